Background: an optimization exercise with open tools, aiming at small area. Do not read the settings as production practice. Where RTL was checked, it was by simulation tests only, not by an equivalence proof against the original. The runs stand in the order in which they began. Some may have run side by side, so a run need not build on the results above it, and the first need not be the original design. Some runs may be left out. An edit can pass the tests and still lose a function that they never use. No functional check of the RTL was part of runs 2 to 6 and 9 to 12. No activity file was given, so power comes from the tool's default toggle rates.

File: run.sh
#!/bin/bash
# synth_recipe.tcl (not shown) runs the flow's synth.tcl, then flattens the netlist and writes it again
# the make line also repeats each setting of config.mk as NAME=value (left out here)
make -C /OpenROAD-flow-scripts/flow DESIGN_CONFIG=/design/flow/config.mk WORK_HOME=/design/flow/orfs CLKGATE_MAP_FILE= SYNTH_SCRIPT=/design/flow/synth_recipe.tcl finish
File: config.mk
export PLATFORM = sky130hd
export DESIGN_NAME = pid_bank
export DESIGN_NICKNAME = pid_bank
export VERILOG_FILES = /design/flow/design.v
export SDC_FILE = /design/flow/constraint.sdc
export NUM_CORES = 4
export LEC_CHECK = 0
export CAP_MARGIN = 20
export CORE_MARGIN = 2
export CORE_UTILIZATION = 40
export SLEW_MARGIN = 20
File: constraint.sdc
create_clock -name core_clock -period 20.0 [get_ports {clk}]
set_input_delay 4.0000 -clock core_clock [delete_from_list [all_inputs] [get_ports {clk}]]
set_output_delay 4.0000 -clock core_clock [all_outputs]
set_load 0.01 [all_outputs]
File: design.v
module pid_bank (
	input          clk,
	input          rst,
	input          sample,
	input  [7:0]   ch_reset,
	input  [7:0]   k1,
	input  [7:0]   k2,
	input  [7:0]   k3,
	input  [255:0] e_in,
	output [255:0] u_out
);
	reg [255:0] U, E, A, B;
	reg [6:0]   ph;
	reg         run, sw, s;
	reg         zE, zA, zB, uz;    
	reg [7:0]   cres;              
	reg [23:0]  kT, kR;
	reg signed [10:0] acc;
	assign u_out = U;
	wire [23:0] k     = {k3, k2, k1};
	wire        bnd   = (ph == 7'd127);
	wire        tick  = sample & ~rst;
	wire [2:0]  ch    = ph[6:4];
	wire        first = (ph[3:0] == 4'd0);
	wire        crm   = ~sw & cres[ch];           
	wire [1:0] tE = zE ? 2'b00 : E[1:0];
	wire [1:0] tA = zA ? 2'b00 : A[1:0];
	wire [1:0] tB = zB ? 2'b00 : B[1:0];
	wire [1:0] tU = (uz | crm) ? 2'b00 : U[1:0];
	wire [1:0] ts = s ? tB : tA;                  
	wire [1:0] to = s ? tA : tB;                  
	wire [1:0] xb  = sw ? ts : tE;
	wire [1:0] x1  = crm ? 2'b00 : (sw ? tE : ts);
	wire [1:0] x0  = crm ? 2'b00 : to;
	wire signed [8:0] d1 = {1'b0, kT[7:0]}   - {1'b0, kR[7:0]};
	wire signed [8:0] d2 = {1'b0, kR[15:8]}  - {1'b0, kT[15:8]};
	wire signed [8:0] d3 = {1'b0, kT[23:16]} - {1'b0, kR[23:16]};
	wire signed [2:0] sb = {1'b0, xb};
	wire signed [2:0] s0 = {1'b0, x0};
	wire signed [2:0] s1 = {1'b0, x1};
	wire signed [2:0] su = {1'b0, tU};
	wire signed [10:0] ai = first ? 11'sd0 : acc;
	wire signed [12:0] sum = su + ai + d1 * sb + d2 * s0 + d3 * s1;
	wire        pend  = run & bnd;                  
	wire [23:0] kR_n  = tick ? 24'd0 : (pend ? kT : kR);
	wire        uz_n  = pend ? 1'b0 : uz;
	wire        sw_n  = tick ? 1'b0 : (pend ? 1'b1 : sw);
	wire        need  = (k != kR_n) | uz_n | ~sw_n;
	wire swp = run & ~sw;
	wire [1:0] E_in = swp ? (s ? B[1:0] : A[1:0]) & {2{~cres[ch]}} : E[1:0];
	wire [1:0] A_in = (swp & ~s) ? E[1:0] : (A[1:0] & {2{~(swp & s & cres[ch])}});
	wire [1:0] B_in = (swp &  s) ? E[1:0] : (B[1:0] & {2{~(swp & ~s & cres[ch])}});
	always @(posedge clk) begin
		A <= {A_in, A[255:2]};
		B <= {B_in, B[255:2]};
		acc <= sum[12:2];
		if (run)
			U <= {sum[1:0], U[255:2]};
		if (tick)
			E <= e_in;
		else if (run)
			E <= {E_in, E[255:2]};
		if (bnd)
			kT <= k;
		if (tick)
			cres <= ch_reset;
		if (rst) begin
			ph  <= 7'd127;
			run <= 1'b0;
			sw  <= 1'b1;
			zE  <= 1'b1;
			zA  <= 1'b1;
			zB  <= 1'b1;
			uz  <= 1'b1;
			kR  <= 24'd0;
			s   <= 1'b0;
		end else begin
			ph  <= ph + 7'd1;
			kR  <= kR_n;
			uz  <= uz_n;
			sw  <= sw_n;
			if (tick) begin
				zE <= 1'b0;
				s  <= ~s;
			end else if (pend & ~sw) begin
				zE <= s ? zB : zA;
				if (s) zB <= zE; else zA <= zE;
			end
			if (bnd)
				run <= need;
		end
	end
endmodule
==> results_dict.tcl, run 1 <==
set metrics [dict create \
    outcome "timing/DRC/antenna clean" \
    antenna_found_initial 14 \
    worstMarginPinSlew_ns 1.21 \
    drive_above_1_share 0.0674 \
    setup_viol 0 \
    core.rowCount 109 \
    grt_pass1_wl_mm 117 \
    setup_slack_ns 13.02 \
    cts_setup_buffers 0 \
    hp-class "reg2reg" \
    ioPinCount 547 \
    min_to "B[152]" \
    final_cell_mix "nand2_1 (787), dfxtp_1 (560), clkdlybuf4s50_1 (546)" \
    final_common_cell "nand2_1" \
    r2r-end "acc[9]" \
    path_cells "clkdlybuf4s50_1, nand2b_4, buf_4, buf_4, buf_4, nand2_1, nand2_1" \
    gp_congestion 0.843 \
    placed_area_um2 42400 \
    r2r_slack_ns 13.42 \
    synth_edf_count 544 \
    final_cell_count_no_fill 4453 \
    path_class "in2reg" \
    synth_area_leaders "edfxtp_1 (46%), dfxtp_1 (31%), nand2_1 (8.3%)" \
    met2_length_mm 35.8 \
    cts_tree "done" \
    r2r_start "ph[5]" \
    dr_total_vias 20525 \
    min_from "B[154]" \
    critPathSlowestCell "buf_4" \
    arrival_ns 7.50 \
    fmax_mhz 143 \
    min_path_cells 0 \
    drt-met1-wl_mm 33.1 \
    p_per_area_nw_per_um2 116 \
    viasPerCell 4.61 \
    final_nets 3606 \
    hpwl_mm 53.0 \
    routed.top_layer "met5" \
    final_cell_area_um2 46200 \
    synthesis.nets 3014 \
    clk_pin_slew_worst_paths_ns 0.06 \
    cpLargestDelayFamily "buffers and inverters" \
    cts_max_path_buffers 3 \
    clock_latency_ns 0.67 \
    wirelength_mm 76.9 \
    relSlewSlack 0.187 \
    start_util 0.404 \
    area_growth_pct 29.6 \
    yosys.area.top_type_share 0.458 \
    drv_slew 0 \
    rsz0062_at_grt "no" \
    ant_nets 0 \
    peakVddDrop_v 0.0000904 \
    critPathBufInv 4 \
    grt_pass1_vias 20500 \
    cts_made_buffers 108 \
    hold_violations 0 \
    syn-cell-area_um2 35700 \
    period_share 0.349 \
    ys_seq_elements 1105 \
    synth.avg_cell_area_um2 13.7 \
    worstPathRequired_ns 20.53 \
    die_area_um2 91600 \
    gr-usage-all-layers 0.165 \
    die_w_um 303 \
    die_h_um 303 \
    synth_cell_types 55 \
    core-area_um2 88400 \
    port_buffers 546 \
    fin_util 0.523 \
    synth_cells 2597 \
    maxCapViolations 0 \
    async_reset_ff_frac 0 \
    h-tree-depth 3 \
    end_kind "register" \
    seq_area_frac_synth 0.772 \
    critPathLaunchType "primary input" \
    overflow 0 \
    met3_length_mm 5.68 \
    grt_max_degree 190 \
    ctsResizeCount 0 \
    cpPeakStageDelay_ns 0.87 \
    drt-initial-drc-count 1406 \
    drc 0 \
    finalCriticalPeriod_ns 6.98 \
    crit_path_frequent_cell "buf_4" \
    leakagePower_nw 18.0 \
    place_ws_ns 12.27 \
    wire_per_inst_um 17.3 \
    skew_ns 0.0367 \
    tns_ns 0 \
    drtPass1Iterations 5 \
    dp.cells 4244 \
    synth_flop_cell "dfxtp_1" \
    netlist.top_cell.by_area "edfxtp_1" \
    r2r_cells 22 \
    cts_root_buf "clkbuf_16" \
    postCtsHoldBufs 0 \
    cp_max_fo 100 \
    ys.warnings.count 1 \
    cts_sinks 1105 \
]
report_power, final:
part | switching, W | internal, W | total, W
Clock | 0.000867 | 0.00123 | 0.00210
Combinational | 0.000335 | 0.000230 | 0.000565
Sequential | 0.0000733 | 0.00261 | 0.00269
worst max-delay path by stage:
stage,start,to,slack [ns],depth (start not counted)
6_report,rst,E[206],13.02,7
5_1_grt,rst,E[54],12.64,7
4_1_cts,rst,E[50],12.98,7
3_5_place_dp,rst,E[54],12.27,7
3_3_place_gp,rst,E[57],12.37,7
2_1_floorplan,run,E[0],7.24,1
worst reg2reg max path: stages (launching register included):
cell and delay, ns:
dfxtp_1 0.51, mux4_2 0.26, mux2_2 0.26, nor3_1 0.08, a31oi_1 0.89, nor2_1 0.15, fa_1 0.50, ha_1 0.28
inv_1 0.05, fa_1 0.51, fa_1 0.49, inv_1 0.04, ha_1 0.28, ha_1 0.22, fa_1 0.48, a21o_1 0.18
a21oi_1 0.24, o21bai_1 0.09, a21oi_1 0.25, o21ai_0 0.19, a21o_1 0.21, a21oi_1 0.18, xnor2_1 0.13
layer usage:
metal	GRT usage	up-vias
met1	0.220	9890
met3	0.0431	164
met4	0.0564	18
li1	-	9814
met2	0.261	639
met5	0	-
layout make-up:
class / instances / area, um2
multi-input combinational: 1286 / 7340
timing repair buffer: 557 / 5560
tap: 1165 / 1460
clock inverter: 45 / 475
fill: 7423 / 42100
inverter: 131 / 499
sequential: 1105 / 27600
antenna: 7 / 17.5
clock buffer: 157 / 3320
synth_stat cells, types with 5 or more instances:
| cell type | instances |
|---|---|
| o32ai_1 | 6 |
| dfxtp_1 | 561 |
| a21oi_2 | 5 |
| ha_1 | 72 |
| fa_1 | 54 |
| xnor2_1 | 43 |
| clkbuf_1 | 60 |
| or2_2 | 5 |
| inv_1 | 130 |
| edfxtp_1 | 544 |
| nor2b_1 | 10 |
| o32a_1 | 5 |
| nand2b_1 | 12 |
| a21boi_0 | 5 |
| nor3_1 | 8 |
| nor3b_1 | 6 |
| a21o_1 | 14 |
| buf_1 | 5 |
| a31oi_1 | 7 |
| mux2i_1 | 6 |
| xor2_1 | 12 |
| nand2_1 | 787 |
| and2_1 | 6 |
| nor2_1 | 80 |
| buf_2 | 7 |
| a21oi_1 | 53 |
| o21ai_0 | 26 |
| nand4_1 | 9 |
| nand3_1 | 19 |
per-stage QoR:
stage	total power (W)	hold WS (ns)
after floorplan	0.00310	0.310
after global placement	0.00329	0.310
after detailed placement	0.00331	0.312
after CTS	0.00541	0.305
after global routing	0.00558	0.313
final	0.00535	0.305
registers in the layout, summed over array words and instances (netlist names), 7 cells and up:
signal  cells
A         256
B         256
E         256
U         256
acc        11
cres        8
kR         24
kT         24
ph          7
kinds of logic after synthesis:
family                     Yosys count  synth area share
adders and majority gates          126            0.0555
muxes                                9           0.00337
DFF                               1105             0.772
and+or+nand+nor                    952             0.107
buffers and inverters              206            0.0225
xor gates and xnor gates            55            0.0135
AOI/OAI and AO/OA                  144            0.0261
==> run 2, diff against run 1 <==
--- a/design.v
+++ b/design.v
@@ -11,7 +11,7 @@
 );
 	reg [255:0] U, E, A, B;
 	reg [6:0]   ph;
-	reg         run, sw, s;
+	reg         run, idl, sw, s;    
 	reg         zE, zA, zB, uz;    
 	reg [7:0]   cres;              
 	reg [23:0]  kT, kR;
@@ -54,12 +54,8 @@
 		A <= {A_in, A[255:2]};
 		B <= {B_in, B[255:2]};
 		acc <= sum[12:2];
-		if (run)
-			U <= {sum[1:0], U[255:2]};
-		if (tick)
-			E <= e_in;
-		else if (run)
-			E <= {E_in, E[255:2]};
+		U <= ({256{run}} & {sum[1:0], U[255:2]}) | ({256{idl}} & U);
+		E <= ({256{tick}} & e_in) | ({256{run}} & {E_in, E[255:2]}) | ({256{~(tick|run)}} & E);
 		if (bnd)
 			kT <= k;
 		if (tick)
@@ -67,6 +63,7 @@
 		if (rst) begin
 			ph  <= 7'd127;
 			run <= 1'b0;
+			idl <= 1'b1;
 			sw  <= 1'b1;
 			zE  <= 1'b1;
 			zA  <= 1'b1;
@@ -86,8 +83,10 @@
 				zE <= s ? zB : zA;
 				if (s) zB <= zE; else zA <= zE;
 			end
-			if (bnd)
+			if (bnd) begin
 				run <= need;
+				idl <= ~need;
+			end
 		end
 	end
 endmodule
--- a/config.mk
+++ b/config.mk
@@ -8,4 +8,6 @@
 export CAP_MARGIN = 20
 export CORE_MARGIN = 2
 export CORE_UTILIZATION = 40
+export CTS_BUF_LIST = sky130_fd_sc_hd__clkbuf_8
+export CTS_CLUSTER_SIZE = 30
 export SLEW_MARGIN = 20
==> run 2 against run 1 <==
  * First-iteration DRC count up 6.5%
  * Area after synthesis down 3.8%
  * Clock power down about 10%
  * Clock skew up 0.017 ns
  * Count of clock-buffer cells in the layout up 52
  * Sequential cell count up 1
==> results_dict.tcl, run 2 <==
set metrics [dict create \
    synth_cells 2982 \
    core.rowCount 107 \
    h-tree-depth 4 \
    cpLargestDelayFamily "simple AND/OR/NAND/NOR gates" \
    ant_nets 0 \
    drv_slew 0 \
    die_area_um2 88200 \
    yosys.area.top_type_share 0.626 \
    rsz0062_at_grt "no" \
    gr-usage-all-layers 0.182 \
    grt_pass1_wl_mm 128 \
    worstPathRequired_ns 20.73 \
    wire_per_inst_um 16.9 \
    peakVddDrop_v 0.0000734 \
    p_switching_w 0.00148 \
    clock_latency_ns 0.81 \
    synth_cell_types 62 \
    die_h_um 297 \
    ys.warnings.count 1 \
    final_nets 3969 \
    path_class "in2reg" \
    critPathBufInv 3 \
    dr_total_vias 23121 \
    p_seq_frac 0.502 \
    end_kind "register" \
    critPathLaunchType "primary input" \
    antenna_found_initial 20 \
    ctsResizeCount 0 \
    ys_seq_elements 1106 \
    netlist.top_cell.by_area "dfxtp_1" \
    syn-cell-area_um2 34300 \
    outcome "timing/DRC/antenna clean" \
    async_reset_ff_frac 0 \
    cts_sinks 1106 \
    final_common_cell "dfxtp_1" \
    synth.avg_cell_area_um2 11.5 \
    drt-initial-drc-count 1498 \
    cts_root_buf "clkbuf_8" \
    synth_flop_cell "dfxtp_1" \
    leakagePower_nw 18.6 \
    synth_edf_count 32 \
    relSlewSlack 0.213 \
    core-area_um2 85100 \
    finalCriticalPeriod_ns 7.56 \
    crit_path_frequent_cell "nand2_1" \
    p_sw_frac 0.279 \
    drc 0 \
    synth_area_leaders "dfxtp_1 (63%), a22o_1 (6.6%), nand2_1 (6.2%)" \
    p_per_area_nw_per_um2 120 \
    wirelength_mm 81.7 \
    area_growth_pct 29.0 \
    final_cell_mix "dfxtp_1 (1072), nand2_1 (567), clkdlybuf4s50_1 (546)" \
    maxCapViolations 0 \
    drive_above_1_share 0.0795 \
    tns_ns 0 \
    skew_ns 0.0533 \
    cpPeakStageDelay_ns 0.98 \
    seq_area_frac_synth 0.654 \
    period_share 0.378 \
    port_buffers 546 \
    synthesis.nets 3399 \
    total_power_w 0.00532 \
    hold_violations 0 \
    cts_max_path_buffers 3 \
    combinationalPowerShare 0.142 \
    cp.depth 7 \
    overflow 0 \
    clk_pin_slew_worst_paths_ns 0.06 \
    start_util 0.403 \
    cts_made_buffers 174 \
    min_path_cells 0 \
    grt_max_degree 220 \
    path_cells "clkdlybuf4s50_1, nand2b_1, inv_8, nor2_4, buf_12, nand2_1, nand2_1" \
    die_w_um 297 \
    fmax_mhz 132 \
    postCtsHoldBufs 0 \
    cts_tree "done" \
    power.internal_w 0.00383 \
    yosysMostFrequentCell "dfxtp_1" \
    hpwl_mm 54.3 \
    synth_commonest_cells "dfxtp_1 (1074), nand2_1 (567), a22o_1 (258)" \
    hold-worst-slack_ns 0.293 \
    cts_setup_buffers 0 \
    ioPinCount 547 \
    setup_slack_ns 12.44 \
    critPathSlowestCell "nor2_4" \
    viasPerCell 4.77 \
    cp_max_fo 217 \
    clkPwrFrac 0.356 \
    place_ws_ns 11.80 \
    hp-class "reg2reg" \
    gp_congestion 0.825 \
    setup_viol 0 \
    drtPass1Iterations 7 \
    worstMarginPinSlew_ns 1.18 \
    r2r_cells 21 \
    grt_pass1_vias 22629 \
    arrival_ns 8.29 \
]
[run 2: cell count changes after synthesis, sizes merged, moves of 6 or more]
cell / before / now
o32ai: 6 / 0
a22oi: 0 / 256
a21o: 14 / 7
nand4: 10 / 16
nor2: 81 / 57
a22o: 2 / 258
buf: 15 / 53
dfxtp: 561 / 1074
nand2: 787 / 569
edfxtp: 544 / 32
a21oi: 59 / 52
nor3: 8 / 18
clkbuf: 60 / 114
[run 2: kinds of logic (layout without fill, tap and decap cells)]
kind of cell             Yosys count  count (layout)  synth area share
AND/OR/NAND/NOR                  738             738            0.0891
AO/OA/AOI/OAI                    654             654             0.147
multiplexers                       7               7           0.00310
adder cells (fa/ha/maj)          126             126            0.0577
flip-flops                      1106            1106             0.654
buffers and inverters            298            1002            0.0347
XOR/XNOR                          53              53            0.0135
other                              0              15                 0
[run 2: layout make-up]
type                       instances  area [um2]
timing repair buffer             561        5620
sequential                      1106       22500
fill                            7757       40900
tap                             1144        1430
multi-input combinational       1578       10700
clock buffer                     209        2880
antenna                           15        37.5
clock inverter                   101         664
inverter                         131         499
[run 2: final timing paths]
path                               end  startpoint  slack, ns
worst max-delay path            E[118]         rst      12.44
worst min-delay path            A[201]      A[203]       0.29
worst max register to register  acc[9]       ph[4]      13.30
worst min register to register  A[201]      A[203]       0.29
[run 2: layer usage]
metal | track usage | up-vias | part of all wire
li1 | - | 11426 | -
met1 | 0.233 | 10900 | 0.44
met2 | 0.278 | 632 | 0.45
met3 | 0.0635 | 151 | 0.076
met4 | 0.0774 | 12 | 0.029
met5 | 0 | - | 0.0010
[run 2: through the flow]
stage / util / cells / cell area (um2)
final: 0.520 / 4845 / 44300
after global routing: 0.520 / 4841 / 44300
after CTS: 0.520 / 4830 / 44200
after detailed placement: 0.478 / 4520 / 40700
after global placement: 0.478 / 4520 / 40700
after floorplan: - / 2982 / 34300
[run 2: power groups by stage]
stage          logic (W)  clock network [W]  registers (W)
2_1_floorplan   0.000550                  0        0.00266
3_3_place_gp    0.000747                  0        0.00271
3_5_place_dp    0.000762                  0        0.00271
4_1_cts         0.000764            0.00196        0.00267
5_1_grt         0.000863            0.00207        0.00270
6_report        0.000757            0.00189        0.00267
==> run 3, diff against run 2 <==
--- a/config.mk
+++ b/config.mk
@@ -8,6 +8,6 @@
 export CAP_MARGIN = 20
 export CORE_MARGIN = 2
 export CORE_UTILIZATION = 40
-export CTS_BUF_LIST = sky130_fd_sc_hd__clkbuf_8
-export CTS_CLUSTER_SIZE = 30
+export CTS_BUF_LIST = sky130_fd_sc_hd__clkbuf_4
+export CTS_CLUSTER_SIZE = 20
 export SLEW_MARGIN = 20
==> run 3 against run 2 <==
  * Die area unchanged
  * Worst setup slack better by 0.32 ns
  * First-iteration DRC count down 4.9%
  * Global-route usage up 0.18 points
  * Critical endpoint is now E[68]
  * Still clean
  * Clock skew up 0.031 ns
  * Largest cell class unchanged
  * Sequential cell count unchanged
==> results_dict.tcl, run 3 <==
set metrics [dict create \
    outcome "timing/DRC/antenna clean" \
    hold_violations 0 \
    ant_nets 0 \
    synth_flop_cell "dfxtp_1" \
    gp_congestion 0.825 \
    ys.warnings.count 1 \
    grt_pass1_vias 23733 \
    min_path_cells 0 \
    cts_root_buf "clkbuf_4" \
    drt-initial-drc-count 1424 \
    overflow 0 \
    r2r-end "acc[9]" \
    maxCapViolations 0 \
    ys_seq_elements 1106 \
    cts_max_path_buffers 4 \
    synth_cell_types 62 \
    clock_latency_ns 1.09 \
    p_per_area_nw_per_um2 119 \
    r2r_cells 21 \
    final_common_cell "dfxtp_1" \
    h-tree-depth 5 \
    setup_viol 0 \
    drtPass1Iterations 7 \
    total_power_w 0.00528 \
    finalCriticalPeriod_ns 7.24 \
    core-area_um2 85100 \
    cts_setup_buffers 0 \
    worstMarginPinSlew_ns 1.18 \
    setup_slack_ns 12.76 \
    worstPathRequired_ns 20.95 \
    synth.avg_cell_area_um2 11.5 \
    synth_area_leaders "dfxtp_1 (63%), a22o_1 (6.6%), nand2_1 (6.2%)" \
    synth_edf_count 32 \
    gr-usage-all-layers 0.184 \
    end_kind "register" \
    seq_area_frac_synth 0.654 \
    grt_pass1_wl_mm 130 \
    tns_ns 0 \
    syn-cell-area_um2 34300 \
    start_util 0.403 \
    die_h_um 297 \
    drive_above_1_share 0.128 \
    cp_max_fo 217 \
    dr_total_vias 23877 \
    ctsResizeCount 0 \
    cts_made_buffers 298 \
    final_nets 4093 \
    yosysMostFrequentCell "dfxtp_1" \
    period_share 0.362 \
    async_reset_ff_frac 0 \
    path_class "in2reg" \
    peakVddDrop_v 0.0000715 \
    viasPerCell 4.76 \
    hpwl_mm 54.3 \
    crit_start "rst" \
    crit_end "E[68]" \
    hold-worst-slack_ns 0.244 \
    clk_pin_slew_worst_paths_ns 0.06 \
    core.rowCount 107 \
    drv_slew 0 \
    cts_sinks 1106 \
    r2r_start "ph[4]" \
    antenna_found_initial 20 \
    fmax_mhz 138 \
    wire_per_inst_um 16.4 \
    die_area_um2 88200 \
    area_growth_pct 28.9 \
    place_ws_ns 11.80 \
    die_w_um 297 \
    postCtsHoldBufs 0 \
    drc 0 \
    grt_max_degree 220 \
    rsz0062_at_grt "no" \
    ioPinCount 547 \
    hp-class "reg2reg" \
    yosys.area.top_type_share 0.626 \
    port_buffers 546 \
    skew_ns 0.0846 \
    cts_tree "done" \
    critPathLaunchType "primary input" \
    arrival_ns 8.19 \
    synth_commonest_cells "dfxtp_1 (1074), nand2_1 (567), a22o_1 (258)" \
    netlist.top_cell.by_area "dfxtp_1" \
    leakagePower_nw 18.7 \
    relSlewSlack 0.214 \
    final_cell_mix "dfxtp_1 (1072), nand2_1 (567), clkdlybuf4s50_1 (546)" \
    r2r_slack_ns 13.32 \
    wirelength_mm 82.4 \
    synth_cells 2982 \
    synthesis.nets 3399 \
]
## run 3: cell counts after synthesis
No cell type changed its count.
## run 3: power by group
| part | switching (W) | internal [W] |
|---|---|---|
| Sequential | 0.000172 | 0.00249 |
| Combinational | 0.000432 | 0.000325 |
| Clock | 0.000851 | 0.00101 |
## run 3: layout make-up
| class | count | area [um2] |
|---|---|---|
| tap | 1144 | 1430 |
| multi-input combinational | 1578 | 10700 |
| inverter | 131 | 499 |
| timing repair buffer | 561 | 5620 |
| antenna | 17 | 42.5 |
| fill | 7856 | 40900 |
| clock inverter | 47 | 235 |
| sequential | 1106 | 22500 |
| clock buffer | 434 | 3260 |
## run 3: critical path, stage by stage
cell             delay (ns)
clkdlybuf4s50_1        0.84
nand2b_1               0.70
inv_8                  0.41
nor2_4                 0.97
buf_12                 0.63
nand2_1                0.13
nand2_1                0.10
## run 3: worst min-delay path by stage
stage,start,to
2_1_floorplan,A[2],A[0]
3_3_place_gp,A[70],A[68]
3_5_place_dp,A[21],A[19]
4_1_cts,A[167],A[165]
5_1_grt,A[167],A[165]
6_report,A[167],A[165]
## run 3: cells by family (layout without fill, tap and decap cells)
logic type | count (synthesis) | in the layout | synth area share
other | 0 | 17 | 0
AND/OR/NAND/NOR | 738 | 738 | 0.0891
XOR/XNOR | 53 | 53 | 0.0135
multiplexers | 7 | 7 | 0.00310
adder cells (fa/ha/maj) | 126 | 126 | 0.0577
AO/OA/AOI/OAI | 654 | 654 | 0.147
buffers and inverters | 298 | 1173 | 0.0347
flip-flops | 1106 | 1106 | 0.654
## run 3: metal layers
metal / track usage / up-vias / wire [um]
li1: - / 11827 / -
met1: 0.227 / 11179 / 36300
met2: 0.282 / 683 / 37400
met3: 0.0697 / 174 / 6260
met4: 0.0889 / 14 / 2320
met5: 0 / - / 94
## run 3: per-stage QoR
step	std cells	cell area, um2	utilization
finish	5018	44200	0.519
global route	5014	44200	0.519
CTS	5001	44200	0.519
detailed placement	4520	40700	0.478
global placement	4520	40700	0.478
floorplan	2982	34300	-
==> run 4, diff against run 3 <==
==> flow/run.sh (new file) <==
#!/bin/bash
# Layout flow: the standard flow (standard.sh) with one change: the
# ports are buffered with sky130_fd_sc_hd__buf_1 (buffer_ports -buffer_cell)
# instead of the cell buffer_ports picks by itself. Every port still gets its
# own buffer. The full output of the flow goes to standard.log here.
set -euo pipefail
export BUFFER_PORTS_ARGS="-buffer_cell sky130_fd_sc_hd__buf_1"
bash standard.sh > standard.log 2>&1
==> standard.sh (new file) <==
#!/bin/bash
# synth_recipe.tcl (not shown) runs the flow's synth.tcl, then flattens the netlist and writes it again
# the make line also repeats each setting of config.mk as NAME=value (left out here)
make -C /OpenROAD-flow-scripts/flow DESIGN_CONFIG=/design/flow/config.mk WORK_HOME=/design/flow/orfs CLKGATE_MAP_FILE= SYNTH_SCRIPT=/design/flow/synth_recipe.tcl "${@:-finish}"
--- a/config.mk
+++ b/config.mk
@@ -8,6 +8,4 @@
 export CAP_MARGIN = 20
 export CORE_MARGIN = 2
 export CORE_UTILIZATION = 40
-export CTS_BUF_LIST = sky130_fd_sc_hd__clkbuf_4
-export CTS_CLUSTER_SIZE = 20
 export SLEW_MARGIN = 20
removed: run.sh
==> run 4 against run 3 <==
  * Clock power rose by 13%
  * Critical path type unchanged
  * Still clean
  * Area after synthesis is the same
  * Largest power group unchanged
  * Combinational power down 8.3%
==> results_dict.tcl, run 4 <==
set metrics [dict create \
    outcome "timing/DRC/antenna clean" \
    synth_edf_count 32 \
    cts_made_buffers 108 \
    path_class "in2reg" \
    fmax_mhz 123 \
    ys_seq_elements 1106 \
    clk_pin_slew_worst_paths_ns 0.06 \
    overflow 0 \
    final_nets 3906 \
    core.rowCount 107 \
    die_area_um2 88200 \
    min_to "B[224]" \
    final_common_cell "dfxtp_1" \
    ys.warnings.count 1 \
    hpwl_mm 52.0 \
    synth.avg_cell_area_um2 11.5 \
    drt-initial-drc-count 1564 \
    syn-cell-area_um2 34300 \
    hold_violations 0 \
    ioPinCount 547 \
    port_buffers 546 \
    grt_pass1_vias 21937 \
    gp_congestion 0.843 \
    setup_viol 0 \
    cp_max_fo 101 \
    synth_cell_types 62 \
    cts_root_buf "clkbuf_16" \
    min_path_cells 0 \
    synth_cells 2982 \
    ctsResizeCount 0 \
    finalCriticalPeriod_ns 8.11 \
    drv_slew 0 \
    synth_commonest_cells "dfxtp_1 (1074), nand2_1 (567), a22o_1 (258)" \
    cts_max_path_buffers 3 \
    critPathLaunchType "primary input" \
    relSlewSlack 0.296 \
    gr-usage-all-layers 0.173 \
    arrival_ns 8.71 \
    place_ws_ns 11.30 \
    async_reset_ff_frac 0 \
    wire_per_inst_um 16.5 \
    ant_nets 0 \
    peakVddDrop_v 0.0000829 \
    cpLargestDelayFamily "buffers and inverters" \
    leakagePower_nw 17.0 \
    cts_sinks 1106 \
    crit_path_frequent_cell "buf_4" \
    synth_area_leaders "dfxtp_1 (63%), a22o_1 (6.6%), nand2_1 (6.2%)" \
    hp-class "reg2reg" \
    cts_tree "done" \
    final_cell_count_no_fill 4739 \
    r2r_slack_ns 13.40 \
    drc 0 \
    seq_area_frac_synth 0.654 \
    yosysMostFrequentCell "dfxtp_1" \
    fin_util 0.483 \
    cpPeakStageDelay_ns 0.93 \
    synthesis.nets 3399 \
    crit_start "rst" \
    r2r_cells 21 \
    drive_above_1_share 0.0640 \
    synth_flop_cell "dfxtp_1" \
    rsz0062_at_grt "no" \
    worstPathRequired_ns 20.60 \
    yosys.area.top_type_share 0.626 \
    setup_slack_ns 11.89 \
    maxCapViolations 0 \
    cts_setup_buffers 0 \
    wirelength_mm 78.1 \
    clock_latency_ns 0.66 \
    path_cells "buf_1, nand2b_1, inv_8, nor2_4, buf_4, buf_4, buf_4, nand2_1, nand2_1" \
    critPathSlowestCell "buf_4" \
    period_share 0.406 \
    h-tree-depth 3 \
    r2r-end "acc[9]" \
    grt_max_degree 217 \
    critPathBufInv 5 \
    grt_pass1_wl_mm 123 \
    antenna_found_initial 21 \
    p_per_area_nw_per_um2 133 \
    worstMarginPinSlew_ns 1.06 \
    area_growth_pct 19.8 \
    netlist.top_cell.by_area "dfxtp_1" \
    dr_total_vias 22933 \
    die_w_um 297 \
    die_h_um 297 \
    postCtsHoldBufs 0 \
    start_util 0.403 \
    end_kind "register" \
    final_cell_mix "dfxtp_1 (1072), nand2_1 (567), buf_1 (546)" \
    drtPass1Iterations 5 \
    nFillCells 7903 \
    tns_ns 0 \
    viasPerCell 4.84 \
    dp.cells 4523 \
    skew_ns 0.0320 \
    r2r_start "ph[4]" \
    min_from "B[226]" \
    core-area_um2 85100 \
]
-- run 4: cell types whose count changed in the layout (fill, tap and decap cells not counted), sizes merged, moves of 5 or more --
cell / previous run / this run
buf: 15 / 564
clkinvlp: 0 / 6
bufinv: 2 / 13
clkinv: 37 / 32
clkbuf: 434 / 141
clkdlybuf4s50: 546 / 0
-- run 4: area by class of cell --
type / count / area, um2 / share of cell area
clock inverter: 56 / 741 / 0.0180
multi-input combinational: 1578 / 10700 / 0.260
tap: 1144 / 1430 / 0.0348
antenna: 19 / 47.5 / 0.00116
clock buffer: 141 / 3050 / 0.0742
inverter: 131 / 499 / 0.0121
sequential: 1106 / 22500 / 0.546
timing repair buffer: 564 / 2200 / 0.0535
-- run 4: logic make-up after synthesis --
logic type,synth area share
flops,0.654
buf+inv,0.0347
compound gates,0.147
fa+ha+maj,0.0577
xor+xnor,0.0135
simple gates,0.0891
mux,0.00310
-- run 4: worst max-delay path by stage --
stage / cells after the start / to / slack (ns)
CTS: 9 / E[76] / 12.02
detailed placement: 9 / E[76] / 11.30
global route: 9 / E[63] / 11.58
global placement: 9 / E[76] / 11.35
floorplan: 21 / acc[9] / 14.34
finish: 9 / E[76] / 11.89
-- run 4: through the flow --
step	hold WS [ns]	cell area (um2)	total power, W
2_1_floorplan	0.310	34300	0.00321
3_3_place_gp	0.310	37300	0.00339
3_5_place_dp	0.312	37300	0.00341
4_1_cts	0.294	41100	0.00554
5_1_grt	0.303	41100	0.00577
6_report	0.301	41100	0.00548
-- run 4: power breakdown --
part / internal (W) / leakage [nW] / total (W) / switching (W)
Sequential: 0.00249 / 9.05 / 0.00267 / 0.000175
Clock: 0.00125 / 1.86 / 0.00211 / 0.000863
Combinational: 0.000264 / 6.14 / 0.000694 / 0.000431
Total: 0.00401 / 17.0 / 0.00548 / 0.00147
-- run 4: worst reg2reg max path, delay by kind of cell (launching register included) --
family	cells	cell delay, ns
AO/OA/AOI/OAI	5	0.93
adder cells (fa/ha/maj)	7	2.63
buffers and inverters	2	0.09
flip-flops	1	0.44
multiplexers	2	1.04
AND/OR/NAND/NOR	5	1.38
-- run 4: routing by layer --
metal	vias to the layer above	routed length (um)	track usage
met5	-	55	0
met4	8	2650	0.0678
met3	154	5900	0.0527
met2	626	34300	0.260
met1	10829	35200	0.231
li1	11316	-	-
==> run 5, diff against run 4 <==
==> flow/run.sh (replaced) <==
#!/bin/bash
# Layout flow: the standard flow (standard.sh) with two changes:
#  - the ports are buffered with sky130_fd_sc_hd__buf_1 (buffer_ports
#    -buffer_cell) instead of the cell buffer_ports picks by itself; every
#    port still gets its own buffer;
#  - clock tree synthesis clusters up to 30 registers per leaf buffer.
# The full output of the flow goes to standard.log here.
set -euo pipefail
export BUFFER_PORTS_ARGS="-buffer_cell sky130_fd_sc_hd__buf_1"
export CTS_ARGS="-sink_clustering_enable -repair_clock_nets -buf_list sky130_fd_sc_hd__clkbuf_16 -sink_clustering_size 30 -sink_clustering_max_diameter 60 -sink_buffer_max_cap_derate 1.0"
bash standard.sh > standard.log 2>&1
==> run 5 against run 4 <==
  * Still clean on timing, DRC and antenna
  * Highest routed layer unchanged
  * Critical path depth stayed put
  * Maximum frequency is 0.66% lower
  * Total power is 8.4% lower
  * Critical endpoint is now E[74]
  * Die area stayed put
==> results_dict.tcl, run 5 <==
set metrics [dict create \
    outcome "timing/DRC/antenna clean" \
    ctsResizeCount 0 \
    cts_made_buffers 73 \
    rsz0062_at_grt "no" \
    viasPerCell 4.83 \
    synth_cells 2982 \
    fin_util 0.470 \
    final_nets 3871 \
    relSlewSlack 0.302 \
    synth_edf_count 32 \
    end_kind "register" \
    synthesis.nets 3399 \
    wirelength_mm 76.9 \
    h-tree-depth 3 \
    antenna_found_initial 21 \
    async_reset_ff_frac 0 \
    cts_max_path_buffers 3 \
    r2r_slack_ns 13.36 \
    grt_pass1_wl_mm 121 \
    die_w_um 297 \
    p_per_area_nw_per_um2 125 \
    overflow 0 \
    min_from "B[251]" \
    r2r-end "acc[9]" \
    tns_ns 0 \
    maxCapViolations 0 \
    netlist.top_cell.by_area "dfxtp_1" \
    min_path_cells 0 \
    final_cell_area_um2 40000 \
    die_area_um2 88200 \
    gr-usage-all-layers 0.169 \
    postCtsHoldBufs 0 \
    min_to "B[249]" \
    crit_path_frequent_cell "buf_4" \
    fmax_mhz 122 \
    worstMarginPinSlew_ns 1.05 \
    core.rowCount 107 \
    area_growth_pct 16.5 \
    synth_area_leaders "dfxtp_1 (63%), a22o_1 (6.6%), nand2_1 (6.2%)" \
    final_cell_mix "dfxtp_1 (1072), nand2_1 (567), buf_1 (546)" \
    drc 0 \
    nFillCells 7995 \
    period_share 0.408 \
    cts_tree "done" \
    ys.warnings.count 1 \
    drtPass1Iterations 5 \
    yosysMostFrequentCell "dfxtp_1" \
    setup_viol 0 \
    cp_max_fo 101 \
    start_util 0.403 \
    wire_per_inst_um 16.5 \
    grt_max_degree 217 \
    final_common_cell "dfxtp_1" \
    seq_area_frac_synth 0.654 \
    core-area_um2 85100 \
    path_class "in2reg" \
    cts_root_buf "clkbuf_16" \
    synth.avg_cell_area_um2 11.5 \
    synth_commonest_cells "dfxtp_1 (1074), nand2_1 (567), a22o_1 (258)" \
    cts_sinks 1106 \
    syn-cell-area_um2 34300 \
    hp-class "reg2reg" \
    synth_flop_cell "dfxtp_1" \
    worstPathRequired_ns 20.57 \
    r2r_cells 21 \
    critPathSlowestCell "buf_4" \
    dr_total_vias 22579 \
    critPathLaunchType "primary input" \
    drt-initial-drc-count 1520 \
    ys_seq_elements 1106 \
    yosys.area.top_type_share 0.626 \
    die_h_um 297 \
    skew_ns 0.0371 \
    hpwl_mm 52.0 \
    ioPinCount 547 \
    drv_slew 0 \
    clk_pin_slew_worst_paths_ns 0.10 \
    finalCriticalPeriod_ns 8.17 \
    hold_violations 0 \
    port_buffers 546 \
    arrival_ns 8.74 \
    grt_pass1_vias 21456 \
    path_cells "buf_1, nand2b_1, inv_8, nor2_4, buf_4, buf_4, buf_4, nand2_1, nand2_1" \
    peakVddDrop_v 0.0000806 \
    cpPeakStageDelay_ns 0.93 \
    ant_nets 0 \
    clock_latency_ns 0.64 \
    gp_congestion 0.843 \
    placed_area_um2 37300 \
    leakagePower_nw 16.5 \
    synth_cell_types 62 \
    r2r_start "ph[4]" \
    cts_setup_buffers 0 \
    drive_above_1_share 0.0498 \
]
[run 5: cell families (layout without fill, tap and decap cells)]
group	count (synthesis)	count (layout)	share of synthesized area
AND/OR/NAND/NOR	738	738	0.0891
flip-flops	1106	1106	0.654
AO/OA/AOI/OAI	654	654	0.147
adder cells (fa/ha/maj)	126	126	0.0577
buffers and inverters	298	828	0.0347
XOR/XNOR	53	53	0.0135
multiplexers	7	7	0.00310
other	0	16	0
[run 5: area by class of cell]
class / count / area [um2] / share of cell area
Antenna cell: 16 / 40.0 / 0.00100
Sequential cell: 1106 / 22500 / 0.562
Inverter: 131 / 499 / 0.0125
Multi-Input combinational cell: 1578 / 10700 / 0.267
Tap cell: 1144 / 1430 / 0.0358
Clock inverter: 59 / 813 / 0.0203
Clock buffer: 74 / 1850 / 0.0463
Timing Repair Buffer: 564 / 2200 / 0.0550
[run 5: worst max path at each step]
stage          start      to  slack (ns)  depth (start not counted)
2_1_floorplan  ph[4]  acc[9]       14.34                         21
3_3_place_gp     rst   E[76]       11.35                          9
3_5_place_dp     rst   E[76]       11.30                          9
4_1_cts          rst   E[74]       11.99                          9
5_1_grt          rst   E[74]       11.53                          9
6_report         rst   E[74]       11.83                          9
[run 5: power breakdown]
| part | switching [W] | internal (W) | leakage (nW) |
|---|---|---|---|
| clock network | 0.000867 | 0.000787 | 1.29 |
| logic | 0.000431 | 0.000264 | 6.14 |
| registers | 0.000175 | 0.00249 | 9.05 |
| total | 0.00147 | 0.00354 | 16.5 |
[run 5: layer usage]
metal	vias to the layer above	routed length [um]	GRT usage	part of all wire
met3	146	5920	0.0500	0.077
li1	11193	-	-	-
met1	10633	34800	0.227	0.45
met4	8	2550	0.0714	0.033
met2	599	33600	0.255	0.44
met5	-	52	0	0.00068
[run 5: stage by stage]
| step | total power (W) | cells | setup WS [ns] | hold WS [ns] |
|---|---|---|---|---|
| 3_3_place_gp | 0.00339 | 4523 | 11.35 | 0.310 |
| 5_1_grt | 0.00530 | 4667 | 11.53 | 0.298 |
| 4_1_cts | 0.00507 | 4656 | 11.99 | 0.305 |
| 2_1_floorplan | 0.00321 | 2982 | 14.34 | 0.310 |
| 3_5_place_dp | 0.00341 | 4523 | 11.30 | 0.312 |
| 6_report | 0.00501 | 4672 | 11.83 | 0.306 |
[run 5: worst max-delay path: cells and delay by family]
kind | cells | cell delay (ns)
buffers and inverters | 5 | 3.20
and+or+nand+nor | 4 | 1.33
==> run 6, diff against run 5 <==
==> flow/run.sh (replaced) <==
#!/bin/bash
# Layout flow: the standard flow (standard.sh) with two changes:
#  - the ports are buffered with sky130_fd_sc_hd__buf_1 (buffer_ports
#    -buffer_cell) instead of the cell buffer_ports picks by itself; every
#    port still gets its own buffer;
#  - clock tree synthesis clusters up to 25 registers per leaf buffer.
# The full output of the flow goes to standard.log here.
set -euo pipefail
export BUFFER_PORTS_ARGS="-buffer_cell sky130_fd_sc_hd__buf_1"
export CTS_ARGS="-sink_clustering_enable -repair_clock_nets -buf_list sky130_fd_sc_hd__clkbuf_16 -sink_clustering_size 25 -sink_clustering_max_diameter 80 -sink_buffer_max_cap_derate 1.0"
bash standard.sh > standard.log 2>&1
==> run 6 against run 5 <==
  * Still clean
  * Final cell count down 1.3%
  * Die area unchanged
  * Maximum frequency up 1.3%
  * Sequential share of layout area up 1.6 points
  * Wire length down 0.86%
  * Critical path type unchanged
  * Critical endpoint is now E[67]
==> results_dict.tcl, run 6 <==
set metrics [dict create \
    setup_viol 0 \
    drive_above_1_share 0.0336 \
    die_area_um2 88200 \
    postCtsHoldBufs 0 \
    fin_util 0.457 \
    start_util 0.403 \
    synth_cell_types 62 \
    ioPinCount 547 \
    period_share 0.403 \
    placed_area_um2 37300 \
    final_common_cell "dfxtp_1" \
    rsz0062_at_grt "no" \
    grt_pass1_wl_mm 120 \
    r2r_slack_ns 13.41 \
    grt_pass1_vias 21157 \
    synth.avg_cell_area_um2 11.5 \
    drv_slew 0 \
    synth_area_leaders "dfxtp_1 (63%), a22o_1 (6.6%), nand2_1 (6.2%)" \
    cts_root_buf "clkbuf_16" \
    cts_sinks 1106 \
    maxCapViolations 0 \
    clk_pin_slew_worst_paths_ns 0.10 \
    drt-initial-drc-count 1363 \
    synth_cells 2982 \
    gp_congestion 0.843 \
    h-tree-depth 2 \
    yosysMostFrequentCell "dfxtp_1" \
    core.rowCount 107 \
    path_class "in2reg" \
    hp-class "reg2reg" \
    synth_edf_count 32 \
    clock_latency_ns 0.63 \
    outcome "timing/DRC/antenna clean" \
    die_h_um 297 \
    syn-cell-area_um2 34300 \
    critPathLaunchType "primary input" \
    final_nets 3853 \
    area_growth_pct 13.3 \
    drc 0 \
    leakagePower_nw 16.0 \
    wire_per_inst_um 16.5 \
    synth_commonest_cells "dfxtp_1 (1074), nand2_1 (567), a22o_1 (258)" \
    dr_total_vias 22430 \
    p_per_area_nw_per_um2 118 \
    wirelength_mm 76.2 \
    antenna_found_initial 21 \
    grt_max_degree 217 \
    synthesis.nets 3399 \
    worstMarginPinSlew_ns 1.15 \
    fmax_mhz 124 \
    netlist.top_cell.by_area "dfxtp_1" \
    final_cell_area_um2 38900 \
    cts_made_buffers 55 \
    core-area_um2 85100 \
    port_buffers 546 \
    cp_max_fo 101 \
    async_reset_ff_frac 0 \
    cts_max_path_buffers 3 \
    yosys.area.top_type_share 0.626 \
    peakVddDrop_v 0.0000725 \
    arrival_ns 8.64 \
    die_w_um 297 \
    ys_seq_elements 1106 \
    gr-usage-all-layers 0.167 \
    finalCriticalPeriod_ns 8.06 \
    ys.warnings.count 1 \
    overflow 0 \
    worstPathRequired_ns 20.58 \
    final_cell_mix "dfxtp_1 (1072), nand2_1 (567), buf_1 (546)" \
    ctsResizeCount 0 \
    synth_flop_cell "dfxtp_1" \
    cts_tree "done" \
    hold_violations 0 \
    end_kind "register" \
    drtPass1Iterations 7 \
    hpwl_mm 52.0 \
    tns_ns 0 \
    viasPerCell 4.86 \
    cts_setup_buffers 0 \
    relSlewSlack 0.234 \
    seq_area_frac_synth 0.654 \
    ant_nets 0 \
    skew_ns 0.0249 \
]
run 6: cell count changes in the layout (fill, tap and decap cells not counted), moves of 4 or more:
cell | before | now
inv_16 | 7 | 1
clkbuf_16 | 74 | 56
inv_12 | 6 | 2
clkinv_8 | 10 | 0
inv_8 | 12 | 5
run 6: path summary, 6_finish.rpt:
path	cells past startpoint	from	to
worst max-delay path	9	rst	E[67]
worst min-delay path	0	B[49]	B[47]
worst max register to register	21	ph[4]	acc[9]
worst min register to register	0	B[49]	B[47]
run 6: layer usage:
| layer | wire, um | global-route usage | vias up |
|---|---|---|---|
| li1 | - | - | 11109 |
| met5 | 64 | 0 | - |
| met1 | 34800 | 0.228 | 10599 |
| met2 | 33000 | 0.251 | 577 |
| met4 | 2610 | 0.0601 | 10 |
| met3 | 5720 | 0.0491 | 135 |
run 6: through the flow:
stage / setup WS, ns / total power [W] / cells / hold WS, ns
final: 11.94 / 0.00458 / 4611 / 0.323
after global routing: 11.55 / 0.00485 / 4607 / 0.318
after CTS: 12.01 / 0.00464 / 4596 / 0.311
after detailed placement: 11.30 / 0.00341 / 4523 / 0.312
after global placement: 11.35 / 0.00339 / 4523 / 0.310
after floorplan: 14.34 / 0.00321 / 2982 / 0.310
run 6: worst max-delay path, cell delays in order:
cell and delay, ns:
buf_1 0.51, nand2b_1 0.70, inv_8 0.38, nor2_4 0.34
buf_4 0.52, buf_4 0.83, buf_4 0.91, nand2_1 0.14
nand2_1 0.10
run 6: power by group:
| group | internal, W | switching (W) |
|---|---|---|
| logic | 0.000264 | 0.000430 |
| registers | 0.00249 | 0.000174 |
| clock network | 0.000521 | 0.000702 |
| total | 0.00327 | 0.00131 |
run 6: cell families after synthesis:
family,count (synthesis),share of synthesized area
compound gates,654,0.147
simple gates,738,0.0891
mux,7,0.00310
fa+ha+maj,126,0.0577
xor+xnor,53,0.0135
buf+inv,298,0.0347
flops,1106,0.654
run 6: area by class of cell:
class / instances / area [um2]
clock buffer: 56 / 1400
clock inverter: 17 / 186
inverter: 131 / 499
tap: 1144 / 1430
timing repair buffer: 564 / 2200
multi-input combinational: 1578 / 10700
fill: 8119 / 46200
antenna: 15 / 37.5
sequential: 1106 / 22500
==> run 7, diff against run 6 <==
--- a/design.v
+++ b/design.v
@@ -15,7 +15,7 @@
 	reg         zE, zA, zB, uz;    
 	reg [7:0]   cres;              
 	reg [23:0]  kT, kR;
-	reg signed [10:0] acc;
+	reg [10:0]  accb;              
 	assign u_out = U;
 	wire [23:0] k     = {k3, k2, k1};
 	wire        bnd   = (ph == 7'd127);
@@ -35,12 +35,16 @@
 	wire signed [8:0] d1 = {1'b0, kT[7:0]}   - {1'b0, kR[7:0]};
 	wire signed [8:0] d2 = {1'b0, kR[15:8]}  - {1'b0, kT[15:8]};
 	wire signed [8:0] d3 = {1'b0, kT[23:16]} - {1'b0, kR[23:16]};
-	wire signed [2:0] sb = {1'b0, xb};
-	wire signed [2:0] s0 = {1'b0, x0};
-	wire signed [2:0] s1 = {1'b0, x1};
-	wire signed [2:0] su = {1'b0, tU};
-	wire signed [10:0] ai = first ? 11'sd0 : acc;
-	wire signed [12:0] sum = su + ai + d1 * sb + d2 * s0 + d3 * s1;
+	function [8:0] pp;
+		input [8:0] d;
+		input       x;
+		pp = x ? {~d[8], d[7:0]} : 9'h100;
+	endfunction
+	wire [10:0] ab = first ? 11'd1024 : accb;
+	wire [12:0] sum = tU + ab + 13'd768
+	                + pp(d1, xb[0]) + {pp(d1, xb[1]), 1'b0}
+	                + pp(d2, x0[0]) + {pp(d2, x0[1]), 1'b0}
+	                + pp(d3, x1[0]) + {pp(d3, x1[1]), 1'b0};
 	wire        pend  = run & bnd;                  
 	wire [23:0] kR_n  = tick ? 24'd0 : (pend ? kT : kR);
 	wire        uz_n  = pend ? 1'b0 : uz;
@@ -53,7 +57,7 @@
 	always @(posedge clk) begin
 		A <= {A_in, A[255:2]};
 		B <= {B_in, B[255:2]};
-		acc <= sum[12:2];
+		accb <= sum[12:2];
 		U <= ({256{run}} & {sum[1:0], U[255:2]}) | ({256{idl}} & U);
 		E <= ({256{tick}} & e_in) | ({256{run}} & {E_in, E[255:2]}) | ({256{~(tick|run)}} & E);
 		if (bnd)
--- a/config.mk
+++ b/config.mk
@@ -7,5 +7,6 @@
 export LEC_CHECK = 0
 export CAP_MARGIN = 20
 export CORE_MARGIN = 2
-export CORE_UTILIZATION = 40
+export CORE_UTILIZATION = 60
+export PLACE_DENSITY = 0.7
 export SLEW_MARGIN = 20
==> run 7 against run 6 <==
  * Still clean
  * Critical path depth up 10
  * Combinational power hardly changed
  * Wire length rose by 0.81%
  * Utilization up 22 points
  * Total power fell by 3.2%
  * Area after synthesis fell by 1.8%
  * Largest power group unchanged
  * Highest routed layer unchanged
==> results_dict.tcl, run 7 <==
set metrics [dict create \
    outcome "timing/DRC/antenna clean" \
    wire_per_inst_um 18.5 \
    grt_pass1_vias 21516 \
    leakagePower_nw 15.5 \
    synth_cell_types 55 \
    worstPathRequired_ns 20.57 \
    drtPass1Iterations 8 \
    grt_max_degree 117 \
    yosysMostFrequentCell "dfxtp_1" \
    async_reset_ff_frac 0 \
    setup_viol 0 \
    area_growth_pct 11.3 \
    cts_tree "done" \
    nFillCells 4395 \
    final_cell_mix "dfxtp_1 (1072), nand2_1 (554), buf_1 (546)" \
    drv_slew 0 \
    hp-class "reg2reg" \
    worstMarginPinSlew_ns 1.16 \
    r2r-end "accb[10]" \
    cp_max_fo 7 \
    r2r_slack_ns 13.77 \
    r2r_cells 19 \
    end_kind "register" \
    antenna_found_initial 20 \
    crit_path_frequent_cell "fa_1" \
    drt-met1-wl_mm 31.9 \
    synth_flop_cell "dfxtp_1" \
    hold-worst-slack_ns 0.319 \
    yosys.area.top_type_share 0.638 \
    ys.warnings.count 1 \
    fmax_mhz 160 \
    cts_root_buf "clkbuf_16" \
    seq_area_frac_synth 0.666 \
    final_nets 3766 \
    start_util 0.609 \
    viasPerCell 5.46 \
    place_ws_ns 13.05 \
    finalCriticalPeriod_ns 6.23 \
    syn-cell-area_um2 33700 \
    arrival_ns 6.80 \
    met3_length_mm 6.82 \
    routed.top_layer "met5" \
    gr-usage-all-layers 0.253 \
    grt_pass1_wl_mm 116 \
    cts_setup_buffers 0 \
    p_per_area_nw_per_um2 118 \
    min_from "B[96]" \
    core.rowCount 86 \
    r2r_start "ph[4]" \
    path_class "reg2reg" \
    ctsResizeCount 0 \
    dp.cells 4073 \
    cts_sinks 1106 \
    clock_latency_ns 0.63 \
    setup_slack_ns 13.77 \
    crit_end "accb[10]" \
    synth_cells 2933 \
    cts_max_path_buffers 3 \
    drt-initial-drc-count 1666 \
    ys_seq_elements 1106 \
    drc 0 \
    fin_util 0.678 \
    core-area_um2 55300 \
    tns_ns 0 \
    cts_made_buffers 50 \
    wirelength_mm 76.8 \
    die_area_um2 58100 \
    synthesis.nets 3322 \
    netlist.top_cell.by_area "dfxtp_1" \
    met2_length_mm 35.7 \
    maxCapViolations 0 \
    synth_area_leaders "dfxtp_1 (64%), a22o_1 (6.7%), nand2_1 (6.2%)" \
    synth_edf_count 32 \
    peakVddDrop_v 0.0000919 \
    ant_nets 0 \
    skew_ns 0.0300 \
    clk_pin_slew_worst_paths_ns 0.10 \
    final_cell_count_no_fill 4148 \
    postCtsHoldBufs 0 \
    synth.avg_cell_area_um2 11.5 \
    h-tree-depth 2 \
    path_cells "mux4_1, mux2_2, and2_1, nor2b_1, and2_1, fa_1, fa_1, inv_1, fa_1, fa_1, inv_1, ha_1, a21o_1, a21oi_1, o21bai_1, a21oi_1, o21ai_0, or4_1, nand3_1" \
    dr_total_vias 22662 \
    die_w_um 241 \
    period_share 0.312 \
    rsz0062_at_grt "no" \
    synth_commonest_cells "dfxtp_1 (1074), nand2_1 (554), a22o_1 (257)" \
    hpwl_mm 53.6 \
    critPathLaunchType "register" \
    hold_violations 0 \
    final_common_cell "dfxtp_1" \
    critPathSlowestCell "mux4_1" \
    port_buffers 546 \
    drive_above_1_share 0.0260 \
    gp_congestion 0.917 \
    die_h_um 241 \
    ioPinCount 547 \
    cpPeakStageDelay_ns 0.58 \
    relSlewSlack 0.222 \
    crit_start "ph[4]" \
    overflow 0 \
]
## run 7: changes by cell type in the layout (fill, tap and decap cells not counted), moves of 12 or more
cell	change
o211ai_1	+14
ha_1	-23
nand2_1	-13
inv_1	-13
and3_1	+12
xnor2_1	-24
a21oi_1	+13
## run 7: area by class of cell
| cell class | count | area, um2 | share of cell area |
|---|---|---|---|
| multi-input cells | 1546 | 10200 | 0.271 |
| clock buffers | 50 | 1250 | 0.0333 |
| diodes | 13 | 32.5 | 0.000867 |
| well taps | 748 | 936 | 0.0249 |
| repair buffers | 562 | 2180 | 0.0580 |
| inverters | 111 | 424 | 0.0113 |
| flip-flops and latches | 1106 | 22500 | 0.599 |
| clock inverters | 12 | 80.1 | 0.00213 |
## run 7: cell families after synthesis
logic type	count (synthesis)	synth area share
AOI/OAI and AO/OA	663	0.150
xor gates and xnor gates	26	0.00676
adders and majority gates	98	0.0473
buffers and inverters	281	0.0328
DFF	1106	0.666
muxes	6	0.00267
and+or+nand+nor	753	0.0941
## run 7: worst max-delay path: cells and delay by family (launching register included)
kind / cells / cell delay (ns)
AOI/OAI and AO/OA: 5 / 1.02
buffers and inverters: 2 / 0.10
adders and majority gates: 5 / 2.23
DFF: 1 / 0.49
muxes: 2 / 0.94
and+or+nand+nor: 5 / 1.38
## run 7: through the flow
stage                     total power [W]  area, um2
after global placement            0.00333      36100
final                             0.00444      37500
after detailed placement          0.00337      36100
after CTS                         0.00446      37500
after global routing              0.00467      37500
after floorplan                   0.00317      33700
## run 7: worst min path at each step
stage,to,slack [ns],cells past startpoint
finish,B[94],0.32,0
global route,B[216],0.33,0
detailed placement,A[50],0.31,0
CTS,B[216],0.32,0
floorplan,A[0],0.31,0
global placement,B[120],0.31,0
## run 7: power by group
part	internal [W]	switching (W)
clock network	0.000456	0.000648
registers	0.00247	0.000168
logic	0.000263	0.000432
## run 7: routing by layer
metal | up-vias | GRT usage
li1 | 10951 | -
met1 | 10846 | 0.325
met2 | 708 | 0.406
met3 | 137 | 0.0825
met4 | 20 | 0.0817
met5 | - | 0
==> run 8, diff against run 7 <==
==> flow/run.sh (replaced) <==
#!/bin/bash
# Layout flow: the standard flow (standard.sh) with two changes:
#  - the ports are buffered with sky130_fd_sc_hd__buf_1 (buffer_ports
#    -buffer_cell) instead of the cell buffer_ports picks by itself; every
#    port still gets its own buffer;
#  - clock tree synthesis clusters up to 30 registers per leaf buffer.
# The full output of the flow goes to standard.log here.
set -euo pipefail
export BUFFER_PORTS_ARGS="-buffer_cell sky130_fd_sc_hd__buf_1"
export CTS_ARGS="-sink_clustering_enable -repair_clock_nets -buf_list sky130_fd_sc_hd__clkbuf_16 -sink_clustering_size 30 -sink_clustering_max_diameter 80 -sink_buffer_max_cap_derate 1.0"
bash standard.sh > standard.log 2>&1
==> run 8 against run 7 <==
  * Utilization fell by 0.14 points
  * Hold slack better by 0.0019 ns
  * Clock power shrank 4%
  * Still clean on timing, DRC and antenna
  * Sequential share of layout area rose by 0.13 points
  * Count of clock-buffer cells in the layout down 5
  * Cell area decreased by 0.21%
  * Clock skew increased by 0.0067 ns
  * Final cell count barely moved
==> results_dict.tcl, run 8 <==
set metrics [dict create \
    r2r-end "accb[10]" \
    core.rowCount 86 \
    gr-usage-all-layers 0.253 \
    hold_violations 0 \
    outcome "timing/DRC/antenna clean" \
    cp_max_fo 116 \
    ctsResizeCount 0 \
    h-tree-depth 2 \
    hpwl_mm 53.6 \
    leakagePower_nw 15.4 \
    critPathLaunchType "primary input" \
    multi_input_area_um2 10200 \
    hp-class "reg2reg" \
    arrival_ns 6.73 \
    end_kind "register" \
    grt_pass1_vias 21374 \
    r2r_cells 19 \
    cts_root_buf "clkbuf_16" \
    synth_top_family_by_area "compound AO/OA/AOI/OAI gates" \
    min_from "B[96]" \
    wire_per_inst_um 18.4 \
    synth_cells 2933 \
    synth_xor_area_frac 0.00676 \
    worstPathRequired_ns 20.56 \
    synth_area_leaders "dfxtp_1 (64%), a22o_1 (6.7%), nand2_1 (6.2%)" \
    area_growth_pct 11.1 \
    drtPass1Iterations 6 \
    syn-cell-area_um2 33700 \
    wirelength_mm 76.5 \
    yosys.area_share.simple 0.0941 \
    synth_mux_area_frac 0.00267 \
    die_h_um 241 \
    r2r_start "ph[4]" \
    port_buffers 546 \
    maxCapViolations 0 \
    final_cell_mix "dfxtp_1 (1072), nand2_1 (554), buf_1 (546)" \
    cts_setup_buffers 0 \
    clk_pin_slew_worst_paths_ns 0.10 \
    die_w_um 241 \
    relSlewSlack 0.231 \
    cts_max_path_buffers 3 \
    final_common_cell "dfxtp_1" \
    finalCriticalPeriod_ns 6.17 \
    peakVddDrop_v 0.0000810 \
    antenna_found_initial 20 \
    crit_end "E[213]" \
    ant_nets 0 \
    ioPinCount 547 \
    crit_start "rst" \
    die_area_um2 58100 \
    viasPerCell 5.47 \
    core-area_um2 55300 \
    gp_congestion 0.917 \
    p_per_area_nw_per_um2 117 \
    async_reset_ff_frac 0 \
    drive_above_1_share 0.0260 \
    cts_sinks 1106 \
    synthesis.nets 3322 \
    cts_made_buffers 44 \
    yosysMostFrequentCell "dfxtp_1" \
    synth_cell_types 55 \
    yosys.area.top_type_share 0.638 \
    ys_seq_elements 1106 \
    synth.avg_cell_area_um2 11.5 \
    place_ws_ns 13.05 \
    final_cell_area_um2 37400 \
    path_class "in2reg" \
    setup_slack_ns 13.83 \
    ys.warnings.count 1 \
    tns_ns 0 \
    drt-initial-drc-count 1813 \
    r2r_slack_ns 13.84 \
    placed_area_um2 36100 \
    nFillCells 4405 \
    postCtsHoldBufs 0 \
    grt_pass1_wl_mm 116 \
    clock_latency_ns 0.62 \
    synth_edf_count 32 \
    skew_ns 0.0366 \
    synth_flop_cell "dfxtp_1" \
    rsz0062_at_grt "no" \
    start_util 0.609 \
    synth_compound_area_frac 0.150 \
    drc 0 \
    dr_total_vias 22714 \
    setup_viol 0 \
    final_nets 3760 \
    seq_area_frac_synth 0.666 \
    drv_slew 0 \
    worstMarginPinSlew_ns 1.15 \
    cts_tree "done" \
    grt_max_degree 117 \
    overflow 0 \
    fmax_mhz 162 \
    synth_fa_ha_area_frac 0.0473 \
    synth_commonest_cells "dfxtp_1 (1074), nand2_1 (554), a22o_1 (257)" \
    period_share 0.309 \
    seq_area_um2 22500 \
    netlist.top_cell.by_area "dfxtp_1" \
]
[run 8: layout make-up]
class / instances / area share
Timing Repair Buffer: 562 / 0.0581
Antenna cell: 15 / 0.00100
Tap cell: 748 / 0.0250
Multi-Input combinational cell: 1546 / 0.271
Sequential cell: 1106 / 0.600
Clock inverter: 16 / 0.00321
Inverter: 111 / 0.0113
Clock buffer: 45 / 0.0301
[run 8: kinds of logic (layout without fill, tap and decap cells)]
| group | after synthesis | in the layout |
|---|---|---|
| other | 0 | 15 |
| xor gates and xnor gates | 26 | 26 |
| muxes | 6 | 6 |
| AOI/OAI and AO/OA | 663 | 663 |
| and+or+nand+nor | 753 | 753 |
| buffers and inverters | 281 | 734 |
| adders and majority gates | 98 | 98 |
| DFF | 1106 | 1106 |
[run 8: how the worst min path moves through the flow]
| stage | depth (start not counted) | slack, ns | to |
|---|---|---|---|
| 4_1_cts | 0 | 0.32 | B[94] |
| 6_report | 0 | 0.32 | B[94] |
| 3_5_place_dp | 0 | 0.31 | A[50] |
| 2_1_floorplan | 0 | 0.31 | A[0] |
| 3_3_place_gp | 0 | 0.31 | B[120] |
| 5_1_grt | 0 | 0.33 | A[12] |
[run 8: routing by layer]
layer | track usage | vias up | part of all wire
met5 | 0 | - | 0.0018
met2 | 0.405 | 673 | 0.47
met3 | 0.0793 | 124 | 0.086
li1 | - | 10941 | -
met1 | 0.327 | 10956 | 0.42
met4 | 0.0804 | 20 | 0.026
[run 8: critical path, stage by stage]
cell      delay (ns)
buf_1           0.19
nand2b_1        0.13
buf_4           0.37
inv_8           0.26
nor2_4          0.61
buf_6           0.69
nand2_1         0.13
nand2_1         0.09
[run 8: metrics by stage]
step	hold slack [ns]	std cells	total power [W]	utilization
floorplan	0.310	2933	0.00317	-
global placement	0.311	4073	0.00333	0.654
detailed placement	0.312	4073	0.00337	0.654
CTS	0.322	4134	0.00442	0.676
global route	0.332	4144	0.00463	0.677
finish	0.320	4149	0.00440	0.677
[run 8: where the power goes]
group / leakage [nW] / internal [W] / switching (W) / total [W]
clock: 0.625 / 0.000419 / 0.000645 / 0.00106
combinational: 5.76 / 0.000263 / 0.000433 / 0.000696
sequential: 9.05 / 0.00247 / 0.000168 / 0.00264
==> run 9, diff against run 8 <==
==> design.v (replaced) <==
module pid_bank (
	input          clk,
	input          rst,
	input          sample,
	input  [7:0]   ch_reset,
	input  [7:0]   k1,
	input  [7:0]   k2,
	input  [7:0]   k3,
	input  [255:0] e_in,
	output [255:0] u_out
);
	reg [255:0] U, E, A, B;
	reg [6:0]   ph;
	reg         run, idl;          
	reg         rt;                
	reg         clr;               
	reg [7:0]   cres;              
	reg [23:0]  kT, kR;
	reg [10:0]  accb;              
	assign u_out = U;
	wire [23:0] k     = {k3, k2, k1};
	wire        bnd   = (ph == 7'd127);
	wire        tick  = sample & ~rst;
	wire [2:0]  ch    = ph[6:4];
	wire        first = (ph[3:0] == 4'd0);
	wire        rot   = run & ~rt;                 
	wire        crm   = rot & cres[ch];           
	wire        mz    = clr | crm;
	wire [1:0] xb = clr ? 2'b00 : (rt ? A[1:0] : E[1:0]);
	wire [1:0] x0 = mz  ? 2'b00 : (rt ? B[1:0] : A[1:0]);
	wire [1:0] x1 = mz  ? 2'b00 : (rt ? E[1:0] : B[1:0]);
	wire [1:0] tU = mz  ? 2'b00 : U[1:0];
	wire [8:0] d1 = {1'b0, kT[7:0]}   - {1'b0, kR[7:0]};
	wire [8:0] d2 = {1'b0, kR[15:8]}  - {1'b0, kT[15:8]};
	wire [8:0] d3 = {1'b0, kT[23:16]} - {1'b0, kR[23:16]};
	function [8:0] pp;
		input [8:0] d;
		input       x;
		pp = x ? {~d[8], d[7:0]} : 9'h100;
	endfunction
	wire [10:0] ab = first ? 11'd1024 : accb;
	wire [12:0] sum = tU + ab + 13'd768
	                + pp(d1, xb[0]) + {pp(d1, xb[1]), 1'b0}
	                + pp(d2, x0[0]) + {pp(d2, x0[1]), 1'b0}
	                + pp(d3, x1[0]) + {pp(d3, x1[1]), 1'b0};
	wire        pend  = run & bnd;                  
	wire [23:0] kR_n  = tick ? 24'd0 : (pend ? kT : kR);
	wire        clr_n = clr & ~pend;
	wire        rt_n  = ~tick & (rt | pend);
	wire        need  = (k != kR_n) | clr_n | ~rt_n;
	wire [1:0] E_in = clr ? 2'b00 : (rot ? B[1:0] & {2{~crm}} : E[1:0]);
	wire [1:0] A_in = clr ? 2'b00 : (rot ? E[1:0] : A[1:0]);
	wire [1:0] B_in = clr ? 2'b00 : (rot ? A[1:0] & {2{~crm}} : B[1:0]);
	always @(posedge clk) begin
		A <= {A_in, A[255:2]};
		B <= {B_in, B[255:2]};
		accb <= sum[12:2];
		U <= ({256{run}} & {sum[1:0], U[255:2]}) | ({256{idl}} & U);
		E <= ({256{tick}} & e_in) | ({256{run}} & {E_in, E[255:2]}) | ({256{~(tick|run)}} & E);
		if (bnd)
			kT <= k;
		if (tick)
			cres <= ch_reset;
		if (rst) begin
			ph  <= 7'd127;
			run <= 1'b0;
			idl <= 1'b1;
			rt  <= 1'b1;
			clr <= 1'b1;
		end else begin
			ph  <= ph + 7'd1;
			kR  <= kR_n;
			rt  <= rt_n;
			if (bnd) begin
				clr <= clr_n;
				run <= need;
				idl <= ~need;
			end
		end
	end
endmodule
==> run 9 against run 8 <==
  * Critical endpoint is now accb[10]
  * Utilization is essentially flat
  * Final cell count down 1.7%
  * Combinational power up 3%
  * Critical path type is now reg2reg
==> results_dict.tcl, run 9 <==
set metrics [dict create \
    wire_per_inst_um 18.6 \
    fmax_mhz 146 \
    ctsResizeCount 0 \
    clk_pin_slew_worst_paths_ns 0.11 \
    synth_cell_types 53 \
    postCtsHoldBufs 0 \
    worstPathRequired_ns 20.54 \
    total_power_w 0.00446 \
    final_nets 3692 \
    synth.avg_cell_area_um2 11.7 \
    final_cell_count_no_fill 4079 \
    relSlewSlack 0.257 \
    antenna_found_initial 21 \
    netlist.top_cell.by_area "dfxtp_1" \
    start_util 0.607 \
    rsz0062_at_grt "no" \
    gp_congestion 0.899 \
    clkPwrFrac 0.241 \
    area_growth_pct 11.4 \
    grt_pass1_vias 21204 \
    p_seq_frac 0.598 \
    critPathLaunchType "register" \
    synth_commonest_cells "dfxtp_1 (1046), nand2_1 (562), a22oi_1 (256)" \
    cpLargestDelayFamily "adder cells" \
    viasPerCell 5.45 \
    die_h_um 240 \
    die_area_um2 57800 \
    die_w_um 240 \
    dr_total_vias 22214 \
    synth_flop_cell "dfxtp_1" \
    critPathBufInv 2 \
    synthesis.nets 3249 \
    ant_nets 0 \
    cpPeakStageDelay_ns 0.64 \
    cts_sinks 1102 \
    grt_pass1_wl_mm 116 \
    yosys.area.top_type_share 0.625 \
    gr-usage-all-layers 0.254 \
    finalCriticalPeriod_ns 6.86 \
    power.internal_w 0.00318 \
    p_per_area_nw_per_um2 119 \
    path_cells "mux4_2, mux2i_1, nor2_1, nor2_1, nand2_1, nor2_1, fa_1, fa_1, fa_1, inv_1, fa_1, inv_1, ha_1, a21o_1, a21oi_1, o21bai_1, a21oi_1, o21ai_0, or4b_2, nand4b_1" \
    drc 0 \
    maxCapViolations 0 \
    final_common_cell "dfxtp_1" \
    drt-initial-drc-count 1526 \
    critPathSlowestCell "or4b_2" \
    cts_root_buf "clkbuf_16" \
    tns_ns 0 \
    core-area_um2 55200 \
    h-tree-depth 2 \
    p_sw_frac 0.287 \
    worstMarginPinSlew_ns 1.12 \
    outcome "timing/DRC/antenna clean" \
    end_kind "register" \
    arrival_ns 7.40 \
    dp.cells 4003 \
    yosysMostFrequentCell "dfxtp_1" \
    synth_edf_count 56 \
    synth_cells 2860 \
    peakVddDrop_v 0.0000774 \
    clock_latency_ns 0.59 \
    drv_slew 0 \
    seq_area_frac_synth 0.675 \
    ioPinCount 547 \
    cts_max_path_buffers 3 \
    core.rowCount 86 \
    combinationalPowerShare 0.160 \
    setup_viol 0 \
    port_buffers 546 \
    cts_made_buffers 45 \
    path_class "reg2reg" \
    grt_max_degree 257 \
    crit_path_frequent_cell "fa_1" \
    final_cell_mix "dfxtp_1 (1044), nand2_1 (562), buf_1 (546)" \
    drive_above_1_share 0.0277 \
    skew_ns 0.0303 \
    hold_violations 0 \
    ys.warnings.count 1 \
    period_share 0.343 \
    hpwl_mm 53.0 \
    overflow 0 \
    drtPass1Iterations 6 \
    ys_seq_elements 1102 \
    synth_area_leaders "dfxtp_1 (62%), a22o_1 (6.7%), nand2_1 (6.3%)" \
    cts_tree "done" \
    p_switching_w 0.00128 \
    leakagePower_nw 15.6 \
    async_reset_ff_frac 0 \
    cp_max_fo 10 \
    syn-cell-area_um2 33500 \
    hp-class "reg2reg" \
    cts_setup_buffers 0 \
    wirelength_mm 75.7 \
]
[run 9: cell count changes in the layout (fill, tap and decap cells not counted), sizes merged, moves of 5 or more]
cell	change
o21ai	-5
or4	+8
dfxtp	-28
a31oi	-5
nor3b	-5
nor4	-7
nor2	-18
nand3	-12
edfxtp	+24
nand2	+8
a21oi	-27
[run 9: cells by family after synthesis]
kind of cell    Yosys count  share of synthesized area
compound gates          619                      0.143
xor+xnor                 26                    0.00680
fa+ha+maj                98                     0.0476
buf+inv                 279                     0.0320
flops                  1102                      0.675
mux                       9                    0.00358
simple gates            727                     0.0917
[run 9: area by class of cell]
class / instances / area, um2
Tap cell: 748 / 936
Timing Repair Buffer: 559 / 2190
Multi-Input combinational cell: 1479 / 9820
Clock buffer: 45 / 1130
Clock inverter: 15 / 154
Antenna cell: 15 / 37.5
Sequential cell: 1102 / 22600
Fill cell: 4354 / 17900
Inverter: 116 / 443
[run 9: path summary, 6_finish.rpt]
| path | from | endpoint | slack [ns] | cells past startpoint |
|---|---|---|---|---|
| worst max-delay path | ph[4] | accb[10] | 13.14 | 20 |
| worst min-delay path | B[12] | B[10] | 0.29 | 0 |
| worst max register to register | ph[4] | accb[10] | 13.14 | 20 |
| worst min register to register | B[12] | B[10] | 0.29 | 0 |
[run 9: per-stage QoR]
step	setup slack, ns	utilization	cell area, um2	hold WS (ns)
6_report	13.14	0.676	37300	0.293
2_1_floorplan	13.92	-	33500	0.310
4_1_cts	13.18	0.675	37300	0.293
3_5_place_dp	12.97	0.652	36000	0.312
3_3_place_gp	13.06	0.652	36000	0.311
5_1_grt	12.64	0.676	37300	0.288
[run 9: per-layer routing]
metal	GRT usage	part of all wire	up-vias
li1	-	-	10682
met4	0.110	0.041	16
met2	0.395	0.46	719
met1	0.330	0.42	10620
met3	0.0736	0.084	177
met5	0	0.0014	-
[run 9: power by group through the flow]
stage	logic (W)	registers (W)	clock network, W
CTS	0.000710	0.00267	0.00110
floorplan	0.000555	0.00265	0
finish	0.000715	0.00267	0.00108
global placement	0.000671	0.00271	0
detailed placement	0.000708	0.00271	0
global route	0.000819	0.00271	0.00118
==> run 10, diff against run 9 <==
==> flow/run.sh (replaced) <==
#!/bin/bash
# Layout flow: the standard flow (standard.sh) with two changes:
#  - the ports are buffered with sky130_fd_sc_hd__buf_1 (buffer_ports
#    -buffer_cell) instead of the cell buffer_ports picks by itself; every
#    port still gets its own buffer;
#  - clock tree synthesis clusters up to 18 registers per leaf buffer.
# The full output of the flow goes to standard.log here.
set -euo pipefail
export BUFFER_PORTS_ARGS="-buffer_cell sky130_fd_sc_hd__buf_1"
export CTS_ARGS="-sink_clustering_enable -repair_clock_nets -buf_list sky130_fd_sc_hd__clkbuf_8 -sink_clustering_size 18 -sink_clustering_max_diameter 60 -sink_buffer_max_cap_derate 1.0"
bash standard.sh > standard.log 2>&1
==> run 10 against run 9 <==
  * Sequential power about the same
  * Sequential share of layout area up 0.096 points
  * Register-to-register slack barely moved
  * Cell area decreased by 0.16%
  * Area after synthesis did not move
  * Total power shrank 1.2%
  * Hold slack improved by 0.025 ns
  * Critical endpoint unchanged
  * Sequential cell count unchanged
  * First-iteration DRC count decreased by 0.79%
  * Largest cell class unchanged
  * Utilization fell by 0.11 points
  * Critical path depth rose by 1
==> results_dict.tcl, run 10 <==
set metrics [dict create \
    dp.cells 4003 \
    tns_ns 0 \
    synth_cells 2860 \
    outcome "timing/DRC/antenna clean" \
    yosys.area.top_type_share 0.625 \
    fin_util 0.675 \
    netlist.top_cell.by_area "dfxtp_1" \
    h-tree-depth 3 \
    critPathBufInv 3 \
    drv_slew 0 \
    min_from "B[190]" \
    ant_nets 0 \
    gr-usage-all-layers 0.255 \
    start_util 0.607 \
    worstPathRequired_ns 20.60 \
    finalCriticalPeriod_ns 6.85 \
    synth.avg_cell_area_um2 11.7 \
    die_area_um2 57800 \
    die_w_um 240 \
    nFillCells 4398 \
    overflow 0 \
    cp_max_fo 10 \
    ys.warnings.count 1 \
    gp_congestion 0.899 \
    relSlewSlack 0.280 \
    dr_total_vias 22414 \
    cpLargestDelayFamily "simple AND/OR/NAND/NOR gates" \
    period_share 0.343 \
    worstMarginPinSlew_ns 1.08 \
    synth_commonest_cells "dfxtp_1 (1046), nand2_1 (562), a22oi_1 (256)" \
    total_power_w 0.00441 \
    cts_root_buf "clkbuf_8" \
    r2r_start "ph[4]" \
    cts_max_path_buffers 3 \
    drc 0 \
    synth_area_leaders "dfxtp_1 (62%), a22o_1 (6.7%), nand2_1 (6.3%)" \
    r2r_slack_ns 13.15 \
    core.rowCount 86 \
    critPathLaunchType "register" \
    seq_area_um2 22600 \
    skew_ns 0.0350 \
    ys_seq_elements 1102 \
    final_cell_mix "dfxtp_1 (1044), nand2_1 (562), buf_1 (546)" \
    hpwl_mm 53.0 \
    grt_pass1_vias 21316 \
    crit_start "ph[4]" \
    hold-worst-slack_ns 0.318 \
    area_growth_pct 11.3 \
    ctsResizeCount 0 \
    syn-cell-area_um2 33500 \
    end_kind "register" \
    grt_max_degree 257 \
    clock_latency_ns 0.68 \
    peakVddDrop_v 0.0000762 \
    synth_cell_types 53 \
    synth_edf_count 56 \
    clk_pin_slew_worst_paths_ns 0.11 \
    p_per_area_nw_per_um2 118 \
    port_buffers 546 \
    cts_setup_buffers 0 \
    arrival_ns 7.46 \
    final_cell_count_no_fill 4118 \
    cpPeakStageDelay_ns 0.64 \
    drtPass1Iterations 8 \
    drive_above_1_share 0.0379 \
    cts_made_buffers 73 \
    cts_sinks 1102 \
    antenna_found_initial 25 \
    path_cells "mux4_2, mux2i_1, nor2_1, nor2_1, nand2_1, or2_2, fa_1, inv_1, fa_1, inv_1, fa_1, fa_1, inv_1, ha_1, a21o_1, a21oi_1, o21bai_1, a21oi_1, o21ai_0, or4b_2, nand4b_1" \
    postCtsHoldBufs 0 \
    cts_tree "done" \
    core-area_um2 55200 \
    path_class "reg2reg" \
    ioPinCount 547 \
    multi_input_area_um2 9820 \
    viasPerCell 5.44 \
    leakagePower_nw 15.6 \
    synth_flop_cell "dfxtp_1" \
    maxCapViolations 0 \
    drt-initial-drc-count 1514 \
    final_nets 3720 \
    hold_violations 0 \
    final_common_cell "dfxtp_1" \
    rsz0062_at_grt "no" \
    seq_area_frac_synth 0.675 \
    crit_path_frequent_cell "fa_1" \
    wire_per_inst_um 18.4 \
    grt_pass1_wl_mm 116 \
    critPathSlowestCell "or4b_2" \
    synthesis.nets 3249 \
    async_reset_ff_frac 0 \
    setup_viol 0 \
    hp-class "reg2reg" \
    die_h_um 240 \
    fmax_mhz 146 \
    wirelength_mm 75.9 \
    yosysMostFrequentCell "dfxtp_1" \
]
==> run 10: area by class of cell <==
cell class / instances / share of cell area
Clock buffer: 77 / 0.0284
Tap cell: 748 / 0.0251
Inverter: 116 / 0.0119
Antenna cell: 18 / 0.00121
Timing Repair Buffer: 559 / 0.0588
Clock inverter: 19 / 0.00413
Multi-Input combinational cell: 1479 / 0.264
Sequential cell: 1102 / 0.607
==> run 10: cells by family after synthesis <==
| logic type | after synthesis | synth area share |
|---|---|---|
| flops | 1102 | 0.675 |
| compound gates | 619 | 0.143 |
| mux | 9 | 0.00358 |
| fa+ha+maj | 98 | 0.0476 |
| simple gates | 727 | 0.0917 |
| buf+inv | 279 | 0.0320 |
| xor+xnor | 26 | 0.00680 |
==> run 10: path summary, 6_finish.rpt <==
path / cells past startpoint / endpoint
worst max-delay path: 21 / accb[10]
worst min-delay path: 0 / B[188]
worst max register to register: 21 / accb[10]
worst min register to register: 0 / B[188]
==> run 10: metal layers <==
metal / track usage / up-vias / part of all wire
met3: 0.0741 / 165 / 0.082
met5: 0 / - / 0.0016
li1: - / 10754 / -
met1: 0.330 / 10730 / 0.42
met2: 0.398 / 747 / 0.46
met4: 0.112 / 18 / 0.035
==> run 10: power by group <==
| part | switching [W] | leakage, nW | internal, W |
|---|---|---|---|
| Combinational | 0.000439 | 5.87 | 0.000274 |
| Clock | 0.000654 | 0.643 | 0.000373 |
| Sequential | 0.000184 | 9.06 | 0.00248 |
==> run 10: per-stage QoR <==
step	setup WS, ns	cell area [um2]
final	13.15	37300
after global routing	12.66	37300
after CTS	13.17	37200
after detailed placement	12.97	36000
after global placement	13.06	36000
after floorplan	13.92	33500
==> run 11, diff against run 10 <==
==> flow/run.sh (replaced) <==
#!/bin/bash
# Layout flow: the standard flow (standard.sh) with two changes:
#  - the ports are buffered with sky130_fd_sc_hd__buf_1 (buffer_ports
#    -buffer_cell) instead of the cell buffer_ports picks by itself; every
#    port still gets its own buffer;
#  - clock tree synthesis clusters up to 20 registers per leaf buffer.
# The full output of the flow goes to standard.log here.
set -euo pipefail
export BUFFER_PORTS_ARGS="-buffer_cell sky130_fd_sc_hd__buf_1"
export CTS_ARGS="-sink_clustering_enable -repair_clock_nets -buf_list sky130_fd_sc_hd__clkbuf_8 -sink_clustering_size 20 -sink_clustering_max_diameter 60 -sink_buffer_max_cap_derate 1.0"
bash standard.sh > standard.log 2>&1
--- a/config.mk
+++ b/config.mk
@@ -7,6 +7,6 @@
 export LEC_CHECK = 0
 export CAP_MARGIN = 20
 export CORE_MARGIN = 2
-export CORE_UTILIZATION = 60
-export PLACE_DENSITY = 0.7
+export CORE_UTILIZATION = 75
+export PLACE_DENSITY = 0.85
 export SLEW_MARGIN = 20
==> run 11 against run 10 <==
  * Still clean on timing, DRC and antenna
  * Worst setup slack got worse by 0.026 ns
  * Total power fell by 0.15%
  * Cell area fell by 0.94%
  * Final cell count fell by 4.1%
  * Combinational power rose by 6.3%
  * Wire length rose by 8.8%
  * Sequential cell count did not move
  * Global-route usage rose by 9.4 points
==> results_dict.tcl, run 11 <==
set metrics [dict create \
    outcome "timing/DRC/antenna clean" \
    worstPathRequired_ns 20.60 \
    drt-initial-drc-count 2503 \
    drv_slew 0 \
    r2r_slack_ns 13.12 \
    async_reset_ff_frac 0 \
    synth_flop_cell "dfxtp_1" \
    worstMarginPinSlew_ns 1.19 \
    tns_ns 0 \
    nFillCells 2454 \
    port_buffers 546 \
    r2r_start "ph[4]" \
    gr-usage-all-layers 0.348 \
    synth_compound_area_frac 0.143 \
    period_share 0.344 \
    ant_nets 0 \
    drive_above_1_share 0.0347 \
    leakagePower_nw 15.5 \
    place_ws_ns 13.06 \
    fmax_mhz 145 \
    yosys.area_share.simple 0.0917 \
    final_nets 3713 \
    synth.avg_cell_area_um2 11.7 \
    synth_commonest_cells "dfxtp_1 (1046), nand2_1 (562), a22oi_1 (256)" \
    wirelength_mm 82.6 \
    synth_edf_count 56 \
    ys.warnings.count 1 \
    cts_max_path_buffers 3 \
    relSlewSlack 0.208 \
    finalCriticalPeriod_ns 6.88 \
    min_from "A[122]" \
    core.rowCount 77 \
    multi_input_area_um2 9820 \
    ioPinCount 547 \
    cp_max_fo 10 \
    synthesis.nets 3249 \
    dr_total_vias 23343 \
    yosys.area.top_type_share 0.625 \
    wire_per_inst_um 20.9 \
    skew_ns 0.0284 \
    die_w_um 215 \
    cts_root_buf "clkbuf_8" \
    critPathLaunchType "register" \
    synth_fa_ha_area_frac 0.0476 \
    path_class "reg2reg" \
    area_growth_pct 10.2 \
    synth_mux_area_frac 0.00358 \
    synth_cell_types 53 \
    h-tree-depth 3 \
    synth_cells 2860 \
    setup_slack_ns 13.12 \
    clk_pin_slew_worst_paths_ns 0.12 \
    cts_sinks 1102 \
    fin_util 0.837 \
    grt_pass1_vias 22983 \
    grt_max_degree 257 \
    arrival_ns 7.47 \
    synth_top_family_by_area "compound AO/OA/AOI/OAI gates" \
    antenna_found_initial 14 \
    postCtsHoldBufs 0 \
    netlist.top_cell.by_area "dfxtp_1" \
    final_cell_mix "dfxtp_1 (1044), nand2_1 (562), buf_1 (546)" \
    grt_pass1_wl_mm 127 \
    setup_viol 0 \
    hold_violations 0 \
    cts_tree "done" \
    seq_area_frac_synth 0.675 \
    core-area_um2 44100 \
    syn-cell-area_um2 33500 \
    gp_congestion 1.01 \
    peakVddDrop_v 0.0000959 \
    clock_latency_ns 0.66 \
    overflow 0 \
    end_kind "register" \
    start_util 0.759 \
    final_common_cell "dfxtp_1" \
    drtPass1Iterations 8 \
    synth_area_leaders "dfxtp_1 (62%), a22o_1 (6.7%), nand2_1 (6.3%)" \
    drc 0 \
    cts_made_buffers 66 \
    yosysMostFrequentCell "dfxtp_1" \
    die_h_um 215 \
    ys_seq_elements 1102 \
    seq_area_um2 22600 \
    synth_xor_area_frac 0.00680 \
    maxCapViolations 0 \
    cts_setup_buffers 0 \
    hpwl_mm 56.4 \
    viasPerCell 5.91 \
    p_per_area_nw_per_um2 119 \
    die_area_um2 46400 \
    hp-class "reg2reg" \
    crit_start "ph[4]" \
    rsz0062_at_grt "no" \
    ctsResizeCount 0 \
]
-- run 11: cell counts after synthesis --
No cell type changed its count.
-- run 11: report_power, final --
| group | total [W] | internal [W] | switching [W] |
|---|---|---|---|
| logic | 0.000758 | 0.000277 | 0.000480 |
| registers | 0.00268 | 0.00249 | 0.000194 |
| clock network | 0.000965 | 0.000324 | 0.000641 |
-- run 11: worst max-delay path, stage by stage, from the launching register on --
cell and delay (ns):
dfxtp_1 0.54, mux4_2 0.58, mux2i_1 0.42, nor2_1 0.08, nor2_1 0.45, nand2_1 0.30, or2_2 0.39, fa_1 0.54
inv_1 0.06, fa_1 0.41, inv_1 0.09, fa_1 0.45, fa_1 0.44, inv_1 0.09, ha_1 0.22, a21o_1 0.18
a21oi_1 0.23, o21bai_1 0.09, a21oi_1 0.26, o21ai_0 0.23, or4b_2 0.65, nand4b_1 0.10
-- run 11: cells by family (layout without fill, tap and decap cells) --
kind of cell / Yosys count / in the layout
xor gates and xnor gates: 26 / 26
muxes: 9 / 9
buffers and inverters: 279 / 758
DFF: 1102 / 1102
AOI/OAI and AO/OA: 619 / 619
other: 0 / 18
and+or+nand+nor: 727 / 727
adders and majority gates: 98 / 98
-- run 11: layout make-up --
class                      count  area share
clock buffer                  70      0.0261
clock inverter                13     0.00224
sequential                  1102       0.613
antenna                       18     0.00122
multi-input combinational   1479       0.266
tap                          592      0.0201
inverter                     116      0.0120
timing repair buffer         559      0.0597
-- run 11: worst paths after layout --
| check | depth (start not counted) | end |
|---|---|---|
| setup / recovery | 21 | accb[10] |
| hold / removal | 0 | A[120] |
| setup reg to reg | 21 | accb[10] |
| hold reg to reg | 0 | A[120] |
-- run 11: stage by stage --
step                hold WS, ns  cell area, um2  power (W)  cells
global placement          0.311           35800    0.00337   3846
floorplan                 0.310           33500    0.00320   2860
finish                    0.322           36900    0.00440   3949
CTS                       0.329           36900    0.00439   3930
detailed placement        0.312           35800    0.00345   3847
global route              0.338           36900    0.00461   3942
-- run 11: layer usage --
layer,share of wire,up-vias,track usage
met3,0.087,249,0.0861
met1,0.38,11242,0.432
met2,0.49,1111,0.577
met4,0.046,6,0.165
li1,-,10735,-
met5,0.00052,-,0
==> run 12, diff against run 11 <==
==> flow/run.sh (replaced) <==
#!/bin/bash
# Layout flow: the standard flow (standard.sh) with two changes:
#  - the ports are buffered with sky130_fd_sc_hd__buf_1 (buffer_ports
#    -buffer_cell) instead of the cell buffer_ports picks by itself; every
#    port still gets its own buffer;
#  - clock tree synthesis clusters up to 10 registers per leaf buffer.
# The full output of the flow goes to standard.log here.
set -euo pipefail
export BUFFER_PORTS_ARGS="-buffer_cell sky130_fd_sc_hd__buf_1"
export CTS_ARGS="-sink_clustering_enable -repair_clock_nets -buf_list sky130_fd_sc_hd__clkbuf_4 -sink_clustering_size 10 -sink_clustering_max_diameter 40 -sink_buffer_max_cap_derate 1.0"
bash standard.sh > standard.log 2>&1
--- a/config.mk
+++ b/config.mk
@@ -7,6 +7,6 @@
 export LEC_CHECK = 0
 export CAP_MARGIN = 20
 export CORE_MARGIN = 2
-export CORE_UTILIZATION = 75
-export PLACE_DENSITY = 0.85
+export CORE_UTILIZATION = 60
+export PLACE_DENSITY = 0.7
 export SLEW_MARGIN = 20
==> run 12 against run 11 <==
  * Still clean
  * Global-route usage shrank 8.6 points
  * Utilization down 15 points
  * Area after synthesis unchanged
  * First-iteration DRC count down 40%
  * Clock skew rose by 0.019 ns
  * Cell area is 2.2% higher
  * Die area up 25%
  * Combinational power shrank 5.7%
  * Critical path depth did not move
==> results_dict.tcl, run 12 <==
set metrics [dict create \
    ioPinCount 547 \
    cts_tree "done" \
    p_per_area_nw_per_um2 122 \
    relSlewSlack 0.117 \
    drt-initial-drc-count 1500 \
    arrival_ns 7.78 \
    hpwl_mm 53.0 \
    cts_made_buffers 141 \
    synthesis.nets 3249 \
    drv_slew 0 \
    worstMarginPinSlew_ns 1.32 \
    setup_viol 0 \
    cts_max_path_buffers 3 \
    async_reset_ff_frac 0 \
    critPathLaunchType "register" \
    clock_latency_ns 0.99 \
    cts_root_buf "clkbuf_4" \
    gp_congestion 0.899 \
    crit_path_frequent_cell "fa_1" \
    critPathBufInv 3 \
    die_area_um2 57800 \
    path_class "reg2reg" \
    fin_util 0.684 \
    start_util 0.607 \
    tns_ns 0 \
    synth_flop_cell "dfxtp_1" \
    placed_area_um2 36000 \
    cts_setup_buffers 0 \
    grt_max_degree 257 \
    min_from "B[95]" \
    seq_area_frac_synth 0.675 \
    port_buffers 546 \
    rsz0062_at_grt "no" \
    worstPathRequired_ns 20.93 \
    final_cell_mix "dfxtp_1 (1044), nand2_1 (562), buf_1 (546)" \
    cp_max_fo 10 \
    ctsResizeCount 0 \
    syn-cell-area_um2 33500 \
    finalCriticalPeriod_ns 6.84 \
    yosysMostFrequentCell "dfxtp_1" \
    drtPass1Iterations 6 \
    ys_seq_elements 1102 \
    leakagePower_nw 15.9 \
    drc 0 \
    dr_total_vias 22778 \
    cts_sinks 1102 \
    yosys.area.top_type_share 0.625 \
    cpPeakStageDelay_ns 0.63 \
    core.rowCount 86 \
    overflow 0 \
    dp.cells 4003 \
    final_common_cell "dfxtp_1" \
    r2r_start "ph[4]" \
    postCtsHoldBufs 0 \
    grt_pass1_vias 22062 \
    synth_commonest_cells "dfxtp_1 (1046), nand2_1 (562), a22oi_1 (256)" \
    skew_ns 0.0474 \
    core-area_um2 55200 \
    fmax_mhz 146 \
    wirelength_mm 77.0 \
    nFillCells 4364 \
    end_kind "register" \
    critPathSlowestCell "or4b_2" \
    antenna_found_initial 25 \
    synth_edf_count 56 \
    period_share 0.342 \
    die_w_um 240 \
    final_cell_count_no_fill 4228 \
    viasPerCell 5.39 \
    final_nets 3788 \
    hold_violations 0 \
    ant_nets 0 \
    synth_cells 2860 \
    synth_cell_types 53 \
    peakVddDrop_v 0.0000754 \
    h-tree-depth 4 \
    synth.avg_cell_area_um2 11.7 \
    place_ws_ns 12.97 \
    ys.warnings.count 1 \
    netlist.top_cell.by_area "dfxtp_1" \
    hp-class "reg2reg" \
    wire_per_inst_um 18.2 \
    grt_pass1_wl_mm 118 \
    r2r_slack_ns 13.16 \
    path_cells "mux4_2, mux2i_1, nor2_1, nor2_1, nand2_1, or2_2, fa_1, inv_1, fa_1, inv_1, fa_1, fa_1, inv_1, ha_1, a21o_1, a21oi_1, o21bai_1, a21oi_1, o21ai_0, or4b_2, nand4b_1" \
    outcome "timing/DRC/antenna clean" \
    gr-usage-all-layers 0.262 \
    synth_area_leaders "dfxtp_1 (62%), a22o_1 (6.7%), nand2_1 (6.3%)" \
    clk_pin_slew_worst_paths_ns 0.11 \
    crit_start "ph[4]" \
    cpLargestDelayFamily "simple AND/OR/NAND/NOR gates" \
    area_growth_pct 12.6 \
    drive_above_1_share 0.0668 \
    final_cell_area_um2 37700 \
    maxCapViolations 0 \
    setup_slack_ns 13.16 \
    die_h_um 240 \
]
run 12: changes by cell type in the layout (fill, tap and decap cells not counted), sizes merged:
cell      previous run  this run
bufinv               0         9
clkbuf              70       156
clkinv               6        25
clkinvlp             2         7
diode               18        21
inv                121       122
run 12: worst paths after layout:
check,cells past startpoint,to
setup / recovery,21,accb[10]
hold / removal,0,B[93]
hold reg to reg,0,B[93]
setup reg to reg,21,accb[10]
run 12: cell type report:
type,instances,area [um2],share of cell area
clock inverter,47,497,0.0132
sequential,1102,22600,0.600
antenna,21,52.6,0.00139
clock buffer,156,1170,0.0310
tap,748,936,0.0248
inverter,116,443,0.0117
timing repair buffer,559,2190,0.0581
multi-input combinational,1479,9820,0.260
run 12: layer usage:
layer	wire, um	global-route usage	vias to the layer above
met5	112	0	-
met1	31800	0.329	10801
met3	6880	0.0958	173
li1	-	-	10983
met2	35400	0.401	805
met4	2850	0.128	16
run 12: stage by stage:
step	total power, W	hold slack, ns
after floorplan	0.00320	0.310
after global placement	0.00338	0.311
after detailed placement	0.00342	0.312
after CTS	0.00462	0.298
after global routing	0.00487	0.302
final	0.00459	0.311
run 12: logic make-up after synthesis:
| logic type | count (synthesis) | share of synthesized area |
|---|---|---|
| flip-flops | 1102 | 0.675 |
| AND/OR/NAND/NOR | 727 | 0.0917 |
| AO/OA/AOI/OAI | 619 | 0.143 |
| buffers and inverters | 279 | 0.0320 |
| adder cells (fa/ha/maj) | 98 | 0.0476 |
| XOR/XNOR | 26 | 0.00680 |
| multiplexers | 9 | 0.00358 |
run 12: report_power, final:
group          leakage (nW)  internal [W]  total [W]  switching, W
logic                  5.87      0.000274   0.000715      0.000440
clock network         0.949      0.000496    0.00121      0.000715
registers              9.06       0.00248    0.00267      0.000184
total                  15.9       0.00326    0.00459       0.00134
==> run 13, diff against run 12 <==
--- a/design.v
+++ b/design.v
@@ -44,10 +44,9 @@
 	                + pp(d2, x0[0]) + {pp(d2, x0[1]), 1'b0}
 	                + pp(d3, x1[0]) + {pp(d3, x1[1]), 1'b0};
 	wire        pend  = run & bnd;                  
-	wire [23:0] kR_n  = tick ? 24'd0 : (pend ? kT : kR);
 	wire        clr_n = clr & ~pend;
 	wire        rt_n  = ~tick & (rt | pend);
-	wire        need  = (k != kR_n) | clr_n | ~rt_n;
+	wire        need  = (k != kT) | clr_n | ~rt_n;
 	wire [1:0] E_in = clr ? 2'b00 : (rot ? B[1:0] & {2{~crm}} : E[1:0]);
 	wire [1:0] A_in = clr ? 2'b00 : (rot ? E[1:0] : A[1:0]);
 	wire [1:0] B_in = clr ? 2'b00 : (rot ? A[1:0] & {2{~crm}} : B[1:0]);
@@ -69,7 +68,10 @@
 			clr <= 1'b1;
 		end else begin
 			ph  <= ph + 7'd1;
-			kR  <= kR_n;
+			if (tick)
+				kR <= 24'd0;
+			else if (pend)
+				kR <= kT;
 			rt  <= rt_n;
 			if (bnd) begin
 				clr <= clr_n;
==> flow/run.sh (replaced) <==
#!/bin/bash
# Layout flow: the standard flow (standard.sh) with two changes:
#  - the ports are buffered with sky130_fd_sc_hd__buf_1 (buffer_ports
#    -buffer_cell) instead of the cell buffer_ports picks by itself; every
#    port still gets its own buffer;
#  - clock tree synthesis clusters up to 18 registers per leaf buffer.
# The full output of the flow goes to standard.log here.
set -euo pipefail
export BUFFER_PORTS_ARGS="-buffer_cell sky130_fd_sc_hd__buf_1"
export CTS_ARGS="-sink_clustering_enable -repair_clock_nets -buf_list sky130_fd_sc_hd__clkbuf_8 -sink_clustering_size 18 -sink_clustering_max_diameter 60 -sink_buffer_max_cap_derate 1.0"
bash standard.sh > standard.log 2>&1
--- a/config.mk
+++ b/config.mk
@@ -7,6 +7,6 @@
 export LEC_CHECK = 0
 export CAP_MARGIN = 20
 export CORE_MARGIN = 2
-export CORE_UTILIZATION = 60
-export PLACE_DENSITY = 0.7
+export CORE_UTILIZATION = 75
+export PLACE_DENSITY = 0.85
 export SLEW_MARGIN = 20
==> run 13 against run 12 <==
  * Register-to-register slack better by 0.24 ns
  * First-iteration DRC count rose by 45%
  * Global-route usage up 6.5 points
  * Sequential share of layout area grew 1.6 points
  * Area after synthesis down 0.90%
  * Worst setup slack improved by 0.24 ns
  * Critical path depth shrank 3
  * Critical endpoint unchanged
  * Largest power group unchanged
==> results_dict.tcl, run 13 <==
set metrics [dict create \
    seq_area_um2 22600 \
    dr_total_vias 22363 \
    gp_congestion 0.917 \
    ioPinCount 547 \
    ys_seq_elements 1102 \
    peakVddDrop_v 0.0000815 \
    critPathLaunchType "register" \
    cts_root_buf "clkbuf_8" \
    setup_viol 0 \
    cts_tree "done" \
    postCtsHoldBufs 0 \
    h-tree-depth 3 \
    synth_cell_types 52 \
    leakagePower_nw 15.4 \
    port_buffers 546 \
    drc 0 \
    min_path_cells 0 \
    cts_made_buffers 72 \
    cp_max_fo 12 \
    synth_area_leaders "dfxtp_1 (63%), a22o_1 (6.7%), nand2_1 (6.0%)" \
    placed_area_um2 35600 \
    end_kind "register" \
    finalCriticalPeriod_ns 6.60 \
    start_util 0.756 \
    final_common_cell "dfxtp_1" \
    grt_max_degree 257 \
    die_area_um2 46000 \
    synth_cells 2791 \
    rsz0062_at_grt "no" \
    gr-usage-met2 0.523 \
    arrival_ns 7.14 \
    top_usage_layer "met2" \
    hp-class "reg2reg" \
    ys.warnings.count 1 \
    grt_pass1_vias 21909 \
    syn-cell-area_um2 33200 \
    wire_per_inst_um 19.7 \
    path_class "reg2reg" \
    synth.avg_cell_area_um2 11.9 \
    final_cell_mix "dfxtp_1 (1044), buf_1 (546), nand2_1 (532)" \
    hold_violations 0 \
    nFillCells 2455 \
    synth_edf_count 56 \
    clock_latency_ns 0.68 \
    worstMarginPinSlew_ns 1.33 \
    drtPass1Iterations 6 \
    core.rowCount 77 \
    outcome "timing/DRC/antenna clean" \
    synth_commonest_cells "dfxtp_1 (1046), nand2_1 (532), a22oi_1 (256)" \
    grt_pass1_wl_mm 119 \
    netlist.top_cell.by_area "dfxtp_1" \
    crit_start "ph[4]" \
    drive_above_1_share 0.0366 \
    gr-usage-met3 0.0800 \
    die_w_um 214 \
    hpwl_mm 52.8 \
    antenna_found_initial 22 \
    clk_pin_slew_worst_paths_ns 0.10 \
    period_share 0.330 \
    wirelength_mm 76.6 \
    gr-usage-all-layers 0.327 \
    yosys.area.top_type_share 0.631 \
    relSlewSlack 0.114 \
    multi_input_area_um2 9650 \
    synth_flop_cell "dfxtp_1" \
    min_from "A[117]" \
    die_h_um 214 \
    final_cell_area_um2 36800 \
    final_nets 3656 \
    r2r_start "ph[4]" \
    async_reset_ff_frac 0 \
    core-area_um2 43900 \
    cts_setup_buffers 0 \
    area_growth_pct 10.8 \
    cts_sinks 1102 \
    synthesis.nets 3180 \
    drt-initial-drc-count 2169 \
    cts_max_path_buffers 3 \
    overflow 0 \
    fmax_mhz 152 \
    yosysMostFrequentCell "dfxtp_1" \
    worstPathRequired_ns 20.54 \
    drv_slew 0 \
    ctsResizeCount 0 \
    r2r_slack_ns 13.40 \
    min_to "A[115]" \
    tns_ns 0 \
    r2r-end "accb[10]" \
    skew_ns 0.0221 \
    ant_nets 0 \
    viasPerCell 5.74 \
    maxCapViolations 0 \
    p_per_area_nw_per_um2 119 \
    r2r_cells 18 \
    grt_use_met1 0.419 \
    seq_area_frac_synth 0.681 \
]
==> run 13: changes by cell type in the layout (fill, tap and decap cells not counted), sizes merged, moves of 18 or more <==
cell,before,now
clkinv,25,3
xor2,8,29
a21oi,37,14
nor2,39,57
nand2,562,535
clkbuf,156,75
==> run 13: cells by family after synthesis <==
| logic type | Yosys count | share of synthesized area |
|---|---|---|
| xor gates and xnor gates | 44 | 0.0116 |
| buffers and inverters | 253 | 0.0287 |
| and+or+nand+nor | 707 | 0.0883 |
| AOI/OAI and AO/OA | 574 | 0.137 |
| DFF | 1102 | 0.681 |
| adders and majority gates | 98 | 0.0480 |
| muxes | 13 | 0.00486 |
==> run 13: per-layer routing <==
| layer | vias to the layer above | part of all wire |
|---|---|---|
| li1 | 10477 | - |
| met1 | 10707 | 0.40 |
| met2 | 960 | 0.47 |
| met5 | - | 0.00017 |
| met4 | 2 | 0.047 |
| met3 | 217 | 0.077 |
==> run 13: worst max-delay path by stage <==
stage                          end  slack [ns]  cells past startpoint
after floorplan              kR[0]       14.22                      2
after global placement        E[2]       13.69                      5
after detailed placement  accb[10]       13.52                     18
after CTS                 accb[10]       13.50                     18
after global routing      accb[10]       13.20                     18
final                     accb[10]       13.40                     18
==> run 13: layout make-up <==
type                    instances  area share
clock inverters                15     0.00405
inverters                     101      0.0103
diodes                         21     0.00143
well taps                     592      0.0201
clock buffers                  75      0.0281
repair buffers                554      0.0584
flip-flops and latches       1102       0.615
multi-input cells            1436       0.262
==> run 13: through the flow <==
stage	total power, W	hold slack (ns)	std cells	util	worst slack, ns
after CTS	0.00438	0.321	3875	0.836	13.50
after floorplan	0.00316	0.310	2791	-	14.22
after detailed placement	0.00338	0.312	3785	0.809	13.52
after global placement	0.00331	0.312	3785	0.809	13.69
final	0.00438	0.323	3896	0.837	13.40
after global routing	0.00458	0.329	3895	0.837	13.20
==> run 13: worst max-delay path: stages (launching register included) <==
cell and delay [ns]:
dfxtp_1 0.45, mux4_2 0.52, mux2_2 0.32, a21oi_2 0.57, nand2_1 0.31, or3_1 0.46
fa_1 0.50, inv_1 0.07, fa_1 0.53, fa_1 0.50, inv_1 0.05, fa_1 0.51
inv_1 0.05, ha_1 0.34, nand3_1 0.12, o211ai_1 0.13, or4_1 0.48, a2111o_1 0.42
o311ai_0 0.13
==> run 13: power breakdown <==
group	switching (W)	total, W	internal (W)	leakage, nW
Clock	0.000647	0.00102	0.000374	0.617
Combinational	0.000433	0.000704	0.000271	5.70
Sequential	0.000178	0.00265	0.00247	9.05
Total	0.00126	0.00438	0.00312	15.4
==> run 14, diff against run 13 <==
==> run.sh (new file) <==
#!/bin/bash
# synth_recipe.tcl (not shown) runs the flow's synth.tcl, then flattens the netlist and writes it again
# the make line also repeats each setting of config.mk as NAME=value (left out here)
make -C /OpenROAD-flow-scripts/flow DESIGN_CONFIG=/design/flow/config.mk WORK_HOME=/design/flow/orfs CLKGATE_MAP_FILE= SYNTH_SCRIPT=/design/flow/synth_recipe.tcl finish
removed: flow/run.sh
removed: standard.sh
==> run 14 against run 13 <==
  * The flow now stops in 4_1_cts
  * Area after synthesis stayed put
  * Synthesized cell count did not move
==> results_dict.tcl, run 14 <==
set metrics [dict create \
    outcome "did not finish" \
    stop_stage "4_1_cts" \
    error "[ERROR DPL-0033] detailed placement checks failed during check placement." \
    synth_edf_count 56 \
    hpwl_mm 64.6 \
    ys_seq_elements 1102 \
    seq_area_frac_synth 0.681 \
    ys.warnings.count 1 \
    synth_top_family_by_area "compound AO/OA/AOI/OAI gates" \
    yosysMostFrequentCell "dfxtp_1" \
    cts_max_path_buffers 3 \
    cts_made_buffers 95 \
    ctsResizeCount 0 \
    synth_flop_cell "dfxtp_1" \
    port_buffers 546 \
    synth_compound_area_frac 0.137 \
    cts_setup_buffers 0 \
    syn-cell-area_um2 33200 \
    synth_mux_area_frac 0.00486 \
    synth.avg_cell_area_um2 11.9 \
    synthesis.nets 3180 \
    ioPinCount 547 \
    die_h_um 214 \
    synth_cells 2791 \
    placed_area_um2 39000 \
    netlist.top_cell.by_area "dfxtp_1" \
    cts_root_buf "clkbuf_16" \
    postCtsHoldBufs 0 \
    synth_fa_ha_area_frac 0.0480 \
    yosys.area.top_type_share 0.631 \
    start_util 0.756 \
    synth_commonest_cells "dfxtp_1 (1046), nand2_1 (532), a22oi_1 (256)" \
    synth_cell_types 52 \
    async_reset_ff_frac 0 \
    cts_sinks 1102 \
    synth_area_leaders "dfxtp_1 (63%), a22o_1 (6.7%), nand2_1 (6.0%)" \
    yosys.area_share.simple 0.0883 \
    core.rowCount 77 \
    h-tree-depth 3 \
    synth_xor_area_frac 0.0116 \
    gp_congestion 0.963 \
    die_w_um 214 \
]
==> run 14: cell counts after synthesis <==
Identical to the previous run, type by type.
==> run 14: power groups by stage <==
stage | logic (W) | registers, W | clock network (W)
2_1_floorplan | 0.000525 | 0.00263 | 0
3_3_place_gp | 0.000696 | 0.00268 | 0
3_5_place_dp | 0.000784 | 0.00270 | 0
==> run 14: stage by stage <==
step / hold WS [ns] / instances / worst slack, ns
after floorplan: 0.310 / 2791 / 14.22
after global placement: 0.312 / 3789 / 11.93
after detailed placement: 0.312 / 3789 / 11.70
==> run 14: kinds of logic after synthesis <==
family,Yosys count
mux,13
flops,1102
simple gates,707
xor+xnor,44
compound gates,574
buf+inv,253
fa+ha+maj,98
==> run 14: worst max-delay path by stage <==
| stage | startpoint | endpoint | depth (start not counted) |
|---|---|---|---|
| floorplan | rst | kR[0] | 2 |
| detailed placement | rst | E[93] | 7 |
| global placement | rst | E[60] | 7 |
==> run 15, diff against run 14 <==
--- a/config.mk
+++ b/config.mk
@@ -7,6 +7,6 @@
 export LEC_CHECK = 0
 export CAP_MARGIN = 20
 export CORE_MARGIN = 2
-export CORE_UTILIZATION = 75
-export PLACE_DENSITY = 0.85
+export CORE_UTILIZATION = 55
+export PLACE_DENSITY = 0.7
 export SLEW_MARGIN = 20
==> run 15 against run 14 <==
  * Now clean on timing, DRC and antenna
  * Area after synthesis stayed put
  * Synthesized cell count is the same
==> results_dict.tcl, run 15 <==
set metrics [dict create \
    async_reset_ff_frac 0 \
    arrival_ns 7.04 \
    dr_total_vias 22103 \
    tns_ns 0 \
    hp-class "reg2reg" \
    cts_made_buffers 101 \
    leakagePower_nw 17.9 \
    ioPinCount 547 \
    yosysMostFrequentCell "dfxtp_1" \
    drc 0 \
    r2r-end "accb[10]" \
    crit_start "ph[4]" \
    drv_slew 0 \
    r2r_start "ph[4]" \
    port_buffers 546 \
    power.internal_w 0.00397 \
    skew_ns 0.0234 \
    seq_area_frac_synth 0.681 \
    synthesis.nets 3180 \
    final_common_cell "dfxtp_1" \
    finalCriticalPeriod_ns 6.52 \
    end_kind "register" \
    hpwl_mm 54.7 \
    overflow 0 \
    grt_pass1_vias 21712 \
    min_path_cells 0 \
    synth_flop_cell "dfxtp_1" \
    ys.warnings.count 1 \
    min_to "A[1]" \
    core-area_um2 60000 \
    rsz0062_at_grt "no" \
    die_area_um2 62400 \
    grt_max_degree 109 \
    p_sw_frac 0.263 \
    hold-worst-slack_ns 0.312 \
    grt_pass1_wl_mm 123 \
    die_h_um 250 \
    ys_seq_elements 1102 \
    antenna_found_initial 24 \
    r2r_cells 18 \
    ctsResizeCount 0 \
    wirelength_mm 79.2 \
    cts_tree "done" \
    cts_setup_buffers 0 \
    r2r_slack_ns 13.48 \
    worstMarginPinSlew_ns 1.12 \
    final_cell_mix "dfxtp_1 (1044), clkdlybuf4s50_1 (546), nand2_1 (532)" \
    combinationalPowerShare 0.138 \
    clk_pin_slew_worst_paths_ns 0.07 \
    path_class "reg2reg" \
    synth_commonest_cells "dfxtp_1 (1046), nand2_1 (532), a22oi_1 (256)" \
    cts_max_path_buffers 3 \
    setup_viol 0 \
    drt-initial-drc-count 1656 \
    p_seq_frac 0.492 \
    synth_cell_types 52 \
    h-tree-depth 3 \
    netlist.top_cell.by_area "dfxtp_1" \
    ant_nets 0 \
    critPathLaunchType "register" \
    p_switching_w 0.00142 \
    cts_sinks 1102 \
    worstPathRequired_ns 20.53 \
    postCtsHoldBufs 0 \
    gp_congestion 0.913 \
    wire_per_inst_um 18.9 \
    cts_root_buf "clkbuf_16" \
    die_w_um 250 \
    period_share 0.326 \
    hold_violations 0 \
    gr-usage-all-layers 0.249 \
    yosys.area.top_type_share 0.631 \
    min_from "A[3]" \
    outcome "timing/DRC/antenna clean" \
    synth.avg_cell_area_um2 11.9 \
    synth_cells 2791 \
    final_nets 3691 \
    start_util 0.553 \
    core.rowCount 90 \
    area_growth_pct 28.9 \
    clock_latency_ns 0.65 \
    peakVddDrop_v 0.0000925 \
    synth_edf_count 56 \
    syn-cell-area_um2 33200 \
    p_per_area_nw_per_um2 126 \
    fmax_mhz 153 \
    maxCapViolations 0 \
    synth_area_leaders "dfxtp_1 (63%), a22o_1 (6.7%), nand2_1 (6.0%)" \
    relSlewSlack 0.256 \
    cp_max_fo 12 \
    drtPass1Iterations 5 \
    clkPwrFrac 0.370 \
    drive_above_1_share 0.0620 \
    viasPerCell 5.28 \
]
[run 15: logic make-up after synthesis]
logic type,count (synthesis),share of synthesized area
XOR/XNOR,44,0.0116
flip-flops,1102,0.681
adder cells (fa/ha/maj),98,0.0480
AND/OR/NAND/NOR,707,0.0883
AO/OA/AOI/OAI,574,0.137
multiplexers,13,0.00486
buffers and inverters,253,0.0287
[run 15: cell type report]
class	instances	area, um2
antenna	17	42.5
clock buffer	143	2990
clock inverter	45	554
fill	4246	17200
inverter	101	379
multi-input combinational	1436	9650
sequential	1102	22600
tap	782	978
timing repair buffer	560	5570
[run 15: metal layers]
| metal | share of wire | GRT usage | up-vias |
|---|---|---|---|
| met5 | 0.00097 | 0 | - |
| met4 | 0.037 | 0.113 | 12 |
| met3 | 0.067 | 0.0641 | 179 |
| met2 | 0.48 | 0.404 | 665 |
| met1 | 0.42 | 0.314 | 10598 |
| li1 | - | - | 10649 |
[run 15: how the worst max path moves through the flow]
stage | end | slack, ns
3_3_place_gp | E[22] | 13.07
5_1_grt | accb[10] | 13.23
6_report | accb[10] | 13.48
3_5_place_dp | E[255] | 12.95
4_1_cts | accb[10] | 13.50
2_1_floorplan | kR[0] | 14.22
[run 15: worst max-delay path, stage by stage, from the launching register on]
cell and delay (ns):
dfxtp_1 0.47, mux4_2 0.55, mux2_2 0.31, a21oi_2 0.58, nand2_1 0.37, or3_1 0.49, fa_1 0.49, inv_1 0.07
fa_1 0.51, fa_1 0.49, inv_1 0.05, fa_1 0.47, inv_1 0.04, ha_1 0.34, nand3_1 0.11, o211ai_1 0.13
or4_1 0.46, a2111o_1 0.38, o311ai_0 0.12
[run 15: stage by stage]
step / utilization / cell area, um2 / power (W) / worst slack, ns / cells
final: 0.713 / 42800 / 0.00539 / 13.48 / 4186
after global routing: 0.713 / 42800 / 0.00564 / 13.23 / 4185
after CTS: 0.712 / 42800 / 0.00543 / 13.50 / 4169
after detailed placement: 0.653 / 39200 / 0.00343 / 12.95 / 3981
after global placement: 0.653 / 39200 / 0.00339 / 13.07 / 3981
after floorplan: - / 33200 / 0.00316 / 14.22 / 2791
[run 15: power groups by stage]
| stage | combinational [W] | clock [W] | sequential, W |
|---|---|---|---|
| finish | 0.000742 | 0.00199 | 0.00265 |
| global route | 0.000842 | 0.00212 | 0.00268 |
| CTS | 0.000743 | 0.00203 | 0.00265 |
| detailed placement | 0.000737 | 0 | 0.00269 |
| global placement | 0.000705 | 0 | 0.00268 |
| floorplan | 0.000525 | 0 | 0.00263 |
==> run 16, diff against run 15 <==
--- a/design.v
+++ b/design.v
@@ -38,8 +38,8 @@
 		input       x;
 		pp = x ? {~d[8], d[7:0]} : 9'h100;
 	endfunction
-	wire [10:0] ab = first ? 11'd1024 : accb;
-	wire [12:0] sum = tU + ab + 13'd768
+	wire [10:0] ab = first ? 11'd768 : accb;
+	wire [12:0] sum = tU + ab
 	                + pp(d1, xb[0]) + {pp(d1, xb[1]), 1'b0}
 	                + pp(d2, x0[0]) + {pp(d2, x0[1]), 1'b0}
 	                + pp(d3, x1[0]) + {pp(d3, x1[1]), 1'b0};
==> flow/run.sh (new file) <==
#!/bin/bash
# Layout flow: the standard flow (standard.sh) with two changes:
#  - the ports are buffered with sky130_fd_sc_hd__buf_1 (buffer_ports
#    -buffer_cell) instead of the cell buffer_ports picks by itself; every
#    port still gets its own buffer;
#  - clock tree synthesis clusters up to 18 registers per leaf buffer.
# The full output of the flow goes to standard.log here.
set -euo pipefail
export BUFFER_PORTS_ARGS="-buffer_cell sky130_fd_sc_hd__buf_1"
export CTS_ARGS="-sink_clustering_enable -repair_clock_nets -buf_list sky130_fd_sc_hd__clkbuf_8 -sink_clustering_size 18 -sink_clustering_max_diameter 60 -sink_buffer_max_cap_derate 1.0"
bash standard.sh > standard.log 2>&1
==> standard.sh (new file) <==
#!/bin/bash
# synth_recipe.tcl (not shown) runs the flow's synth.tcl, then flattens the netlist and writes it again
# the make line also repeats each setting of config.mk as NAME=value (left out here)
make -C /OpenROAD-flow-scripts/flow DESIGN_CONFIG=/design/flow/config.mk WORK_HOME=/design/flow/orfs CLKGATE_MAP_FILE= SYNTH_SCRIPT=/design/flow/synth_recipe.tcl "${@:-finish}"
--- a/config.mk
+++ b/config.mk
@@ -7,6 +7,6 @@
 export LEC_CHECK = 0
 export CAP_MARGIN = 20
 export CORE_MARGIN = 2
-export CORE_UTILIZATION = 55
-export PLACE_DENSITY = 0.7
+export CORE_UTILIZATION = 75
+export PLACE_DENSITY = 0.85
 export SLEW_MARGIN = 20
removed: run.sh
==> run 16 against run 15 <==
  * Still clean
  * Die area down 26%
  * Highest routed layer unchanged
  * Final cell count is 7.4% lower
  * Worst setup slack lost 0.13 ns
  * Via count grew 0.32%
  * Non-clock buffer count shrank 4
  * Cell area fell by 14%
  * Utilization grew 12 points
  * Largest cell class unchanged
==> results_dict.tcl, run 16 <==
set metrics [dict create \
    outcome "timing/DRC/antenna clean" \
    final_cell_mix "dfxtp_1 (1044), buf_1 (546), nand2_1 (531)" \
    relSlewSlack 0.181 \
    gp_congestion 0.985 \
    p_sw_frac 0.285 \
    gr-usage-all-layers 0.324 \
    period_share 0.332 \
    synth_compound_area_frac 0.137 \
    cts_setup_buffers 0 \
    synth_cells 2780 \
    grt_pass1_wl_mm 118 \
    path_class "reg2reg" \
    synth_area_leaders "dfxtp_1 (63%), a22o_1 (6.8%), nand2_1 (6.0%)" \
    ant_nets 0 \
    peakVddDrop_v 0.0000790 \
    cts_tree "done" \
    clkPwrFrac 0.229 \
    total_power_w 0.00431 \
    clock_latency_ns 0.66 \
    core.rowCount 77 \
    die_w_um 214 \
    antenna_found_initial 15 \
    arrival_ns 7.23 \
    synth_mux_area_frac 0.00495 \
    synth_flop_cell "dfxtp_1" \
    ctsResizeCount 0 \
    start_util 0.754 \
    end_kind "register" \
    dr_total_vias 22174 \
    drive_above_1_share 0.0349 \
    async_reset_ff_frac 0 \
    final_common_cell "dfxtp_1" \
    clk_pin_slew_worst_paths_ns 0.11 \
    area_growth_pct 10.6 \
    wirelength_mm 75.8 \
    port_buffers 546 \
    grt_max_degree 264 \
    ys.warnings.count 1 \
    drv_slew 0 \
    cts_sinks 1102 \
    yosys.area.top_type_share 0.632 \
    p_per_area_nw_per_um2 117 \
    ys_seq_elements 1102 \
    final_nets 3640 \
    multi_input_area_um2 9640 \
    cts_root_buf "clkbuf_8" \
    die_h_um 214 \
    worstPathRequired_ns 20.58 \
    maxCapViolations 0 \
    synth_xor_area_frac 0.0124 \
    yosys.area_share.simple 0.0896 \
    rsz0062_at_grt "no" \
    netlist.top_cell.by_area "dfxtp_1" \
    cts_made_buffers 72 \
    grt_pass1_vias 21584 \
    drt-initial-drc-count 2012 \
    yosysMostFrequentCell "dfxtp_1" \
    power.internal_w 0.00308 \
    finalCriticalPeriod_ns 6.65 \
    drtPass1Iterations 6 \
    synth.avg_cell_area_um2 11.9 \
    viasPerCell 5.72 \
    cp_max_fo 103 \
    core-area_um2 43900 \
    die_area_um2 45900 \
    worstMarginPinSlew_ns 1.23 \
    hp-class "reg2reg" \
    p_switching_w 0.00123 \
    synth_fa_ha_area_frac 0.0464 \
    fmax_mhz 150 \
    synth_cell_types 52 \
    skew_ns 0.0280 \
    synthesis.nets 3164 \
    seq_area_um2 22600 \
    hold_violations 0 \
    synth_top_family_by_area "compound AO/OA/AOI/OAI gates" \
    drc 0 \
    seq_area_frac_synth 0.683 \
    postCtsHoldBufs 0 \
    h-tree-depth 3 \
    synth_edf_count 56 \
    synth_commonest_cells "dfxtp_1 (1046), nand2_1 (531), a22o_1 (256)" \
    setup_viol 0 \
    combinationalPowerShare 0.155 \
    overflow 0 \
    p_seq_frac 0.616 \
    critPathLaunchType "register" \
    nFillCells 2454 \
    ioPinCount 547 \
    tns_ns 0 \
    wire_per_inst_um 19.6 \
    syn-cell-area_um2 33100 \
    leakagePower_nw 15.3 \
    hpwl_mm 53.6 \
    cts_max_path_buffers 3 \
]
-- run 16: metal layers --
layer / track usage / wire [um] / vias up
met4: 0.180 / 4280 / 6
met3: 0.0803 / 6020 / 212
met2: 0.518 / 35400 / 915
li1: - / - / 10428
met5: 0 / 41 / -
met1: 0.409 / 30000 / 10613
-- run 16: final cells by class --
type,count,area share
inverters,86,0.00881
multi-input cells,1438,0.263
repair buffers,556,0.0587
well taps,592,0.0202
flip-flops and latches,1102,0.617
clock inverters,12,0.00215
diodes,16,0.00109
clock buffers,76,0.0285
-- run 16: path summary, 6_finish.rpt --
| kind | start | to | slack, ns | cells after the start |
|---|---|---|---|---|
| max | run | accb[10] | 13.35 | 18 |
| min | A[218] | A[216] | 0.31 | 0 |
| max reg2reg | run | accb[10] | 13.35 | 18 |
| min reg2reg | A[218] | A[216] | 0.31 | 0 |
-- run 16: through the flow --
step / std cells / setup slack, ns / util / area [um2] / hold slack, ns
global route: 3876 / 12.94 / 0.834 / 36600 / 0.326
global placement: 3774 / 13.48 / 0.808 / 35500 / 0.311
detailed placement: 3774 / 13.37 / 0.808 / 35500 / 0.312
finish: 3878 / 13.35 / 0.834 / 36600 / 0.313
floorplan: 2780 / 14.33 / - / 33100 / 0.310
CTS: 3862 / 13.46 / 0.833 / 36600 / 0.318
-- run 16: logic make-up after synthesis --
| group | Yosys count |
|---|---|
| AO/OA/AOI/OAI | 567 |
| XOR/XNOR | 47 |
| adder cells (fa/ha/maj) | 93 |
| buffers and inverters | 240 |
| flip-flops | 1102 |
| multiplexers | 13 |
| AND/OR/NAND/NOR | 718 |
-- run 16: power by group through the flow --
stage | combinational (W) | sequential, W | clock [W]
2_1_floorplan | 0.000506 | 0.00263 | 0
3_3_place_gp | 0.000614 | 0.00268 | 0
3_5_place_dp | 0.000656 | 0.00269 | 0
4_1_cts | 0.000660 | 0.00265 | 0.00100
5_1_grt | 0.000750 | 0.00268 | 0.00108
6_report | 0.000668 | 0.00265 | 0.000985
-- run 16: critical path: stages (launching register included) --
cell	delay [ns]
dfxtp_4	1.06
inv_1	0.26
nor2_1	0.46
a21oi_2	0.26
nand2_1	0.30
nor2_1	0.10
fa_1	0.52
inv_1	0.06
fa_1	0.55
fa_1	0.44
fa_1	0.51
inv_1	0.05
ha_1	0.21
fa_1	0.48
a21oi_1	0.22
o211ai_1	0.15
or4_1	0.45
a2111o_1	0.39
o211ai_1	0.09
==> run 17, diff against run 16 <==
==> flow/run.sh (replaced) <==
#!/bin/bash
# Layout flow: the standard flow (standard.sh) with two changes:
#  - the ports are buffered with sky130_fd_sc_hd__buf_1 (buffer_ports
#    -buffer_cell) instead of the cell buffer_ports picks by itself; every
#    port still gets its own buffer;
#  - clock tree synthesis clusters up to 30 registers per leaf buffer.
# The full output of the flow goes to standard.log here.
set -euo pipefail
export BUFFER_PORTS_ARGS="-buffer_cell sky130_fd_sc_hd__buf_1"
export CTS_ARGS="-sink_clustering_enable -repair_clock_nets -buf_list sky130_fd_sc_hd__clkbuf_16 -sink_clustering_size 30 -sink_clustering_max_diameter 70 -sink_buffer_max_cap_derate 1.0"
bash standard.sh > standard.log 2>&1
==> run 17 against run 16 <==
  * Still clean
  * Utilization increased by 0.49 points
  * Wire length is 4.3% higher
  * Sequential share of layout area fell by 0.36 points
  * Total power up 2.8%
  * Die area unchanged
==> results_dict.tcl, run 17 <==
set metrics [dict create \
    crit_path_frequent_cell "fa_1" \
    fmax_mhz 157 \
    cp_max_fo 11 \
    cpLargestDelayFamily "adder cells" \
    synth_commonest_cells "dfxtp_1 (1046), nand2_1 (531), a22o_1 (256)" \
    critPathSlowestCell "mux4_1" \
    path_cells "mux4_1, mux2_2, a21oi_2, nand2_1, nor2_1, fa_1, fa_1, inv_1, fa_1, fa_1, inv_1, ha_1, fa_1, a21oi_1, o211ai_1, or4_1, a2111o_1, o211ai_1" \
    postCtsHoldBufs 0 \
    grt_pass1_vias 21608 \
    setup_viol 0 \
    r2r_cells 18 \
    drc 0 \
    arrival_ns 6.91 \
    hp-class "reg2reg" \
    netlist.top_cell.by_area "dfxtp_1" \
    antenna_found_initial 16 \
    setup_slack_ns 13.63 \
    gp_congestion 0.985 \
    grt_use_met1 0.428 \
    cts_made_buffers 45 \
    cts_max_path_buffers 3 \
    drv_slew 0 \
    die_w_um 214 \
    final_common_cell "dfxtp_1" \
    synth_edf_count 56 \
    final_cell_mix "dfxtp_1 (1044), buf_1 (546), nand2_1 (531)" \
    ys_seq_elements 1102 \
    final_nets 3614 \
    fin_util 0.839 \
    synthesis.nets 3164 \
    hpwl_mm 53.6 \
    clk_pin_slew_worst_paths_ns 0.11 \
    yosysMostFrequentCell "dfxtp_1" \
    hold-worst-slack_ns 0.319 \
    syn-cell-area_um2 33100 \
    ant_nets 0 \
    ioPinCount 547 \
    cts_setup_buffers 0 \
    critPathLaunchType "register" \
    grt_pass1_wl_mm 121 \
    final_cell_area_um2 36900 \
    tns_ns 0 \
    rsz0062_at_grt "no" \
    clock_latency_ns 0.63 \
    gr-usage-met2 0.541 \
    wire_per_inst_um 20.5 \
    dr_total_vias 22331 \
    start_util 0.754 \
    async_reset_ff_frac 0 \
    gr-usage-all-layers 0.335 \
    viasPerCell 5.79 \
    top_usage_layer "met2" \
    worstPathRequired_ns 20.55 \
    overflow 0 \
    cts_sinks 1102 \
    peakVddDrop_v 0.0000887 \
    drtPass1Iterations 7 \
    skew_ns 0.0277 \
    placed_area_um2 35500 \
    leakagePower_nw 15.4 \
    critPathBufInv 2 \
    cts_tree "done" \
    die_h_um 214 \
    yosys.area.top_type_share 0.632 \
    port_buffers 546 \
    maxCapViolations 0 \
    end_kind "register" \
    synth_cells 2780 \
    min_path_cells 0 \
    outcome "timing/DRC/antenna clean" \
    cpPeakStageDelay_ns 0.56 \
    period_share 0.318 \
    place_ws_ns 13.37 \
    ctsResizeCount 0 \
    h-tree-depth 2 \
    synth.avg_cell_area_um2 11.9 \
    synth_flop_cell "dfxtp_1" \
    path_class "reg2reg" \
    grt_max_degree 264 \
    relSlewSlack 0.0946 \
    ys.warnings.count 1 \
    cts_root_buf "clkbuf_16" \
    nFillCells 2375 \
    drive_above_1_share 0.0268 \
    synth_area_leaders "dfxtp_1 (63%), a22o_1 (6.8%), nand2_1 (6.0%)" \
    finalCriticalPeriod_ns 6.37 \
    hold_violations 0 \
    core.rowCount 77 \
    drt-initial-drc-count 2040 \
    synth_cell_types 52 \
    wirelength_mm 79.1 \
    p_per_area_nw_per_um2 120 \
    worstMarginPinSlew_ns 1.36 \
    cp.depth 18 \
    seq_area_frac_synth 0.683 \
    gr-usage-met3 0.0682 \
    core-area_um2 43900 \
    area_growth_pct 11.2 \
    die_area_um2 45900 \
]
==> run 17: worst register-to-register path, stage by stage (launching register included) <==
cell	delay (ns)
dfxtp_1	0.44
mux4_1	0.56
mux2_2	0.30
a21oi_2	0.45
nand2_1	0.32
nor2_1	0.22
fa_1	0.47
fa_1	0.54
inv_1	0.05
fa_1	0.38
fa_1	0.53
inv_1	0.05
ha_1	0.22
fa_1	0.47
a21oi_1	0.21
o211ai_1	0.15
or4_1	0.45
a2111o_1	0.39
o211ai_1	0.09
==> run 17: stage by stage <==
stage / instances / power, W
3_5_place_dp: 3774 / 0.00335
3_3_place_gp: 3774 / 0.00329
2_1_floorplan: 2780 / 0.00314
6_report: 3856 / 0.00442
5_1_grt: 3854 / 0.00462
4_1_cts: 3838 / 0.00441
==> run 17: final timing paths <==
check          from        to  slack (ns)
max           ph[4]  accb[10]       13.63
min          A[184]    A[182]        0.32
max reg2reg   ph[4]  accb[10]       13.63
min reg2reg  A[184]    A[182]        0.32
==> run 17: cell type report <==
| class | instances | area [um2] | share of cell area |
|---|---|---|---|
| Antenna cell | 17 | 42.5 | 0.00115 |
| Inverter | 86 | 323 | 0.00876 |
| Clock buffer | 45 | 1130 | 0.0305 |
| Timing Repair Buffer | 557 | 2180 | 0.0591 |
| Multi-Input combinational cell | 1438 | 9640 | 0.262 |
| Tap cell | 592 | 741 | 0.0201 |
| Clock inverter | 19 | 185 | 0.00502 |
| Sequential cell | 1102 | 22600 | 0.614 |
==> run 17: logic make-up after synthesis <==
family / count (synthesis) / synth area share
xor+xnor: 47 / 0.0124
compound gates: 567 / 0.137
buf+inv: 240 / 0.0273
fa+ha+maj: 93 / 0.0464
mux: 13 / 0.00495
simple gates: 718 / 0.0896
flops: 1102 / 0.683
==> run 17: routing by layer <==
layer | up-vias | wire, um | part of all wire
met2 | 1015 | 37500 | 0.47
met3 | 203 | 6040 | 0.076
met1 | 10710 | 31200 | 0.39
met5 | - | 25 | 0.00032
met4 | 4 | 4380 | 0.055
li1 | 10399 | - | -
==> run 17: power by group <==
part / switching [W] / internal, W / total [W]
clock network: 0.000665 / 0.000426 / 0.00109
logic: 0.000429 / 0.000259 / 0.000687
registers: 0.000174 / 0.00247 / 0.00265
total: 0.00127 / 0.00316 / 0.00442
==> run 18, diff against run 17 <==
==> flow/run.sh (replaced) <==
#!/bin/bash
# Layout flow: the standard flow (standard.sh) with two changes:
#  - the ports are buffered with sky130_fd_sc_hd__buf_1 (buffer_ports
#    -buffer_cell) instead of the cell buffer_ports picks by itself; every
#    port still gets its own buffer;
#  - clock tree synthesis clusters up to 20 registers per leaf buffer.
# The full output of the flow goes to standard.log here.
set -euo pipefail
export BUFFER_PORTS_ARGS="-buffer_cell sky130_fd_sc_hd__buf_1"
export CTS_ARGS="-sink_clustering_enable -repair_clock_nets -buf_list sky130_fd_sc_hd__clkbuf_8 -sink_clustering_size 20 -sink_clustering_max_diameter 50 -sink_buffer_max_cap_derate 1.0"
bash standard.sh > standard.log 2>&1
==> run 18 against run 17 <==
  * Synthesized cell count unchanged
  * Cell area hardly changed
  * Final cell count increased by 0.88%
  * Non-clock buffer count stayed put
  * Die area did not move
  * Total power down 0.32%
  * Area after synthesis is the same
  * Clock power about the same
  * Global-route usage decreased by 0.47 points
  * Hold slack improved by 0.0016 ns
  * Combinational power about the same
  * Maximum frequency shrank 1.4%
  * Critical path type unchanged
  * Largest cell class unchanged
  * Largest power group unchanged
==> results_dict.tcl, run 18 <==
set metrics [dict create \
    outcome "timing/DRC/antenna clean" \
    cts_tree "done" \
    gr-usage-all-layers 0.330 \
    drive_above_1_share 0.0384 \
    synth_cells 2780 \
    final_cell_count_no_fill 3890 \
    hold_violations 0 \
    nFillCells 2359 \
    cts_setup_buffers 0 \
    total_power_w 0.00441 \
    clk_pin_slew_worst_paths_ns 0.12 \
    p_seq_frac 0.600 \
    min_from "A[184]" \
    synth_edf_count 56 \
    fmax_mhz 155 \
    viasPerCell 5.74 \
    grt_use_met1 0.413 \
    syn-cell-area_um2 33100 \
    path_cells "mux4_1, mux2_2, a21oi_2, nand2_1, nor2_1, fa_1, fa_1, inv_1, fa_1, fa_1, inv_1, ha_1, fa_1, a21oi_1, o211ai_1, or4_1, a2111o_1, o211ai_1" \
    synth_area_leaders "dfxtp_1 (63%), a22o_1 (6.8%), nand2_1 (6.0%)" \
    clkPwrFrac 0.245 \
    overflow 0 \
    die_h_um 214 \
    p_sw_frac 0.287 \
    cts_root_buf "clkbuf_8" \
    gp_congestion 0.985 \
    final_cell_mix "dfxtp_1 (1044), buf_1 (546), nand2_1 (531)" \
    grt_pass1_wl_mm 120 \
    ys.warnings.count 1 \
    async_reset_ff_frac 0 \
    grt_pass1_vias 21684 \
    power.internal_w 0.00314 \
    cts_made_buffers 71 \
    r2r_start "ph[4]" \
    wirelength_mm 77.2 \
    hpwl_mm 53.6 \
    rsz0062_at_grt "no" \
    ioPinCount 547 \
    critPathLaunchType "register" \
    leakagePower_nw 15.4 \
    maxCapViolations 0 \
    area_growth_pct 11.2 \
    h-tree-depth 3 \
    ant_nets 0 \
    peakVddDrop_v 0.0000783 \
    p_switching_w 0.00127 \
    setup_viol 0 \
    crit_path_frequent_cell "fa_1" \
    path_class "reg2reg" \
    die_w_um 214 \
    top_usage_layer "met2" \
    gr-usage-met3 0.0820 \
    clock_latency_ns 0.67 \
    cp_max_fo 11 \
    hp-class "reg2reg" \
    period_share 0.323 \
    critPathBufInv 2 \
    skew_ns 0.0345 \
    netlist.top_cell.by_area "dfxtp_1" \
    synth_commonest_cells "dfxtp_1 (1046), nand2_1 (531), a22o_1 (256)" \
    synth_flop_cell "dfxtp_1" \
    place_ws_ns 13.37 \
    dp.cells 3774 \
    cts_max_path_buffers 3 \
    synthesis.nets 3164 \
    final_nets 3640 \
    core-area_um2 43900 \
    p_per_area_nw_per_um2 120 \
    cts_sinks 1102 \
    synth_cell_types 52 \
    final_common_cell "dfxtp_1" \
    finalCriticalPeriod_ns 6.45 \
    grt_max_degree 264 \
    gr-usage-met2 0.533 \
    start_util 0.754 \
    arrival_ns 7.03 \
    antenna_found_initial 12 \
    synth.avg_cell_area_um2 11.9 \
    drv_slew 0 \
    cpLargestDelayFamily "adder cells" \
    combinationalPowerShare 0.155 \
    cpPeakStageDelay_ns 0.56 \
    relSlewSlack 0.127 \
    core.rowCount 77 \
    seq_area_frac_synth 0.683 \
    drt-initial-drc-count 2278 \
    ctsResizeCount 0 \
    crit_start "ph[4]" \
    tns_ns 0 \
    ys_seq_elements 1102 \
    die_area_um2 45900 \
    dr_total_vias 22330 \
    postCtsHoldBufs 0 \
    setup_slack_ns 13.55 \
    port_buffers 546 \
    wire_per_inst_um 19.9 \
    drc 0 \
    drtPass1Iterations 6 \
    critPathSlowestCell "mux4_1" \
    worstPathRequired_ns 20.57 \
    yosysMostFrequentCell "dfxtp_1" \
    yosys.area.top_type_share 0.632 \
    end_kind "register" \
    worstMarginPinSlew_ns 1.31 \
]
run 18: power by group through the flow:
stage                     Combinational [W]  Sequential [W]  Clock [W]
after floorplan                    0.000506         0.00263          0
after global placement             0.000614         0.00268          0
after detailed placement           0.000656         0.00269          0
after CTS                          0.000664         0.00265    0.00109
after global routing               0.000768         0.00267    0.00117
final                              0.000685         0.00264    0.00108
run 18: area by class of cell:
class                           count  area [um2]  share of cell area
Clock buffer                       73        1000              0.0272
Antenna cell                       13        32.5            0.000882
Clock inverter                     29         323             0.00875
Multi-Input combinational cell   1438        9640               0.261
Inverter                           86         323             0.00875
Sequential cell                  1102       22600               0.614
Timing Repair Buffer              557        2180              0.0590
Tap cell                          592         741              0.0201
run 18: worst paths after layout:
check | endpoint | cells past startpoint | slack (ns)
max | accb[10] | 18 | 13.55
min | A[182] | 0 | 0.32
max reg2reg | accb[10] | 18 | 13.55
min reg2reg | A[182] | 0 | 0.32
run 18: per-layer routing:
layer	part of all wire	vias up	wire (um)
met5	0.00017	-	13
met4	0.052	2	4020
met3	0.081	223	6260
met2	0.47	975	36700
met1	0.39	10680	30300
li1	-	10450	-
run 18: kinds of logic after synthesis:
kind of cell	count (synthesis)	synth area share
flip-flops	1102	0.683
AND/OR/NAND/NOR	718	0.0896
buffers and inverters	240	0.0273
XOR/XNOR	47	0.0124
adder cells (fa/ha/maj)	93	0.0464
AO/OA/AOI/OAI	567	0.137
multiplexers	13	0.00495
run 18: metrics by stage:
stage                     area (um2)  hold slack (ns)   util
final                          36900            0.321  0.839
after global routing           36900            0.313  0.839
after CTS                      36800            0.314  0.838
after detailed placement       35500            0.312  0.808
after global placement         35500            0.311  0.808
after floorplan                33100            0.310      -

static timing again, ports no longer ideal:
Ports are ideal in the flow. The routed layouts listed here were re-timed in OpenROAD. Step 1 assumes that a clkbuf_16 drives the clock port and a buf_2 every other input. Step 2 times the ports against the registers' clock, not the clock port: input delays grow and output delays shrink by t, the midpoint of the rising clock arrivals with the driver on. Three values: ideal, step 1, step 2; two values: the first two.
| run | t (ns) | slack for setup (ns) | hold WS [ns] | worst setup path at the end | slew at the worst register clock pin (ns) |
|---|---|---|---|---|---|
| run 1 | 0.723 | 13.022 / 12.965 / 12.242 | 0.305 / 0.305 / 0.305 | input to register | 0.07 / 0.07 |
| run 2 | 0.853 | 12.439 / 12.478 / 11.625 | 0.293 / 0.293 / 0.293 | input to register | 0.07 / 0.07 |
| run 3 | 1.107 | 12.760 / 12.796 / 11.690 | 0.244 / 0.244 / 0.244 | input to register | 0.07 / 0.07 |
| run 4 | 0.712 | 11.888 / 11.928 / 11.217 | 0.301 / 0.301 / 0.301 | input to register | 0.07 / 0.07 |
| run 5 | 0.692 | 11.834 / 11.875 / 11.184 | 0.306 / 0.306 / 0.306 | input to register | 0.10 / 0.10 |
| run 6 | 0.684 | 11.941 / 11.981 / 11.296 | 0.323 / 0.323 / 0.323 | input to register | 0.10 / 0.10 |
| run 7 | 0.682 | 13.768 / 13.768 / 13.169 | 0.319 / 0.319 / 0.319 | input to register | 0.10 / 0.10 |
| run 8 | 0.672 | 13.828 / 13.841 / 13.196 | 0.320 / 0.320 / 0.320 | input to register | 0.12 / 0.12 |
| run 9 | 0.651 | 13.144 / 13.144 / 12.952 | 0.293 / 0.293 / 0.293 | input to register | 0.12 / 0.12 |
| run 10 | 0.724 | 13.150 / 13.150 / 12.970 | 0.318 / 0.318 / 0.318 | input to register | 0.12 / 0.12 |
| run 11 | 0.710 | 13.124 / 13.124 / 13.007 | 0.322 / 0.322 / 0.322 | input to register | 0.12 / 0.12 |
| run 12 | 1.029 | 13.157 / 13.157 / 12.763 | 0.311 / 0.311 / 0.311 | input to register | 0.12 / 0.12 |
| run 13 | 0.729 | 13.402 / 13.402 / 13.315 | 0.323 / 0.323 / 0.323 | input to register | 0.11 / 0.11 |
| run 15 | 0.701 | 13.484 / 13.484 / 12.862 | 0.312 / 0.312 / 0.312 | input to register | 0.07 / 0.07 |
| run 16 | 0.695 | 13.352 / 13.352 / 13.352 | 0.313 / 0.313 / 0.313 | register to register | 0.11 / 0.11 |
| run 17 | 0.671 | 13.635 / 13.635 / 13.468 | 0.319 / 0.319 / 0.319 | input to register | 0.11 / 0.11 |
| run 18 | 0.706 | 13.545 / 13.545 / 13.507 | 0.321 / 0.321 / 0.321 | input to register | 0.12 / 0.12 |
After both steps every run listed still meets setup and hold. The setup slack of run 3, which loses most, moves by +0.036 ns with the drivers and by -1.070 ns with both steps.
